This is an optimization exercise on Yosys and OpenROAD, whose aim is small area, not a production implementation. In this exercise RTL edits were held to simulation tests only and were not proved equivalent to the original. Order is by start time. A run may have started before the one above it ended, and the first run may already hold edits. Some runs may be left out. An edit can pass the tests and still lose a function that they never use. Power figures rest on the tool's default switching activity, not on a simulated workload.

`design/flow/run.sh`:
```
#!/bin/bash
# synth_recipe.tcl (not shown) runs the flow's synth.tcl, then flattens the netlist and writes it again
# the make line also repeats each setting of config.mk as NAME=value (left out here)
make -C /OpenROAD-flow-scripts/flow DESIGN_CONFIG=/design/flow/config.mk WORK_HOME=/design/flow/orfs CLKGATE_MAP_FILE= SYNTH_SCRIPT=/design/flow/synth_recipe.tcl finish
```
`design/flow/config.mk`:
```
export PLATFORM = sky130hd
export DESIGN_NAME = battleship_top
export DESIGN_NICKNAME = battleship_top
export VERILOG_FILES = /design/flow/design.v
export SDC_FILE = /design/flow/constraint.sdc
export NUM_CORES = 4
export LEC_CHECK = 0
export CAP_MARGIN = 20
export CORE_MARGIN = 2
export CORE_UTILIZATION = 40
export SLEW_MARGIN = 20
```
`design/flow/constraint.sdc`:
```
create_clock -name core_clock -period 10.0 [get_ports {clk}]
set_input_delay 2.0000 -clock core_clock [delete_from_list [all_inputs] [get_ports {clk}]]
set_output_delay 2.0000 -clock core_clock [all_outputs]
set_load 0.01 [all_outputs]
```
`design/flow/design.v`:
```
module uart_tx #(
    parameter CLK_HZ   = 100_000_000,
    parameter BAUD     = 115_200,
    parameter BAUD_DIV = CLK_HZ / BAUD             
) (
    input  wire clk,
    input  wire rst,
    input  wire start,         
    input  wire [7:0] data,    
    output reg  tx,            
    output reg  busy           
);
    reg [12:0] ctr;            
    reg [9:0]  shift;          
    always @(posedge clk) begin
        if (rst) begin
            tx    <= 1'b1;
            busy  <= 1'b0;
            ctr   <= 0;
            shift <= 10'h3FF;
        end else if (!busy) begin
            if (start) begin
                busy  <= 1'b1;
                shift <= {1'b1, data, 1'b0};    
                ctr   <= BAUD_DIV - 1;
            end
            tx <= 1'b1;                         
        end else begin
            if (ctr == 0) begin                 
                tx    <= shift[0];              
                shift <= {1'b1, shift[9:1]};    
                ctr   <= BAUD_DIV - 1;
                if (shift == 10'h3FF)           
                    busy <= 1'b0;
            end else
                ctr <= ctr - 1;
        end
    end
endmodule
`timescale 1ns / 1ps
module clock_dividers(
    input wire clk,
    input wire rst,
    output reg mux_clk,
    output wire mux_rise           
);
    reg [31:0] counter;
    assign mux_rise = (counter == 100000) && !mux_clk;
    always @(posedge clk) begin
        if (rst) begin
            counter <= 0;
            mux_clk <= 0;
        end else if (counter == 100000) begin
            counter <= 0;
            mux_clk <= ~mux_clk;
        end else begin
            counter <= counter + 1;
        end
    end
endmodule
`timescale 1ns / 1ps
module scoreboard(
    input clk,
    input rst,
    input [1:0] p1_score,
    input [1:0] p2_score,
    output reg [6:0] seg,
    output reg [3:0] an
    );
    wire mux_clk;
    wire mux_rise;
    clock_dividers clkdv(.clk(clk), .rst(rst), .mux_clk(mux_clk), .mux_rise(mux_rise));
    reg [3:0] anode;
    always @ (posedge clk) begin
        if (rst)
            anode <= 0;
        else if (mux_rise) begin
            if (anode == 3)
                anode <= 0;
            else if(anode == 0)
                anode <= 3;
        end
    end
    reg[1:0] selectDigit;
    reg[3:0] selectAnode;
    always @(*) begin
        if(anode == 0) begin
            selectDigit = p2_score;
            an = 4'b1110;
        end else begin  
            selectDigit = p1_score;
            an = 4'b0111;
        end
        case(selectDigit)
           2'b00: seg = 7'b1000000;  
           2'b01: seg = 7'b1111001;  
           2'b10: seg = 7'b0100100;  
           2'b11: seg  =7'b0110000;  
           default: seg = 7'b1000000;  
        endcase
    end    
endmodule
`timescale 1ns / 1ps
module decoder(
    input clk,
    input rst,
    input [3:0] row,                       
    output reg [3:0] col,                  
    output reg [3:0] dec_out             
    );
    parameter LAG = 10;                    
	reg [19:0] scan_timer;                 
	reg [1:0] col_select;                  
	always @(posedge clk)           
		if (rst) begin
			scan_timer <= 0;
			col_select <= 0;
		end
		else if(scan_timer == 99_999) begin     
			scan_timer <= 0;
			col_select <= col_select + 1;
		end
		else
			scan_timer <= scan_timer + 1;
	always @(posedge clk)
		if (rst) begin
			col <= 4'b0111;
			dec_out <= 4'b0000;
		end
		else
		case(col_select)
			2'b00 :	begin
					   col <= 4'b0111;
					   if(scan_timer == LAG)
						  case(row)
						      4'b0111 :	dec_out <= 4'b0001;	 
						      4'b1011 :	dec_out <= 4'b0100;	 
						      4'b1101 :	dec_out <= 4'b0111;	 
						      4'b1110 :	dec_out <= 4'b0000;	 
						  endcase
					end
			2'b01 :	begin
					   col <= 4'b1011;
					   if(scan_timer == LAG)
						  case(row)    		
						      4'b0111 :	dec_out <= 4'b0010;	 
						      4'b1011 :	dec_out <= 4'b0101;	 
						      4'b1101 :	dec_out <= 4'b1000;	 
					          4'b1110 : dec_out <= 4'b1111;	 
			              endcase
			        end 
			2'b10 :	begin       
					   col <= 4'b1101;
					   if(scan_timer == LAG)
						  case(row)    		       
						      4'b0111 :	dec_out <= 4'b0011;	 
						      4'b1011 :	dec_out <= 4'b0110;	 
						      4'b1101 :	dec_out <= 4'b1001;	 
						      4'b1110 : dec_out <= 4'b1110;	 
						  endcase      
					end
			2'b11 :	begin
					   col <= 4'b1110;
					   if(scan_timer == LAG)
						  case(row)    
						      4'b0111 :	dec_out <= 4'b1010;	 
						      4'b1011 :	dec_out <= 4'b1011;	 
						      4'b1101 :	dec_out <= 4'b1100;	 
						      4'b1110 :	dec_out <= 4'b1101;	 
						  endcase      
					end
		endcase
endmodule
`timescale 1ns / 1ps
module keyFromSwitches(
    input clk,
    input rst,
    input [3:0] row,
    output [3:0] col,
    output wire [3:0] key
    );
    decoder d(.clk(clk), .rst(rst), .row(row), .col(col), .dec_out(key));
endmodule
`timescale 1ns / 1ps
module display(
    input clk,
    input rst,
    input [3:0] row,
    output [3:0] col,
    output reg [15:0] value,
    output wire [3:0] key
    );
    keyFromSwitches k(.clk(clk), .rst(rst), .row(row), .col(col), .key(key));
    always @(posedge clk) begin
        if (rst)
             value <= 16'b0000000000000001;
        else
        case(key)
             4'b0000: value <= 16'b0000000000000001;
             4'b0001: value <= 16'b0000000000000010;
             4'b0010: value <= 16'b0000000000000100;
             4'b0011: value <= 16'b0000000000001000;
             4'b0100: value <= 16'b0000000000010000;
             4'b0101: value <= 16'b0000000000100000;
             4'b0110: value <= 16'b0000000001000000;
             4'b0111: value <= 16'b0000000010000000;
             4'b1000: value <= 16'b0000000100000000;
             4'b1001: value <= 16'b0000001000000000;
             4'b1010: value <= 16'b0000010000000000;
             4'b1011: value <= 16'b0000100000000000;
             4'b1100: value <= 16'b0001000000000000;
             4'b1101: value <= 16'b0010000000000000;
             4'b1110: value <= 16'b0100000000000000;
             4'b1111: value <= 16'b1000000000000000;
        endcase
    end
endmodule
`timescale 1ns / 1ps
module battleship_top(
    input clk,
    input rst,
    input confirm,
    input btnReset,
    input [3:0] row,
    output [3:0] col,
    output [15:0] led,
    output [6:0] seg,
    output [3:0] an,
    output uart_tx
    );
    reg [2:0] tx_stage;
    reg [7:0] tx_byte;
    reg       tx_start;
    wire      tx_busy;
    uart_tx #(.BAUD_DIV(868)) UTX (
        .clk   (clk),
        .rst   (rst),
        .start (tx_start),
        .data  (tx_byte),
        .tx    (uart_tx),
        .busy  (tx_busy)
    );
    reg [15:0] p1_board;
    reg [15:0] p2_board;
    reg [1:0] p1_ships;
    reg [1:0] p2_ships;
    scoreboard scoreboard(
        .clk(clk),
        .rst(rst),
        .p1_score(p1_ships),
        .p2_score(p2_ships),
        .seg(seg),
        .an(an)
    );
    reg [15:0] p1_guesses;
    reg [15:0] p2_guesses;
    reg player;
    reg [1:0] mode;
    reg winner;
    wire [3:0] sw;
    wire [15:0] select_led;
    display d(.clk(clk), .rst(rst), .row(row), .col(col), .value(select_led), .key(sw));
    reg [16:0] c_debounce;     
    reg confirm_pulse;   
    reg player_snap;          
    reg [3:0] square_snap;          
    always @(posedge clk) begin
      if (rst) begin
        tx_stage      <= 3'd0;
        tx_start      <= 1'b0;
        p1_board      <= 16'b0;
        p2_board      <= 16'b0;
        p1_ships      <= 2'b00;
        p2_ships      <= 2'b00;
        p1_guesses    <= 16'b0;
        p2_guesses    <= 16'b0;
        player        <= 1'b0;
        mode          <= 2'b00;
        winner        <= 1'b0;
        c_debounce    <= 17'd0;
        confirm_pulse <= 1'b0;
      end else begin
        tx_start <= 1'b0; 
        if (confirm == 1'b0)
            c_debounce <= 17'd0;                     
        else if (c_debounce != 17'h1_FFFF)
            c_debounce <= c_debounce + 1'b1;         
        confirm_pulse <= (c_debounce == 17'h1_FFFE);
        if (confirm_pulse) begin
            player_snap  <= player;  
            square_snap  <= sw;
        end
        case (tx_stage)
            3'd0: begin                                  
                if (confirm_pulse && !tx_busy) begin
                    tx_byte  <= "P";                     
                    tx_start <= 1'b1;
                    tx_stage <= 3'd1;
                end
            end
            3'd1: if (!tx_busy && !tx_start) begin                    
                    tx_byte  <= player_snap ? "2" : "1";
                    tx_start <= 1'b1;
                    tx_stage <= 3'd2;
                  end
            3'd2: if (!tx_busy && !tx_start) begin                    
                    tx_byte  <= ":";
                    tx_start <= 1'b1;
                    tx_stage <= 3'd3;
                  end
            3'd3: if (!tx_busy && !tx_start) begin                    
                    tx_byte  <= (square_snap < 10) ? ("0"+square_snap)
                                                   : ("A"+square_snap-4'd10);
                    tx_start <= 1'b1;
                    tx_stage <= 3'd4;
                  end
            3'd4: if (!tx_busy && !tx_start) begin                    
                    tx_byte  <= 8'd13;
                    tx_start <= 1'b1;
                    tx_stage <= 3'd5;
                  end
            3'd5: if (!tx_busy && !tx_start) begin                    
                    tx_byte  <= 8'd10;
                    tx_start <= 1'b1;
                    tx_stage <= 3'd0;                    
                  end
        endcase
        if (confirm_pulse) begin
            if (mode == 0) begin  
                if (!player) begin
                    if(btnReset) begin  
                        p1_board <= 0;
                        p1_ships <= 0;
                    end
                    if (!p1_board[sw] && p1_ships < 3) begin
                        p1_board[sw] <= 1'b1;
                        p1_ships <= p1_ships + 1'b1;
                        if (p1_ships == 2)           
                            player <= 1'b1;          
                    end
                end else begin
                    if(btnReset) begin  
                        p2_board <= 0;
                        p2_ships <= 0;
                    end
                    if (!p2_board[sw] && p2_ships < 3) begin
                        p2_board[sw] <= 1'b1;
                        p2_ships <= p2_ships + 1'b1;
                        if (p2_ships == 2) begin           
                            player <= 1'b0;          
                            mode <= 2'b01;
                        end
                    end
                end
            end else if (mode == 1) begin  
                if (!player) begin
                    if(!p1_guesses[sw]) begin
                        if (p2_board[sw]) begin  
                            p1_guesses[sw] <= 1'b1;     
                            player <= 1'b1;
                            p2_ships <= p2_ships - 1;
                            if (p2_ships == 1) begin
                                mode <= 2'b10;  
                                winner <= 1'b0;
                            end
                        end else begin
                            player <= 1'b1;
                        end
                    end
                end else begin
                    if(!p2_guesses[sw]) begin
                        if (p1_board[sw]) begin  
                            p2_guesses[sw] <= 1'b1;     
                            player <= 1'b0; 
                            p1_ships <= p1_ships - 1;
                            if (p1_ships == 1) begin
                                mode <= 2'b10;  
                                winner <= 1'b1;
                            end          
                        end else begin
                            player <= 1'b0;
                        end
                    end
                end
            end else if (mode == 2) begin  
                if (btnReset) begin  
                    p1_board <= 0;
                    p2_board <= 0;
                    p1_guesses <= 0;
                    p2_guesses <= 0;
                    p1_ships <= 0;
                    p2_ships <= 0;
                    mode <= 0;
                    player <= 1'b0;
                end
            end
        end
      end
    end
    reg [15:0] led_r;
    always @(*) begin
        if (mode == 0 && !player && p1_ships < 3)           
            led_r = p1_board | select_led;     
        else if (mode == 0 && player && p2_ships < 3)       
            led_r = p2_board | select_led;
        else if (mode == 1 && !player)       
            led_r = p1_guesses | select_led; 
        else if (mode == 1 && player)      
            led_r = p2_guesses | select_led;
        else if (mode == 2 && !winner)  
            led_r = 16'b1111111111111111; 
        else  
            led_r = 16'b1111111111111111;    
    end
    assign led = led_r;
endmodule
```
==> impl_metrics.csv, run 1 <==
group,metric,value,unit
status,status,"no timing/DRC/antenna violations",
critical_path,end_kind,"output port",
hold_path,hold_depth,1,
final_layout,drive_gt1_frac,0.07023,
yosys,netlist_area,0.01042,sq mm
floorplanning,chipHeight,165.4,microns
yosys,synth_cells,1183,
pwr,power.share.clock,0.410,
sta,hold_slack,0.4590,ns
pwr,p_total,2.098,mW
floorplanning,placementRows,59,
clocking,cts-root-buf,"clkbuf_16",
final_layout,area_delta_synth_final,12.36,%
yosys,synthArstFlopShare,0,
critical_path,reg2reg_depth,7,
final_layout,multi_input_area,0.005678,sq mm
pwr,power_leakage,4.291,nW
sta,layout_min_cycle_time,5.281,ns
drt,wl_per_cell,16.70,microns
pwr,p_switching,0.5651,mW
clocking,cts-resized-gates,0,
critical_path,required,8.00,ns
sta,clock_skew,0.01918,ns
critical_path,crit_type,"reg2out",
final_layout,postLayoutCoreUtil,0.4530,
global_routing,grt_pass1_wl,41.81,mm
yosys,ys_ff_latch,209,
drt,drc,0,
yosys,synth.avg_cell_area,8.806,sq um
pwr,seq_power_share,0.450,
sta,rsz0062_at_grt,"false",
yosys,synth_edf_count,12,
drt,drt_iter0_drc,651,
sta,maxSlewHeadroom,0.3674,
place,hpwl,17.10,mm
sta,clock.fmax,0.1893,GHz
sta,setup_viol,0,
pwr,p_int,1.533,mW
global_routing,grt_overflow_total,0,
global_routing,grt_max_degree,74,
final_layout,fin_nets,1219,
global_routing,grtUsageTotal,0.1885,
place,place_congestion,0.8355,
sta,hold_violations,0,
pwr,ir_worst_vdd,139.2,uV
floorplanning,die_w,165.4,microns
final_layout,antenna_cells,0,
clocking,cts_tree,"done",
pwr,switching_share,0.2693,
clocking,clock_path_buffers,3,
clocking,cts_buffers,23,
sta,finalSetupTns,0,ns
clocking,path_clk_slew,0.06,ns
clocking,ctsHoldBuffers,0,
final_layout,final_cell_mix,"nor2_1 (220), dfxtp_1 (197), nand2_1 (75)",
clocking,cts_setup_buffers,0,
sta,tightest_slew,0.9357,ns
sta,fin_crit_sh,0.5281,
final_layout,mostFrequentLayoutCell,"nor2_1",
floorplanning,core-area,0.02584,sq mm
run,drv_cap,0,
floorplanning,start_util,0.4032,
drt,ant_nets,0,
critical_path,cp-start-kind,"flip-flop",
sta,setup_ws,4.719,ns
clocking,htreeDepth,1,
critical_path,arrival,3.28,ns
yosys,synth.yosys.seq_area_share,0.4132,
yosys,synth_cell_type_count,80,
global_routing,grt_antenna_before_repair,0,
drt,viasPerCell,5.586,
clocking,clock_sinks,209,
drt,dr.pass1.iters,5,
global_routing,grt_pass1_vias,7875,
yosys,ys.flop_type,"dfxtp_1",
sta,maxSlewViolCount,0,
floorplanning,io_pins,40,
hold_path,hp-class,"reg2reg",
drt,vias,8552,
place,pre_cts_ws,5.281,ns
yosys,ys_warn_count,6,
place,portBuffers,36,
pwr,p_comb_frac,0.140,
critical_path,path_max_fanout,32,
clocking,clock_latency,0.51,ns
floorplanning,fp.dieArea,0.02735,sq mm
drt,routed_wl,25.58,mm
pwr,power_density,179.3,mW/mm^2
final_layout,fillCellCount,2524,
final_layout,regArea,0.004304,sq mm
cell type report:
cell class	instances	area share
inverter	30	0.009621
clock buffer	33	0.05847
timing repair buffer	44	0.03602
sequential	209	0.3677
tap	335	0.03581
multi-input combinational	873	0.4851
clock inverter	7	0.007269
stage by stage:
| stage | cells | instance area, sq um |
|---|---|---|
| CTS | 1530 | 11690 |
| detailed placement | 1490 | 10920 |
| floorplan | 1184 | 10420 |
| global route | 1531 | 11710 |
| finish | 1531 | 11710 |
| global placement | 1490 | 10920 |
per-layer routing:
layer	GRT usage	part of all wire	vias to the layer above
li1	-	-	4203
met1	0.2777	0.49	4037
met2	0.2822	0.42	271
met3	0.03621	0.068	41
met4	0.04781	0.017	0
met5	0	0	-
registers in the layout (all words and copies together), names as in the netlist, 16 cells and up:
signal / flops
p2_board: 16
d.k.d.scan_timer: 20
p1_guesses: 16
c_debounce: 17
scoreboard.clkdv.counter: 32
p1_board: 16
p2_guesses: 16
d.value: 16
cell families after synthesis:
logic type / synth area share
fa+ha+maj: 0.03603
mux: 0.06017
simple gates: 0.2292
xor+xnor: 0.06221
flops: 0.4132
compound gates: 0.1558
other cells: 0.0007209
buf+inv: 0.04276
critical path: stages (launching register included):
cell             delay (ns)
dfxtp_1                0.34
inv_1                  0.11
ha_1                   0.41
nand2_1                0.20
or2_2                  0.58
a311oi_1               0.36
a211o_1                0.21
clkdlybuf4s50_1        0.55
power by group through the flow:
stage               Clock (mW)  Sequential, mW  Combinational (mW)
finish                   0.861           0.943               0.294
global route             0.919           0.950               0.340
CTS                      0.887           0.943               0.294
detailed placement           0           0.961               0.292
global placement             0           0.961               0.290
floorplan                    0           0.939               0.253
final timing paths:
check	start	to	slack [ns]
min	scoreboard.clkdv.counter[0]	scoreboard.clkdv.counter[0]	0.46
max reg2reg	d.k.d.dec_out[0]	p1_board[0]	6.53
max	mode[1]	led[2]	4.72
min reg2reg	scoreboard.clkdv.counter[0]	scoreboard.clkdv.counter[0]	0.46
synth_stat cells (13+ instances only):
master / number / area share
nand3_1: 29 / 0.014
and2_1: 17 / 0.010
ha_1: 30 / 0.036
nor2b_1: 13 / 0.0078
a211o_1: 17 / 0.014
and3_1: 16 / 0.0096
a22oi_1: 34 / 0.025
xor2_1: 51 / 0.043
xnor2_1: 23 / 0.019
a311oi_1: 19 / 0.016
nor3_1: 26 / 0.012
inv_1: 27 / 0.0097
nor4_1: 13 / 0.0078
a31oi_1: 21 / 0.013
clkbuf_1: 53 / 0.019
o21ai_0: 24 / 0.012
a21oi_1: 45 / 0.022
nand2_1: 75 / 0.027
nand4_1: 19 / 0.011
nor2_1: 221 / 0.080
dfxtp_1: 197 / 0.38
mux2i_1: 27 / 0.026
==> run 2: changes to the inputs <==
==> design/flow/design.v (replaced) <==
module battleship_top(
    input clk,
    input rst,
    input confirm,
    input btnReset,
    input [3:0] row,
    output [3:0] col,
    output [15:0] led,
    output [6:0] seg,
    output [3:0] an,
    output uart_tx
    );
    reg [16:0] sc;
    reg [1:0] cd;
    reg       wrapped;               
    wire sc_term = (sc == 17'h1AB94);
    wire sc_lag  = (sc == 17'h1FC00);
    always @(posedge clk) begin
        if (rst | sc_term) sc <= 17'h1FFFF;
        else               sc <= {sc[15:0], sc[16] ^ sc[13]};
        wrapped <= ~rst & sc_term;
        if (rst)          cd <= 2'd0;
        else if (wrapped) cd <= {cd[0], ~cd[1]};    
    end
    reg [3:0] col_r;
    always @(*) begin
        case (cd)
            2'b00: col_r = 4'b0111; 2'b01: col_r = 4'b1011;
            2'b11: col_r = 4'b1101; default: col_r = 4'b1110;
        endcase
    end
    assign col = col_r;
    reg [3:0] key;                   
    reg [3:0] kold;                  
    reg [1:0] rsel;
    reg       rvalid;
    always @(*) begin
        rvalid = 1'b1;
        rsel = 2'd0;
        case (row)
            4'b0111: rsel = 2'd0;
            4'b1011: rsel = 2'd1;
            4'b1101: rsel = 2'd2;
            4'b1110: rsel = 2'd3;
            default: rvalid = 1'b0;
        endcase
    end
    reg [3:0] kcode;
    always @(*) begin
        case ({cd, rsel})
            4'b0000: kcode = 4'h1; 4'b0001: kcode = 4'h4; 4'b0010: kcode = 4'h7; 4'b0011: kcode = 4'h0;
            4'b0100: kcode = 4'h2; 4'b0101: kcode = 4'h5; 4'b0110: kcode = 4'h8; 4'b0111: kcode = 4'hF;
            4'b1100: kcode = 4'h3; 4'b1101: kcode = 4'h6; 4'b1110: kcode = 4'h9; 4'b1111: kcode = 4'hE;
            4'b1000: kcode = 4'hA; 4'b1001: kcode = 4'hB; 4'b1010: kcode = 4'hC; default: kcode = 4'hD;
        endcase
    end
    always @(posedge clk) begin
        if (rst)                    key <= 4'd0;
        else if (sc_lag & rvalid)   key <= kcode;
        kold <= rst ? 4'd0 : key;
    end
    reg [16:0] db;
    reg pulse;
    wire db_term = (db == 17'hFFFF);
    always @(posedge clk) begin
        if (rst | ~confirm) db <= 17'h1FFFF;
        else if (db_term)   db <= 0;
        else                db <= {db[15:0], db[16] ^ db[13]};
        pulse <= ~rst & db_term;
    end
    reg [1:0] mode;                  
    reg       player;
    reg [3:0] a0, a1, a2, b0, b1, b2;    
    reg [1:0] an_, bn_;              
    reg [2:0] ah, bh;                
    reg [1:0] ac, bc;                
    wire       sel = player ^ mode[0];           
    wire [3:0] t0 = sel ? b0 : a0;
    wire [3:0] t1 = sel ? b1 : a1;
    wire [3:0] t2 = sel ? b2 : a2;
    wire [1:0] tn = sel ? bn_ : an_;
    wire [2:0] th = sel ? bh : ah;
    wire [1:0] tc = sel ? bc : ac;
    wire [2:0] tv = {tn[1] & ~tn[0], tn[1], tn[1] | tn[0]};
    wire [2:0] match = tv & {t2 == key, t1 == key, t0 == key};
    wire occ = |match;
    wire already = |(match & th);
    wire place = ~occ & ~(tc[1] & ~tc[0]);
    function [1:0] inc2(input [1:0] v); inc2 = {v[0], ~v[1]}; endfunction
    function [1:0] dec2(input [1:0] v); dec2 = {~v[0], v[1]}; endfunction
    always @(posedge clk) begin
        if (rst) begin
            mode <= 2'd0; player <= 1'b0;
            an_ <= 2'd0; bn_ <= 2'd0; ah <= 3'd0; bh <= 3'd0; ac <= 2'd0; bc <= 2'd0;
        end else if (pulse) begin
            case (mode)
            2'd0: begin
                if (btnReset) begin
                    if (sel) begin bn_ <= 2'd0; bc <= 2'd0; end
                    else     begin an_ <= 2'd0; ac <= 2'd0; end
                end
                if (place) begin
                    if (sel) begin
                        bn_ <= btnReset ? 2'b01 : inc2(bn_);
                        bc <= inc2(bc);
                        if (btnReset | bn_ == 2'd0) b0 <= key;
                        else if (bn_ == 2'b01)      b1 <= key;
                        else                        b2 <= key;
                    end else begin
                        an_ <= btnReset ? 2'b01 : inc2(an_);
                        ac <= inc2(ac);
                        if (btnReset | an_ == 2'd0) a0 <= key;
                        else if (an_ == 2'b01)      a1 <= key;
                        else                        a2 <= key;
                    end
                    if (tc == 2'b11) begin
                        player <= ~player;
                        if (player) mode <= 2'd1;
                    end
                end
            end
            2'd1: if (!already) begin
                player <= ~player;
                if (occ) begin
                    if (sel) begin bh <= bh | match; bc <= dec2(bc); end
                    else     begin ah <= ah | match; ac <= dec2(ac); end
                    if (tc == 2'b01) mode <= 2'd2;
                end
            end
            default: if (btnReset) begin
                mode <= 2'd0; player <= 1'b0;
                an_ <= 2'd0; bn_ <= 2'd0; ah <= 3'd0; bh <= 3'd0; ac <= 2'd0; bc <= 2'd0;
            end
            endcase
        end
    end
    wire [2:0] show = mode[0] ? th : tv;
    genvar gi;
    generate for (gi = 0; gi < 16; gi = gi + 1) begin : g_led
        assign led[gi] = mode[1] | (kold == gi) | (show[0] & (t0 == gi))
                       | (show[1] & (t1 == gi)) | (show[2] & (t2 == gi));
    end endgenerate
    reg [16:0] sb;
    reg mclk, dig;
    wire sb_term = (sb == 17'h15728);
    always @(posedge clk) begin
        if (rst | sb_term) sb <= 17'h1FFFF;
        else               sb <= {sb[15:0], sb[16] ^ sb[13]};
        if (rst) begin mclk <= 1'b0; dig <= 1'b0; end
        else if (sb_term) begin mclk <= ~mclk; dig <= dig ^ ~mclk; end
    end
    wire [1:0] digit = dig ? ac : bc;
    assign an = dig ? 4'b0111 : 4'b1110;
    assign seg = (digit == 2'b00) ? 7'b1000000 :
                 (digit == 2'b01) ? 7'b1111001 :
                 (digit == 2'b11) ? 7'b0100100 : 7'b0110000;
    reg [2:0] stage;                 
    reg [3:0] ph;
    reg [9:0] uc;
    reg       psnap;
    reg [3:0] ssnap;
    wire uc_term = (uc == 10'h299);
    wire urun = ~(ph[3] & (ph[1] | ph[2]));       
    reg [3:0] ph_inc;
    always @(*) begin
        case (ph)
            4'd0: ph_inc = 4'd1; 4'd1: ph_inc = 4'd2; 4'd2: ph_inc = 4'd3; 4'd3: ph_inc = 4'd4;
            4'd4: ph_inc = 4'd5; 4'd5: ph_inc = 4'd6; 4'd6: ph_inc = 4'd7; 4'd7: ph_inc = 4'd8;
            4'd8: ph_inc = 4'd9; default: ph_inc = 4'd10;
        endcase
    end
    reg [2:0] stage_inc;
    always @(*) begin
        case (stage)
            3'd0: stage_inc = 3'd1; 3'd1: stage_inc = 3'd2; 3'd2: stage_inc = 3'd3;
            3'd3: stage_inc = 3'd4; 3'd4: stage_inc = 3'd5; default: stage_inc = 3'd0;
        endcase
    end
    always @(posedge clk) begin
        if (~urun | uc_term) uc <= 10'h3FF;
        else                 uc <= {uc[8:0], uc[9] ^ uc[6]};
        if (rst) begin
            ph <= 4'd10; stage <= 3'd0;
        end else if (ph == 4'd11) ph <= 4'd0;
        else if (ph == 4'd10) begin
            if (stage != 3'd0 || pulse) begin
                ph <= 4'd11;
                stage <= stage_inc;
            end
        end else if (uc_term) ph <= ph_inc;
        if (pulse) begin
            psnap <= player;
            ssnap <= key;
        end
    end
    reg [7:0] tbyte;
    always @(*) begin
        case (stage)
            3'd1: tbyte = "P";
            3'd2: tbyte = psnap ? "2" : "1";
            3'd3: tbyte = ":";
            3'd4: case (ssnap)
                    4'hA: tbyte = "A"; 4'hB: tbyte = "B"; 4'hC: tbyte = "C";
                    4'hD: tbyte = "D"; 4'hE: tbyte = "E"; 4'hF: tbyte = "F";
                    default: tbyte = {4'h3, ssnap};
                  endcase
            3'd5: tbyte = 8'd13;
            default: tbyte = 8'd10;
        endcase
    end
    reg txb;
    always @(*) begin
        case (ph)
            4'd1: txb = 1'b0;
            4'd2: txb = tbyte[0]; 4'd3: txb = tbyte[1]; 4'd4: txb = tbyte[2]; 4'd5: txb = tbyte[3];
            4'd6: txb = tbyte[4]; 4'd7: txb = tbyte[5]; 4'd8: txb = tbyte[6]; 4'd9: txb = tbyte[7];
            default: txb = 1'b1;
        endcase
    end
    assign uart_tx = txb;
endmodule
==> impl_metrics.csv, run 2 <==
group,metric,value,unit
critical_path,end_kind,"output port",
critical_path,rr_endpoint,"b2[2]",
floorplanning,placementRows,47,
yosys,synth_cell_type_count,70,
critical_path,path_depth,7,
yosys,ys_ff_latch,128,
drt,drc,0,
critical_path,slowest_delay,0.75,ns
sta,clock_skew,0.007784,ns
place,dpl_cell_area,0.007067,sq mm
place,hpwl,11.10,mm
hold_path,hp-class,"reg2reg",
critical_path,crit_type,"reg2out",
sta,rsz0062_at_grt,"false",
yosys,netlist.area_leader.share,0.2992,
clocking,cts-root-buf,"clkbuf_16",
yosys,synthArstFlopShare,0,
yosys,synth_edf_count,29,
pwr,ir_worst_vdd,133.5,uV
floorplanning,io_pins,40,
clocking,cts_setup_buffers,0,
final_layout,fin_nets,754,
sta,fin_crit_sh,0.5613,
drt,viasPerCell,5.757,
critical_path,r2r_start,"player",
floorplanning,die_w,132.7,microns
status,status,"no timing/DRC/antenna violations",
drt,vias,5573,
drt,dr.pass1.iters,6,
drt,drt_iter0_drc,638,
final_layout,antenna_cells,0,
critical_path,required,8.00,ns
yosys,synth_top_area_cell,"dfxtp_1",
hold_path,hold_start,"uc[4]",
global_routing,grt_max_degree,71,
clocking,cts_buffers,17,
critical_path,path_max_fanout,28,
floorplanning,start_util,0.4038,
final_layout,stdcell_area,0.007711,sq mm
critical_path,crit_end,"led[8]",
sta,setup_viol,0,
sta,layout_min_cycle_time,5.613,ns
clocking,clock_path_buffers,2,
global_routing,grt_antenna_before_repair,0,
drt,ant_nets,0,
final_layout,mostFrequentLayoutCell,"dfxtp_1",
place,portBuffers,36,
place,place_congestion,0.9034,
drt,routed_wl,16.26,mm
critical_path,crit_family,"compound AO/OA/AOI/OAI gates",
critical_path,timing.critical_path.buf_inv,2,
yosys,netlist_area,0.006625,sq mm
yosys,ys_warn_count,1,
critical_path,slowest_stage,"dfxtp_1",
drt,wl_per_cell,16.79,microns
final_layout,reg.largest.list,"db x17, sb x17, sc x17",
clocking,ctsHoldBuffers,0,
floorplanning,chipHeight,132.7,microns
sta,maxSlewViolCount,0,
clocking,cts-resized-gates,0,
clocking,cts_tree,"done",
critical_path,arrival,3.61,ns
floorplanning,core-area,0.01641,sq mm
final_layout,area_delta_synth_final,16.39,%
critical_path,r2r_slack,6.32,ns
yosys,synth.yosys.seq_area_share,0.4306,
critical_path,cp-start-kind,"flip-flop",
clocking,path_clk_slew,0.06,ns
sta,hold_violations,0,
global_routing,grt_overflow_total,0,
critical_path,cp_cell_sequence,"xor2_4, buf_16, nand2_1, a31oi_1, o21ai_0, o221ai_1, clkdlybuf4s50_1",
sta,finalSetupTns,0,ns
critical_path,crit_path_start,"player",
yosys,yosysMostFrequentCell,"dfxtp_1",
critical_path,reg2reg_depth,7,
sta,maxSlewHeadroom,0.4402,
yosys,synth_cells,721,
yosys,ys.flop_type,"dfxtp_1",
yosys,synth.avg_cell_area,9.189,sq um
yosys,synth_area_leaders,"dfxtp_1 (30%), edfxtp_1 (13%), nor2_1 (3.3%)",
final_layout,drive_gt1_frac,0.08690,
pwr,p_total,1.364,mW
pwr,power_leakage,2.621,nW
sta,tightest_slew,0.8334,ns
clocking,clock_sinks,128,
global_routing,grt_pass1_vias,5296,
sta,clock.fmax,0.1782,GHz
final_layout,final_cell_mix,"dfxtp_1 (99), nor2_1 (59), clkdlybuf4s50_1 (35)",
run,drv_cap,0,
floorplanning,fp.dieArea,0.01761,sq mm
global_routing,grt_pass1_wl,26.64,mm
clocking,clock_latency,0.43,ns
yosys,synth_common_cells,"dfxtp_1 (99), nor2_1 (59), o21ai_0 (33)",
clocking,htreeDepth,4,
pwr,power_density,176.9,mW/mm^2
global_routing,grtUsageTotal,0.1871,
[run 2: changes by cell type in the layout (fill, tap and decap cells not counted), sizes merged, moves of 19 or more]
cell,delta
a22oi,-33
xor2,-35
dfxtp,-98
or3,+22
nor2,-162
ha,-19
nand2,-46
[run 2: how the worst min path moves through the flow]
stage / end / slack [ns] / cells past startpoint
global route: sb[11] / 0.46 / 1
global placement: uc[1] / 0.41 / 1
CTS: sb[16] / 0.44 / 1
detailed placement: sb[16] / 0.42 / 1
floorplan: uc[9] / 0.40 / 1
finish: uc[5] / 0.44 / 1
[run 2: layer usage]
layer	part of all wire	track usage
met1	0.47	0.2419
met2	0.47	0.3014
met3	0.048	0.05287
met4	0.014	0.06332
met5	0	0
[run 2: kinds of logic after synthesis]
family	share of synthesized area
other cells	0.001134
flops	0.4306
compound gates	0.1932
simple gates	0.2319
buf+inv	0.05118
xor+xnor	0.04627
mux	0.02493
fa+ha+maj	0.02077
[run 2: final cells by class]
type                            instances  area [sq um]
Inverter                               29         108.9
Tap cell                              220         275.3
Clock buffer                           19         442.9
Fill cell                            1500          8696
Timing Repair Buffer                   42         420.4
Multi-Input combinational cell        517          3437
Clock inverter                         13         173.9
Sequential cell                       128          2853
[run 2: where the power goes]
part / internal, mW / leakage, nW / total [mW] / switching [mW]
logic: 0.0598 / 1.20 / 0.168 / 0.108
registers: 0.535 / 1.12 / 0.548 / 0.0129
clock network: 0.404 / 0.305 / 0.648 / 0.244
[run 2: per-stage QoR]
stage / util / worst slack [ns] / std cells / hold WS, ns
2_1_floorplan: - / 5.894 / 722 / 0.4011
3_3_place_gp: 0.4307 / 4.776 / 935 / 0.4091
3_5_place_dp: 0.4307 / 4.568 / 935 / 0.4237
4_1_cts: 0.4683 / 4.104 / 967 / 0.4395
5_1_grt: 0.4700 / 4.216 / 968 / 0.4563
6_report: 0.4700 / 4.387 / 968 / 0.4351
==> run 3: changes to the inputs <==
--- a/design/flow/design.v
+++ b/design/flow/design.v
@@ -15,7 +15,7 @@
     reg       wrapped;               
-    wire sc_term = (sc == 17'h1AB94);
-    wire sc_lag  = (sc == 17'h1FC00);
-    always @(posedge clk) begin
-        if (rst | sc_term) sc <= 17'h1FFFF;
-        else               sc <= {sc[15:0], sc[16] ^ sc[13]};
+    wire sc_term = (sc == 17'h164F1);
+    wire sc_lag  = (sc == 17'h6AA);
+    always @(posedge clk) begin
+        if (rst | sc_term) sc <= 17'h1;
+        else               sc <= {~sc[15:0], sc[16] ^ sc[13]};
         wrapped <= ~rst & sc_term;
@@ -63,7 +63,7 @@
     reg pulse;
-    wire db_term = (db == 17'hFFFF);
-    always @(posedge clk) begin
-        if (rst | ~confirm) db <= 17'h1FFFF;
-        else if (db_term)   db <= 0;
-        else                db <= {db[15:0], db[16] ^ db[13]};
+    wire db_term = (db == 17'h5555);
+    always @(posedge clk) begin
+        if (rst | ~confirm) db <= 17'h15554;
+        else if (db_term)   db <= 17'h15555;
+        else                db <= {~db[15:0], db[16] ^ db[13]};
         pulse <= ~rst & db_term;
@@ -73,3 +73,2 @@
     reg [3:0] a0, a1, a2, b0, b1, b2;    
-    reg [1:0] an_, bn_;              
     reg [2:0] ah, bh;                
@@ -80,6 +79,5 @@
     wire [3:0] t2 = sel ? b2 : a2;
-    wire [1:0] tn = sel ? bn_ : an_;
     wire [2:0] th = sel ? bh : ah;
     wire [1:0] tc = sel ? bc : ac;
-    wire [2:0] tv = {tn[1] & ~tn[0], tn[1], tn[1] | tn[0]};
+    wire [2:0] tv = mode[0] ? 3'b111 : {tc[1] & ~tc[0], tc[1], tc[1] | tc[0]};
     wire [2:0] match = tv & {t2 == key, t1 == key, t0 == key};
@@ -88,2 +86,6 @@
     wire place = ~occ & ~(tc[1] & ~tc[0]);
+    wire [2:0] wslot = btnReset ? {tc[1] & tc[0], tc[0], 1'b1}
+                                : {tc[1] & tc[0], ~tc[1] & tc[0], ~tc[1] & ~tc[0]};
+    wire [2:0] wa = {3{pulse & ~mode[0] & ~mode[1] & place & ~sel}} & wslot;
+    wire [2:0] wb = {3{pulse & ~mode[0] & ~mode[1] & place &  sel}} & wslot;
     function [1:0] inc2(input [1:0] v); inc2 = {v[0], ~v[1]}; endfunction
@@ -91,5 +93,11 @@
     always @(posedge clk) begin
+        if (wa[0]) a0 <= key;
+        if (wa[1]) a1 <= key;
+        if (wa[2]) a2 <= key;
+        if (wb[0]) b0 <= key;
+        if (wb[1]) b1 <= key;
+        if (wb[2]) b2 <= key;
         if (rst) begin
             mode <= 2'd0; player <= 1'b0;
-            an_ <= 2'd0; bn_ <= 2'd0; ah <= 3'd0; bh <= 3'd0; ac <= 2'd0; bc <= 2'd0;
+            ah <= 3'd0; bh <= 3'd0; ac <= 2'd0; bc <= 2'd0;
         end else if (pulse) begin
@@ -98,19 +106,8 @@
                 if (btnReset) begin
-                    if (sel) begin bn_ <= 2'd0; bc <= 2'd0; end
-                    else     begin an_ <= 2'd0; ac <= 2'd0; end
+                    if (sel) bc <= 2'd0;
+                    else     ac <= 2'd0;
                 end
                 if (place) begin
-                    if (sel) begin
-                        bn_ <= btnReset ? 2'b01 : inc2(bn_);
-                        bc <= inc2(bc);
-                        if (btnReset | bn_ == 2'd0) b0 <= key;
-                        else if (bn_ == 2'b01)      b1 <= key;
-                        else                        b2 <= key;
-                    end else begin
-                        an_ <= btnReset ? 2'b01 : inc2(an_);
-                        ac <= inc2(ac);
-                        if (btnReset | an_ == 2'd0) a0 <= key;
-                        else if (an_ == 2'b01)      a1 <= key;
-                        else                        a2 <= key;
-                    end
+                    if (sel) bc <= inc2(bc);
+                    else     ac <= inc2(ac);
                     if (tc == 2'b11) begin
@@ -131,3 +128,3 @@
                 mode <= 2'd0; player <= 1'b0;
-                an_ <= 2'd0; bn_ <= 2'd0; ah <= 3'd0; bh <= 3'd0; ac <= 2'd0; bc <= 2'd0;
+                ah <= 3'd0; bh <= 3'd0; ac <= 2'd0; bc <= 2'd0;
             end
@@ -144,6 +141,6 @@
     reg mclk, dig;
-    wire sb_term = (sb == 17'h15728);
-    always @(posedge clk) begin
-        if (rst | sb_term) sb <= 17'h1FFFF;
-        else               sb <= {sb[15:0], sb[16] ^ sb[13]};
+    wire sb_term = (sb == 17'h1361C);
+    always @(posedge clk) begin
+        if (rst | sb_term) sb <= 17'h1;
+        else               sb <= {~sb[15:0], sb[16] ^ sb[13]};
         if (rst) begin mclk <= 1'b0; dig <= 1'b0; end
@@ -161,3 +158,3 @@
     reg [3:0] ssnap;
-    wire uc_term = (uc == 10'h299);
+    wire uc_term = (uc == 10'h211);
     wire urun = ~(ph[3] & (ph[1] | ph[2]));       
@@ -179,4 +176,4 @@
     always @(posedge clk) begin
-        if (~urun | uc_term) uc <= 10'h3FF;
-        else                 uc <= {uc[8:0], uc[9] ^ uc[6]};
+        if (~urun | uc_term) uc <= 10'h1;
+        else                 uc <= {~uc[8:0], uc[9] ^ uc[6]};
         if (rst) begin
==> design/flow/flow/run.sh (new file) <==
#!/bin/bash
# Own layout flow: the standard flow (standard.sh) with three changes.
#  1. Synthesis runs the standard flow's own synthesis script, except that ABC maps with an
#     area-oriented script (flow/area.abc) and Yosys's full-adder extraction is off
#     (ADDER_MAP_FILE empty). Registers, their names and cell types are untouched.
#  2. Port buffers use the smallest buffer, sky130_fd_sc_hd__buf_1.
#  3. CTS uses clkbuf_4 buffers and inserts no dummy loads.
# Each tool's log is under orfs/logs/; make's own output goes to flow_make.log.
set -euo pipefail
W=$PWD
F=$W/flow
ORFS_SYNTH=$FLOW_HOME/scripts/synth.tcl

# synth_core.tcl: ORFS's synth.tcl, with the ABC script taken from MY_ABC_SCRIPT
sed 's|^  log_cmd abc {\*}\$abc_args$|  set abc_args [lreplace $abc_args 1 1 $::env(MY_ABC_SCRIPT)]\n  log_cmd abc {*}$abc_args|' \
    "$ORFS_SYNTH" > "$W/synth_core.tcl"
grep -q 'MY_ABC_SCRIPT' "$W/synth_core.tcl"
# my_synth.tcl: the standard flow's synthesis script, sourcing synth_core.tcl instead of synth.tcl
sed "s|source \$::env(SCRIPTS_DIR)/synth.tcl|source $W/synth_core.tcl|" "$W/synth_recipe.tcl" > "$W/my_synth.tcl"
grep -q 'synth_core.tcl' "$W/my_synth.tcl"

export MY_ABC_SCRIPT=$F/area.abc
bash "$W/standard.sh" \
    "SYNTH_SCRIPT=$W/my_synth.tcl" \
    "ADDER_MAP_FILE=" \
    "BUFFER_PORTS_ARGS=-buffer_cell sky130_fd_sc_hd__buf_1" \
    "CTS_ARGS=-sink_clustering_enable -repair_clock_nets -dont_use_dummy_load -buf_list sky130_fd_sc_hd__clkbuf_4" \
    finish > "$W/flow_make.log" 2>&1
==> design/flow/flow/area.abc (new file) <==
&get -n
&st
&syn2
&dch -f
&nf -a -R 1000
&put
==> design/flow/standard.sh (new file) <==
#!/bin/bash
# synth_recipe.tcl (not shown) runs the flow's synth.tcl, then flattens the netlist and writes it again
# the make line also repeats each setting of config.mk as NAME=value (left out here)
make -C /OpenROAD-flow-scripts/flow DESIGN_CONFIG=/design/flow/config.mk WORK_HOME=/design/flow/orfs CLKGATE_MAP_FILE= SYNTH_SCRIPT=/design/flow/synth_recipe.tcl "${@:-finish}"
removed: design/flow/run.sh
==> impl_metrics.csv, run 3 <==
group,metric,value,unit
pwr,power_leakage,1.992,nW
place,hpwl,8.248,mm
sta,setup_viol,0,
yosys,netlist.area_leader.share,0.3576,
final_layout,area_delta_synth_final,8.986,%
final_layout,drive_gt1_frac,0.03460,
yosys,synth_area_leaders,"dfxtp_1 (36%), edfxtp_1 (16%), nor2_1 (8.2%)",
yosys,synthArstFlopShare,0,
global_routing,grt_max_degree,36,
sta,rsz0062_at_grt,"false",
final_layout,multi_input_area,0.002489,sq mm
floorplanning,io_pins,40,
clocking,clock_path_buffers,2,
clocking,cts_setup_buffers,0,
global_routing,grt_pass1_wl,19.18,mm
global_routing,grtUsageTotal,0.1666,
yosys,synth.avg_cell_area,9.566,sq um
place,dp_cells,766,
critical_path,arrival,3.65,ns
clocking,htreeDepth,4,
yosys,synth_top_area_cell,"dfxtp_1",
clocking,ctsHoldBuffers,0,
global_routing,grt_antenna_before_repair,0,
final_layout,fin_cells,783,
yosys,ys.flop_type,"dfxtp_1",
drt,vias,4279,
critical_path,crit_type,"reg2out",
clocking,cts_tree,"done",
floorplanning,start_util,0.4049,
final_layout,antenna_cells,0,
pwr,power_density,147.0,mW/mm^2
clocking,clock_sinks,124,
floorplanning,fp.dieArea,0.01424,sq mm
drt,drt_iter0_drc,363,
yosys,netlist_area,0.005319,sq mm
drt,wl_per_cell,14.67,microns
drt,routed_wl,11.49,mm
drt,ant_nets,0,
place,place_congestion,0.8778,
sta,maxSlewViolCount,0,
floorplanning,core-area,0.01314,sq mm
clocking,cts-resized-gates,0,
yosys,synth_cells,556,
yosys,ys_ff_latch,124,
sta,clock_skew,0.03492,ns
yosys,synth_edf_count,29,
run,drv_cap,0,
yosys,synth_common_cells,"nor2_1 (116), dfxtp_1 (95), nand2_1 (34)",
status,status,"no timing/DRC/antenna violations",
clocking,cts_buffers,17,
clocking,cts-root-buf,"clkbuf_4",
sta,finalSetupTns,0,ns
floorplanning,die_w,119.3,microns
critical_path,cp-start-kind,"flip-flop",
floorplanning,chipHeight,119.3,microns
yosys,yosysMostFrequentCell,"nor2_1",
hold_path,hp-class,"reg2reg",
sta,layout_min_cycle_time,5.647,ns
global_routing,grt_pass1_vias,4039,
final_layout,fillCellCount,1296,
final_layout,regArea,0.002773,sq mm
clocking,path_clk_slew,0.10,ns
final_layout,reg.largest.list,"db x17, sb x17, sc x17",
critical_path,end_kind,"output port",
sta,hold_violations,0,
yosys,ys_warn_count,1,
floorplanning,placementRows,42,
final_layout,mostFrequentLayoutCell,"nor2_1",
sta,fin_crit_sh,0.5647,
place,portBuffers,36,
pwr,ir_worst_vdd,99.04,uV
drt,dr.pass1.iters,5,
sta,tightest_slew,0.8563,ns
sta,clock.fmax,0.1771,GHz
clocking,clock_latency,0.48,ns
drt,viasPerCell,5.465,
critical_path,required,8.00,ns
sta,maxSlewHeadroom,0.4283,
final_layout,fin_nets,617,
yosys,synth.yosys.seq_area_share,0.5213,
critical_path,path_max_fanout,23,
drt,drc,0,
global_routing,grt_overflow_total,0,
yosys,synth_cell_type_count,46,
final_layout,final_cell_mix,"nor2_1 (116), dfxtp_1 (95), buf_1 (36)",
[run 3: cell types whose count changed after synthesis, moves of 16 or more]
cell | previous run | this run
a221o_1 | 1 | 32
or3_1 | 30 | 4
nor2_1 | 59 | 116
o221ai_1 | 16 | 0
inv_1 | 29 | 0
a221oi_1 | 20 | 4
a21o_1 | 21 | 1
clkbuf_1 | 29 | 0
[run 3: cells by family (layout without fill, tap and decap cells)]
family / count (synthesis) / after routing / share of synthesized area
compound gates: 122 / 122 / 0.1621
xor+xnor: 18 / 18 / 0.02964
buf+inv: 15 / 65 / 0.01412
flops: 124 / 124 / 0.5213
mux: 22 / 22 / 0.04234
other cells: 2 / 3 / 0.001412
simple gates: 253 / 253 / 0.2291
[run 3: layer usage]
| metal | GRT usage | share of wire | vias to the layer above |
|---|---|---|---|
| li1 | - | - | 2122 |
| met1 | 0.2198 | 0.48 | 2012 |
| met2 | 0.2733 | 0.46 | 134 |
| met3 | 0.04693 | 0.052 | 11 |
| met4 | 0.03676 | 0.0084 | 0 |
| met5 | 0 | 0 | - |
[run 3: through the flow]
| step | util | hold WS [ns] | cell area (sq um) | power, mW | setup WS [ns] |
|---|---|---|---|---|---|
| 4_1_cts | 0.4408 | 0.3806 | 5791 | 0.8642 | 4.425 |
| 5_1_grt | 0.4412 | 0.3865 | 5797 | 0.9015 | 4.193 |
| 6_report | 0.4412 | 0.3805 | 5797 | 0.8523 | 4.353 |
| 3_5_place_dp | 0.4310 | 0.3693 | 5663 | 0.6428 | 4.976 |
| 3_3_place_gp | 0.4310 | 0.3656 | 5663 | 0.6400 | 5.159 |
| 2_1_floorplan | - | 0.3580 | 5323 | 0.6195 | 4.573 |
[run 3: layout make-up]
cell class	instances	area share
flip-flops and latches	124	0.4783
multi-input cells	418	0.4293
well taps	176	0.03799
repair buffers	38	0.02590
clock buffers	17	0.02202
inverters	10	0.006475
[run 3: critical path, cell delays in order (launching register included)]
cell and delay (ns):
dfxtp_1 0.75, xor2_2 0.17, buf_4 0.32, mux2_1 0.43
nor2_1 0.22, nor2_1 0.10, nor4_1 0.75, a221o_1 0.29
buf_1 0.15
[run 3: worst paths after layout]
kind / start / to / slack (ns) / cells past startpoint
setup / recovery: mode[0] / led[13] / 4.35 / 8
hold reg to reg: db[15] / db[16] / 0.38 / 1
setup reg to reg: mode[0] / bh[0] / 5.74 / 14
hold / removal: db[15] / db[16] / 0.38 / 1
[run 3: report_power, final]
| part | switching (mW) | leakage [nW] | internal [mW] |
|---|---|---|---|
| registers | 0.0191 | 1.05 | 0.535 |
| logic | 0.0489 | 0.867 | 0.0286 |
| clock network | 0.143 | 0.0782 | 0.0778 |
| total | 0.211 | 1.99 | 0.641 |
==> run 4: changes to the inputs <==
==> design/flow/design.v (replaced) <==
module battleship_top(
    input clk,
    input rst,
    input confirm,
    input btnReset,
    input [3:0] row,
    output [3:0] col,
    output [15:0] led,
    output [6:0] seg,
    output [3:0] an,
    output uart_tx
    );
    reg [16:0] sc;
    reg [1:0] cd;
    reg       wrapped;               
    wire sc_term = (sc == 17'h164F1);
    wire sc_lag  = (sc == 17'h6AA);
    always @(posedge clk) begin
        if (rst | sc_term) sc <= 17'h1;
        else               sc <= {~sc[15:0], sc[16] ^ sc[13]};
        wrapped <= ~rst & sc_term;
        if (rst)          cd <= 2'd0;
        else if (wrapped) cd <= {cd[0], ~cd[1]};    
    end
    reg [3:0] col_r;
    always @(*) begin
        case (cd)
            2'b00: col_r = 4'b0111; 2'b01: col_r = 4'b1011;
            2'b11: col_r = 4'b1101; default: col_r = 4'b1110;
        endcase
    end
    assign col = col_r;
    reg [3:0] key;                   
    reg [3:0] kold;                  
    reg [1:0] rsel;
    reg       rvalid;
    always @(*) begin
        rvalid = 1'b1;
        rsel = 2'd0;
        case (row)
            4'b0111: rsel = 2'd0;
            4'b1011: rsel = 2'd1;
            4'b1101: rsel = 2'd2;
            4'b1110: rsel = 2'd3;
            default: rvalid = 1'b0;
        endcase
    end
    reg [3:0] kcode;
    always @(*) begin
        case ({cd, rsel})
            4'b0000: kcode = 4'h1; 4'b0001: kcode = 4'h4; 4'b0010: kcode = 4'h7; 4'b0011: kcode = 4'h0;
            4'b0100: kcode = 4'h2; 4'b0101: kcode = 4'h5; 4'b0110: kcode = 4'h8; 4'b0111: kcode = 4'hF;
            4'b1100: kcode = 4'h3; 4'b1101: kcode = 4'h6; 4'b1110: kcode = 4'h9; 4'b1111: kcode = 4'hE;
            4'b1000: kcode = 4'hA; 4'b1001: kcode = 4'hB; 4'b1010: kcode = 4'hC; default: kcode = 4'hD;
        endcase
    end
    always @(posedge clk) begin
        if (rst)                    key <= 4'd0;
        else if (sc_lag & rvalid)   key <= kcode;
        kold <= rst ? 4'd0 : key;
    end
    reg [16:0] db;
    reg pulse;
    wire db_term = (db == 17'h5555);
    always @(posedge clk) begin
        if (rst | ~confirm) db <= 17'h15554;
        else if (db_term)   db <= 17'h15555;
        else                db <= {~db[15:0], db[16] ^ db[13]};
        pulse <= ~rst & db_term;
    end
    reg       fire;                  
    reg       player;
    reg [3:0] a0, a1, a2, b0, b1, b2;    
    reg [2:0] ax, bx;
    wire       over = fire & ((&ax) | (&bx));
    wire       sel = player ^ fire;              
    wire [3:0] t0 = sel ? b0 : a0;
    wire [3:0] t1 = sel ? b1 : a1;
    wire [3:0] t2 = sel ? b2 : a2;
    wire [2:0] tx = sel ? bx : ax;
    wire [2:0] eq = {t2 == key, t1 == key, t0 == key};
    wire       hit_x = |(eq & tx);               
    wire       any = |eq;                        
    wire       place = ~hit_x & ~tx[2];
    wire [2:0] xinc = {tx[1], tx[0], 1'b1};
    wire [2:0] wslot = btnReset ? xinc : (xinc & ~tx);
    wire       wr = pulse & ~fire & place;
    wire [2:0] wa = {3{wr & ~sel}} & wslot;
    wire [2:0] wb = {3{wr &  sel}} & wslot;
    wire [2:0] lowest = {eq[2] & ~eq[1] & ~eq[0], eq[1] & ~eq[0], eq[0]};
    always @(posedge clk) begin
        if (wa[0]) a0 <= key;
        if (wa[1]) a1 <= key;
        if (wa[2]) a2 <= key;
        if (wb[0]) b0 <= key;
        if (wb[1]) b1 <= key;
        if (wb[2]) b2 <= key;
        if (rst) begin
            fire <= 1'b0; player <= 1'b0; ax <= 3'd0; bx <= 3'd0;
        end else if (pulse) begin
            if (!fire) begin
                if (btnReset | place) begin
                    if (sel) bx <= place ? xinc : 3'd0;
                    else     ax <= place ? xinc : 3'd0;
                end
                if (place & tx[1]) begin             
                    player <= ~player;
                    if (player) begin
                        fire <= 1'b1; ax <= 3'd0; bx <= 3'd0;
                    end
                end
            end else if (!over) begin
                if (!hit_x) begin
                    player <= ~player;
                    if (sel) bx <= bx | lowest;
                    else     ax <= ax | lowest;
                end
            end else if (btnReset) begin
                fire <= 1'b0; player <= 1'b0; ax <= 3'd0; bx <= 3'd0;
            end
        end
    end
    function [1:0] ships(input f, input [2:0] x);
        case ({f, x})
            4'b0000: ships = 2'd0; 4'b0001: ships = 2'd1; 4'b0011: ships = 2'd2; 4'b0111: ships = 2'd3;
            4'b1000: ships = 2'd3;
            4'b1001, 4'b1010, 4'b1100: ships = 2'd2;
            4'b1011, 4'b1101, 4'b1110: ships = 2'd1;
            4'b1111: ships = 2'd0;
            default: ships = 2'bxx;
        endcase
    endfunction
    wire [1:0] ac = ships(fire, ax);
    wire [1:0] bc = ships(fire, bx);
    genvar gi;
    generate for (gi = 0; gi < 16; gi = gi + 1) begin : g_led
        assign led[gi] = over | (kold == gi) | (tx[0] & (t0 == gi))
                       | (tx[1] & (t1 == gi)) | (tx[2] & (t2 == gi));
    end endgenerate
    reg [16:0] sb;
    reg mclk, dig;
    wire sb_term = (sb == 17'h1361C);
    always @(posedge clk) begin
        if (rst | sb_term) sb <= 17'h1;
        else               sb <= {~sb[15:0], sb[16] ^ sb[13]};
        if (rst) begin mclk <= 1'b0; dig <= 1'b0; end
        else if (sb_term) begin mclk <= ~mclk; dig <= dig ^ ~mclk; end
    end
    wire [1:0] digit = dig ? ac : bc;
    assign an = dig ? 4'b0111 : 4'b1110;
    assign seg = (digit == 2'd0) ? 7'b1000000 :
                 (digit == 2'd1) ? 7'b1111001 :
                 (digit == 2'd2) ? 7'b0100100 : 7'b0110000;
    localparam ST_LF = 3'd0, ST_P1 = 3'd7, ST_P2 = 3'd6, ST_D1 = 3'd2, ST_D2 = 3'd1,
               ST_COL = 3'd4, ST_HEX = 3'd3, ST_CR = 3'd5;
    reg [2:0] stage;
    reg [3:0] ph;
    reg [9:0] uc;
    reg [3:0] ssnap;
    wire uc_term = (uc == 10'h211);
    wire urun = ph[3] | (ph[1] ^ ph[0]);
    reg [3:0] ph_inc;
    always @(*) begin
        case (ph)
            4'b0001: ph_inc = 4'b0010;
            4'b0010: ph_inc = 4'b1000;
            4'b1000: ph_inc = 4'b1001; 4'b1001: ph_inc = 4'b1010; 4'b1010: ph_inc = 4'b1011;
            4'b1011: ph_inc = 4'b1100; 4'b1100: ph_inc = 4'b1101; 4'b1101: ph_inc = 4'b1110;
            4'b1110: ph_inc = 4'b1111;
            default: ph_inc = 4'b0011;
        endcase
    end
    reg [2:0] stage_inc;
    always @(*) begin
        case (stage)
            ST_LF:  stage_inc = player ? ST_P2 : ST_P1;
            ST_P1:  stage_inc = ST_D1;
            ST_P2:  stage_inc = ST_D2;
            ST_D1:  stage_inc = ST_COL;
            ST_D2:  stage_inc = ST_COL;
            ST_COL: stage_inc = ST_HEX;
            ST_HEX: stage_inc = ST_CR;
            default: stage_inc = ST_LF;
        endcase
    end
    always @(posedge clk) begin
        if (~urun | uc_term) uc <= 10'h1;
        else                 uc <= {~uc[8:0], uc[9] ^ uc[6]};
        if (rst) begin
            ph <= 4'b0011; stage <= ST_LF;
        end else if (ph == 4'b0000) ph <= 4'b0001;
        else if (ph == 4'b0011) begin
            if (stage != ST_LF || pulse) begin
                ph <= 4'b0000;
                stage <= stage_inc;
            end
        end else if (uc_term) ph <= ph_inc;
        if (pulse) ssnap <= key;
    end
    reg [7:0] tbyte;
    always @(*) begin
        case (stage)
            ST_P1, ST_P2: tbyte = "P";
            ST_D1: tbyte = "1";
            ST_D2: tbyte = "2";
            ST_COL: tbyte = ":";
            ST_HEX: case (ssnap)
                    4'hA: tbyte = "A"; 4'hB: tbyte = "B"; 4'hC: tbyte = "C";
                    4'hD: tbyte = "D"; 4'hE: tbyte = "E"; 4'hF: tbyte = "F";
                    default: tbyte = {4'h3, ssnap};
                  endcase
            ST_CR: tbyte = 8'd13;
            default: tbyte = 8'd10;
        endcase
    end
    assign uart_tx = ph[3] ? tbyte[ph[2:0]] : ~(ph == 4'b0010);
endmodule
==> impl_metrics.csv, run 4 <==
group,metric,value,unit
status,status,"no timing/DRC/antenna violations",
final_layout,area_delta_synth_final,9.063,%
hold_path,hold_start,"db[1]",
sta,clock_skew,0.04061,ns
drt,ant_nets,0,
yosys,yosysMostFrequentCell,"nor2_1",
final_layout,drive_gt1_frac,0.03628,
drt,drt_iter0_drc,360,
sta,maxSlewViolCount,0,
critical_path,required,8.00,ns
final_layout,mostFrequentLayoutCell,"nor2_1",
drt,drc,0,
sta,clock.fmax,0.2002,GHz
floorplanning,io_pins,40,
drt,viasPerCell,5.460,
pwr,ir_worst_vdd,90.19,uV
yosys,ys_warn_count,1,
sta,finalSetupTns,0,ns
drt,wl_met2,5.613,mm
clocking,path_clk_slew,0.11,ns
critical_path,reg2reg_depth,9,
sta,tightest_slew,0.7564,ns
drt,route.met3.wl,659,microns
clocking,clock_sinks,118,
hold_path,holdPathEnd,"db[2]",
place,dpl_cell_area,0.005550,sq mm
final_layout,fin_nets,644,
floorplanning,start_util,0.4119,
drt,dr.pass1.iters,5,
yosys,synth_edf_count,28,
global_routing,grt_overflow_total,0,
sta,layout_min_cycle_time,4.995,ns
yosys,synth_cells,583,
critical_path,path_max_fanout,20,
clocking,cts-resized-gates,0,
yosys,synth.avg_cell_area,8.952,sq um
yosys,synth_top_area_cell,"dfxtp_1",
sta,setup_viol,0,
drt,wl_per_cell,14.26,microns
drt,vias,4401,
clocking,ctsHoldBuffers,0,
yosys,ys_ff_latch,118,
floorplanning,die_w,118.2,microns
yosys,synth_area_leaders,"dfxtp_1 (35%), edfxtp_1 (16%), nor2_1 (8.8%)",
final_layout,antenna_cells,0,
hold_path,hp-class,"reg2reg",
clocking,cts_buffers,17,
floorplanning,core-area,0.01267,sq mm
critical_path,r2r_start,"fire",
critical_path,crit_type,"reg2out",
yosys,synth_common_cells,"nor2_1 (123), dfxtp_1 (90), nand2_1 (60)",
floorplanning,fp.dieArea,0.01398,sq mm
final_layout,final_cell_mix,"nor2_1 (122), dfxtp_1 (90), nand2_1 (60)",
drt,routed_wl,11.50,mm
yosys,synth_cell_type_count,46,
place,hpwl,8.273,mm
floorplanning,placementRows,41,
place,place_congestion,0.9363,
drt,highest_layer,"met4",
hold_path,hold_depth,1,
clocking,clock_latency,0.47,ns
final_layout,reg.largest.list,"db x17, sb x17, sc x17",
clocking,clock_path_buffers,2,
drt,drt-met1-wl,5.085,mm
global_routing,grtUsageTotal,0.1661,
sta,hold_violations,0,
yosys,synth.yosys.seq_area_share,0.5064,
clocking,cts-root-buf,"clkbuf_4",
yosys,synthArstFlopShare,0,
yosys,netlist_area,0.005219,sq mm
global_routing,grt_pass1_wl,18.93,mm
place,portBuffers,36,
yosys,ys.flop_type,"dfxtp_1",
clocking,cts_setup_buffers,0,
pwr,power_density,154.7,mW/mm^2
sta,fin_crit_sh,0.4995,
critical_path,r2r_slack,6.31,ns
global_routing,grt_antenna_before_repair,0,
global_routing,grt_max_degree,36,
clocking,cts_tree,"done",
critical_path,arrival,3.00,ns
run,drv_cap,0,
yosys,netlist.area_leader.share,0.3452,
critical_path,cp-start-kind,"flip-flop",
clocking,htreeDepth,4,
floorplanning,chipHeight,118.2,microns
critical_path,rr_endpoint,"a2[2]",
critical_path,end_kind,"output port",
pwr,power_leakage,1.988,nW
final_layout,stdcell_area,0.005692,sq mm
sta,rsz0062_at_grt,"false",
global_routing,grt_pass1_vias,4041,
sta,maxSlewHeadroom,0.4958,
## run 4: area by class of cell
type	count	area (sq um)
Clock buffer	17	127.6
Multi-Input combinational cell	451	2519
Tap cell	172	215.2
Timing Repair Buffer	38	150.1
Sequential cell	118	2643
Inverter	10	37.54
Fill cell	1264	6979
## run 4: worst max path at each step
stage	from	endpoint	slack, ns	cells past startpoint
detailed placement	fire	led[0]	5.52	9
global route	fire	led[0]	4.73	9
floorplan	fire	led[11]	5.33	6
CTS	fire	led[0]	4.99	9
finish	fire	led[0]	5.00	9
global placement	fire	led[0]	5.51	9
## run 4: cell families after synthesis
family                    Yosys count  synth area share
muxes                              12           0.02565
and+or+nand+nor                   300            0.2688
buffers and inverters              15           0.01439
other                               2          0.001439
xor gates and xnor gates           23           0.03860
DFF                               118            0.5064
AOI/OAI and AO/OA                 113            0.1448
## run 4: metal layers
metal / up-vias / global-route usage
li1: 2191 / -
met5: - / 0
met4: 0 / 0.05045
met3: 14 / 0.05309
met1: 2068 / 0.2065
met2: 128 / 0.2746
## run 4: power breakdown
group | leakage (nW) | internal [mW] | switching, mW
logic | 0.920 | 0.0508 | 0.0650
clock network | 0.0782 | 0.0776 | 0.134
registers | 0.990 | 0.519 | 0.0341
## run 4: worst max-delay path: stages, from the launching register on
cell      delay [ns]
dfxtp_1         0.67
xor2_1          0.18
buf_4           0.29
nor2_1          0.07
a21oi_1         0.52
nand2b_1        0.21
nor2_1          0.09
a22oi_1         0.28
nand2_1         0.09
buf_1           0.13
## run 4: metrics by stage
step	hold slack, ns	cells	power [mW]	worst slack, ns	util
after floorplan	0.3580	584	0.6468	5.328	-
after global placement	0.3646	789	0.6744	5.510	0.4380
after detailed placement	0.3684	789	0.6785	5.519	0.4380
after CTS	0.3853	806	0.8941	4.992	0.4481
after global routing	0.4075	806	0.9401	4.733	0.4492
final	0.3843	806	0.8804	5.005	0.4492
==> run 5: changes to the inputs <==
==> design/flow/flow/area.abc (replaced) <==
&get -n
&st
&deepsyn -T 120
&dch -f
&nf -a -R 1000
&put
==> impl_metrics.csv, run 5 <==
group,metric,value,unit
status,status,"no timing/DRC/antenna violations",
drt,dr.pass1.iters,6,
critical_path,arrival,3.22,ns
final_layout,antenna_cells,0,
yosys,yosysMostFrequentCell,"nor2_1",
yosys,synth.avg_cell_area,9.341,sq um
sta,setup_ws,4.779,ns
sta,hold_slack,0.3804,ns
sta,layout_min_cycle_time,5.221,ns
clocking,ctsHoldBuffers,0,
place,hpwl,8.015,mm
yosys,netlist_area,0.005054,sq mm
global_routing,grt_antenna_before_repair,0,
sta,tightest_slew,0.9012,ns
floorplanning,core-area,0.01247,sq mm
hold_path,hold_depth,1,
drt,drt_iter0_drc,374,
yosys,ys.flop_type,"dfxtp_1",
final_layout,stdcell_area,0.005530,sq mm
drt,routed_wl,10.83,mm
place,portBuffers,36,
pwr,power_density,160.4,mW/mm^2
clocking,cts_buffers,17,
yosys,ys_warn_count,1,
place,dpl_cell_area,0.005385,sq mm
yosys,netlist.area_leader.share,0.3565,
yosys,synthMuxAreaShare,0.03838,
pwr,p_switching,0.2370,mW
clocking,htreeDepth,4,
pwr,seq_power_share,0.622,
global_routing,grt_overflow_total,0,
yosys,synth.yosys.seq_area_share,0.5229,
yosys,synth_xor_area_frac,0.03986,
critical_path,cp_cell_sequence,"xor2_4, nor2_1, a21oi_1, nand2b_1, nor2_1, a22oi_1, nand3_1, buf_1",
critical_path,slowest_delay,0.69,ns
floorplanning,fp.dieArea,0.01355,sq mm
yosys,synth_cell_type_count,51,
global_routing,grtUsageTotal,0.1689,
sta,maxSlewViolCount,0,
clocking,cts-resized-gates,0,
yosys,synthArstFlopShare,0,
sta,maxSlewHeadroom,0.3989,
yosys,synth_common_cells,"nor2_1 (102), dfxtp_1 (90), nand2_1 (51)",
sta,finalSetupTns,0,ns
final_layout,drive_gt1_frac,0.03384,
global_routing,grt_max_degree,36,
floorplanning,chipHeight,116.4,microns
floorplanning,io_pins,40,
drt,vias,4071,
sta,fin_crit_sh,0.5221,
floorplanning,placementRows,41,
critical_path,critPathMostFrequentCell,"nor2_1",
final_layout,fin_nets,601,
critical_path,path_depth,8,
run,drv_cap,0,
yosys,ys_ff_latch,118,
final_layout,mostFrequentLayoutCell,"nor2_1",
clocking,clock_latency,0.48,ns
floorplanning,start_util,0.4054,
yosys,synth-simple-area-share,0.2419,
clocking,path_clk_slew,0.09,ns
yosys,synth_cells,541,
critical_path,path_max_fanout,19,
sta,clock.fmax,0.1915,GHz
sta,hold_violations,0,
pwr,switching_share,0.2671,
sta,setup_viol,0,
pwr,p_comb_frac,0.143,
critical_path,slowest_stage,"dfxtp_1",
clocking,clock_sinks,118,
drt,wl_per_cell,14.20,microns
drt,ant_nets,0,
pwr,power_leakage,1.924,nW
yosys,synth_top_family_by_area,"simple AND/OR/NAND/NOR gates",
critical_path,cp-start-kind,"flip-flop",
critical_path,required,8.00,ns
final_layout,fillCellCount,1243,
critical_path,timing.critical_path.buf_inv,1,
final_layout,area_delta_synth_final,9.433,%
critical_path,crit_family,"compound AO/OA/AOI/OAI gates",
yosys,synth_area_leaders,"dfxtp_1 (36%), edfxtp_1 (17%), nor2_1 (7.6%)",
global_routing,grt_pass1_vias,3741,
critical_path,crit_type,"reg2out",
pwr,power.share.clock,0.235,
yosys,synthAdderAreaFrac,0,
drt,viasPerCell,5.336,
place,pre_cts_ws,5.054,ns
clocking,cts_setup_buffers,0,
pwr,ir_worst_vdd,65.73,uV
yosys,synth_edf_count,28,
sta,clock_skew,0.03407,ns
yosys,synth_top_area_cell,"dfxtp_1",
pwr,p_int,0.6503,mW
final_layout,final_cell_mix,"nor2_1 (102), dfxtp_1 (90), nand2_1 (51)",
sta,rsz0062_at_grt,"false",
critical_path,end_kind,"output port",
final_layout,reg.largest.list,"db x17, sb x17, sc x17",
clocking,cts-root-buf,"clkbuf_4",
hold_path,hp-class,"reg2reg",
clocking,clock_path_buffers,2,
place,place_congestion,0.8547,
global_routing,grt_pass1_wl,17.68,mm
yosys,synth_compound_area_frac,0.1369,
floorplanning,die_w,116.4,microns
drt,drc,0,
critical_path,reg2reg_depth,8,
clocking,cts_tree,"done",
run 5: cell types whose count changed after synthesis, sizes merged, moves of 3 or more:
| cell | previous run | this run |
|---|---|---|
| nand2b | 16 | 10 |
| nor3 | 23 | 19 |
| a22o | 0 | 3 |
| clkinv | 10 | 15 |
| nand4 | 10 | 5 |
| mux2i | 10 | 16 |
| o211ai | 4 | 1 |
| o21ai | 21 | 14 |
| nor2 | 123 | 102 |
| nand2 | 60 | 51 |
run 5: kinds of logic after synthesis:
group | Yosys count
other cells | 2
xor+xnor | 23
compound gates | 102
simple gates | 257
buf+inv | 20
flops | 118
mux | 19
run 5: final timing paths:
check / start / to / slack [ns]
worst max-delay path: fire / led[7] / 4.78
worst min-delay path: db[15] / db[16] / 0.38
worst max register to register: fire / b0[2] / 6.05
worst min register to register: db[15] / db[16] / 0.38
run 5: metal layers:
layer,GRT usage,share of wire
met1,0.2172,0.47
met5,0,0
met3,0.05812,0.054
met2,0.2601,0.45
met4,0.07143,0.027
run 5: worst register-to-register path, cell delays in order, from the launching register on:
cell and delay, ns:
dfxtp_1 0.69, xor2_4 0.61, mux2i_1 0.52, xor2_1 0.12, nand4_1 0.20, o22ai_1 0.12, or2_0 0.33, nor3_1 0.41
a21boi_0 0.59
run 5: through the flow:
stage | utilization | instances | power, mW
final | 0.4436 | 763 | 0.8873
after global routing | 0.4436 | 763 | 0.9483
after floorplan | - | 542 | 0.6541
after global placement | 0.4320 | 746 | 0.6831
after CTS | 0.4422 | 763 | 0.8990
after detailed placement | 0.4320 | 746 | 0.6873
run 5: layout make-up:
type	count	area (sq um)	share of cell area
tap	172	215.2	0.03891
multi-input combinational	404	2346	0.4242
timing repair buffer	37	142.6	0.02579
clock buffer	17	127.6	0.02308
sequential	118	2643	0.4778
inverter	15	56.30	0.01018
run 5: power by group through the flow:
| stage | Combinational (mW) | Sequential [mW] | Clock (mW) |
|---|---|---|---|
| 5_1_grt | 0.147 | 0.557 | 0.244 |
| 4_1_cts | 0.127 | 0.551 | 0.221 |
| 2_1_floorplan | 0.101 | 0.553 | 0 |
| 6_report | 0.127 | 0.552 | 0.209 |
| 3_3_place_gp | 0.122 | 0.561 | 0 |
| 3_5_place_dp | 0.126 | 0.561 | 0 |
==> run 6: changes to the inputs <==
--- a/design/flow/design.v
+++ b/design/flow/design.v
@@ -90,2 +90,9 @@
     wire [2:0] lowest = {eq[2] & ~eq[1] & ~eq[0], eq[1] & ~eq[0], eq[0]};
+    wire       third = place & tx[1];                          
+    wire       start = ~fire & third & player;                 
+    wire       greset = over & btnReset;                       
+    wire       clr_all = rst | (pulse & (start | greset));
+    wire       upd = pulse & (fire ? (~over & ~hit_x) : (place | btnReset));
+    wire [2:0] newx = fire ? (tx | lowest) : (place ? xinc : 3'd0);
+    wire       ptog = pulse & (fire ? (~over & ~hit_x) : third);
     always @(posedge clk) begin
@@ -97,39 +104,13 @@
         if (wb[2]) b2 <= key;
-        if (rst) begin
-            fire <= 1'b0; player <= 1'b0; ax <= 3'd0; bx <= 3'd0;
-        end else if (pulse) begin
-            if (!fire) begin
-                if (btnReset | place) begin
-                    if (sel) bx <= place ? xinc : 3'd0;
-                    else     ax <= place ? xinc : 3'd0;
-                end
-                if (place & tx[1]) begin             
-                    player <= ~player;
-                    if (player) begin
-                        fire <= 1'b1; ax <= 3'd0; bx <= 3'd0;
-                    end
-                end
-            end else if (!over) begin
-                if (!hit_x) begin
-                    player <= ~player;
-                    if (sel) bx <= bx | lowest;
-                    else     ax <= ax | lowest;
-                end
-            end else if (btnReset) begin
-                fire <= 1'b0; player <= 1'b0; ax <= 3'd0; bx <= 3'd0;
-            end
+        if (clr_all)          ax <= 3'd0;
+        else if (upd & ~sel)  ax <= newx;
+        if (clr_all)          bx <= 3'd0;
+        else if (upd &  sel)  bx <= newx;
+        if (rst | (pulse & greset)) begin
+            fire <= 1'b0; player <= 1'b0;
+        end else begin
+            if (pulse & start) fire <= 1'b1;
+            if (ptog) player <= ~player;
         end
     end
-    function [1:0] ships(input f, input [2:0] x);
-        case ({f, x})
-            4'b0000: ships = 2'd0; 4'b0001: ships = 2'd1; 4'b0011: ships = 2'd2; 4'b0111: ships = 2'd3;
-            4'b1000: ships = 2'd3;
-            4'b1001, 4'b1010, 4'b1100: ships = 2'd2;
-            4'b1011, 4'b1101, 4'b1110: ships = 2'd1;
-            4'b1111: ships = 2'd0;
-            default: ships = 2'bxx;
-        endcase
-    endfunction
-    wire [1:0] ac = ships(fire, ax);
-    wire [1:0] bc = ships(fire, bx);
     genvar gi;
@@ -148,7 +129,16 @@
     end
-    wire [1:0] digit = dig ? ac : bc;
+    wire [2:0] xd = dig ? ax : bx;
+    reg  [6:0] seg_r;
+    always @(*) begin
+        case ({fire, xd})
+            4'b0000, 4'b1111:                            seg_r = 7'b1000000;    
+            4'b0001, 4'b0010, 4'b0100,
+            4'b1011, 4'b1101, 4'b1110:                   seg_r = 7'b1111001;    
+            4'b0011, 4'b0101, 4'b0110,
+            4'b1001, 4'b1010, 4'b1100:                   seg_r = 7'b0100100;    
+            default:                                     seg_r = 7'b0110000;    
+        endcase
+    end
     assign an = dig ? 4'b0111 : 4'b1110;
-    assign seg = (digit == 2'd0) ? 7'b1000000 :
-                 (digit == 2'd1) ? 7'b1111001 :
-                 (digit == 2'd2) ? 7'b0100100 : 7'b0110000;
+    assign seg = seg_r;
     localparam ST_LF = 3'd0, ST_P1 = 3'd7, ST_P2 = 3'd6, ST_D1 = 3'd2, ST_D2 = 3'd1,
@@ -161,11 +151,12 @@
     wire urun = ph[3] | (ph[1] ^ ph[0]);
-    reg [3:0] ph_inc;
+    wire go = (stage != ST_LF) | pulse;        
+    reg [3:0] ph_next;
     always @(*) begin
         case (ph)
-            4'b0001: ph_inc = 4'b0010;
-            4'b0010: ph_inc = 4'b1000;
-            4'b1000: ph_inc = 4'b1001; 4'b1001: ph_inc = 4'b1010; 4'b1010: ph_inc = 4'b1011;
-            4'b1011: ph_inc = 4'b1100; 4'b1100: ph_inc = 4'b1101; 4'b1101: ph_inc = 4'b1110;
-            4'b1110: ph_inc = 4'b1111;
-            default: ph_inc = 4'b0011;
+            4'b0000: ph_next = 4'b0001;
+            4'b0011: ph_next = go ? 4'b0000 : 4'b0011;
+            4'b0001: ph_next = uc_term ? 4'b0010 : 4'b0001;
+            4'b0010: ph_next = uc_term ? 4'b1000 : 4'b0010;
+            4'b1111: ph_next = uc_term ? 4'b0011 : 4'b1111;
+            default: ph_next = uc_term ? {1'b1, ph[2:0] + 3'd1} : ph;
         endcase
@@ -188,11 +179,5 @@
         else                 uc <= {~uc[8:0], uc[9] ^ uc[6]};
-        if (rst) begin
-            ph <= 4'b0011; stage <= ST_LF;
-        end else if (ph == 4'b0000) ph <= 4'b0001;
-        else if (ph == 4'b0011) begin
-            if (stage != ST_LF || pulse) begin
-                ph <= 4'b0000;
-                stage <= stage_inc;
-            end
-        end else if (uc_term) ph <= ph_inc;
+        ph <= rst ? 4'b0011 : ph_next;
+        if (rst)                       stage <= ST_LF;
+        else if ((ph == 4'b0011) & go) stage <= stage_inc;
         if (pulse) ssnap <= key;
==> impl_metrics.csv, run 6 <==
group,metric,value,unit
drt,routed_wl,10.62,mm
sta,setup_viol,0,
yosys,synth_area_leaders,"dfxtp_1 (36%), edfxtp_1 (17%), nor2_1 (6.7%)",
yosys,netlist_area,0.004995,sq mm
yosys,synth.avg_cell_area,9.550,sq um
pwr,power_leakage,1.932,nW
yosys,synthAdderAreaFrac,0,
final_layout,area_delta_synth_final,9.569,%
clocking,htreeDepth,4,
drt,vias,3983,
hold_path,hold_start,"db[15]",
clocking,cts-resized-gates,0,
critical_path,reg2reg_depth,12,
pwr,p_total,0.8623,mW
yosys,synth_edf_count,28,
yosys,synth_top_area_cell,"dfxtp_1",
drt,dr.pass1.iters,6,
yosys,synth.yosys.seq_area_share,0.5291,
floorplanning,chipHeight,115.7,microns
critical_path,required,8.00,ns
drt,ant_nets,0,
yosys,synth_cell_type_count,50,
critical_path,r2r_slack,6.34,ns
pwr,p_switching,0.2241,mW
final_layout,reg.largest.list,"db x17, sb x17, sc x17",
critical_path,r2r_start,"fire",
final_layout,antenna_cells,0,
yosys,synth_cells,523,
sta,maxSlewViolCount,0,
pwr,power_density,157.6,mW/mm^2
final_layout,fin_cells,744,
pwr,p_comb_frac,0.114,
final_layout,fillCellCount,1258,
drt,wl_per_cell,14.27,microns
global_routing,grt_antenna_before_repair,0,
final_layout,drive_gt1_frac,0.03819,
yosys,synth_top_family_by_area,"simple AND/OR/NAND/NOR gates",
yosys,synth_xor_area_frac,0.04734,
place,pre_cts_ws,5.628,ns
clocking,clock_sinks,118,
pwr,switching_share,0.2599,
place,place_congestion,0.9750,
sta,hold_violations,0,
critical_path,crit_type,"reg2out",
hold_path,holdPathEnd,"db[16]",
hold_path,hold_depth,1,
drt,drc,0,
clocking,cts_buffers,17,
sta,layout_min_cycle_time,4.914,ns
floorplanning,core-area,0.01211,sq mm
sta,tightest_slew,0.6812,ns
clocking,cts_setup_buffers,0,
sta,maxSlewHeadroom,0.5431,
sta,clock_skew,0.04641,ns
global_routing,grt_max_degree,24,
global_routing,grt_pass1_wl,17.49,mm
clocking,clock_path_buffers,2,
global_routing,grt_overflow_total,0,
yosys,ys_warn_count,1,
pwr,seq_power_share,0.635,
critical_path,end_kind,"output port",
yosys,synthMuxAreaShare,0.04534,
clocking,cts_tree,"done",
floorplanning,die_w,115.7,microns
critical_path,arrival,2.91,ns
clocking,ctsHoldBuffers,0,
yosys,ys.flop_type,"dfxtp_1",
global_routing,grtUsageTotal,0.1654,
drt,viasPerCell,5.353,
yosys,synth-simple-area-share,0.2237,
yosys,synth_common_cells,"dfxtp_1 (90), nor2_1 (89), nand2_1 (61)",
floorplanning,fp.dieArea,0.01340,sq mm
final_layout,mostFrequentLayoutCell,"dfxtp_1",
yosys,yosysMostFrequentCell,"dfxtp_1",
clocking,path_clk_slew,0.11,ns
sta,rsz0062_at_grt,"false",
clocking,clock_latency,0.50,ns
yosys,synth_compound_area_frac,0.1373,
drt,drt_iter0_drc,305,
sta,hold_slack,0.3709,ns
yosys,synthArstFlopShare,0,
sta,finalSetupTns,0,ns
yosys,netlist.area_leader.share,0.3607,
hold_path,hp-class,"reg2reg",
final_layout,fin_nets,586,
floorplanning,start_util,0.4124,
critical_path,cp-start-kind,"flip-flop",
critical_path,path_max_fanout,22,
pwr,ir_worst_vdd,96.19,uV
floorplanning,placementRows,40,
pwr,p_int,0.6381,mW
floorplanning,io_pins,40,
clocking,cts-root-buf,"clkbuf_4",
sta,fin_crit_sh,0.4914,
final_layout,final_cell_mix,"dfxtp_1 (90), nor2_1 (89), nand2_1 (61)",
global_routing,grt_pass1_vias,3726,
sta,setup_ws,5.086,ns
place,hpwl,7.751,mm
critical_path,rr_endpoint,"bx[2]",
place,portBuffers,36,
sta,clock.fmax,0.2035,GHz
run,drv_cap,0,
place,dp_cells,727,
pwr,power.share.clock,0.250,
status,status,"no timing/DRC/antenna violations",
yosys,ys_ff_latch,118,
[run 6: worst max-delay path: stages, from the launching register on]
cell	delay [ns]
dfxtp_1	0.60
xor2_2	0.16
buf_4	0.32
mux2_1	0.38
nor3_1	0.49
a22oi_1	0.20
nand3_1	0.12
buf_1	0.16
[run 6: how the worst max path moves through the flow]
stage | startpoint | endpoint | slack [ns]
floorplan | fire | led[13] | 4.96
global placement | fire | led[15] | 5.65
detailed placement | fire | led[11] | 5.63
CTS | fire | led[11] | 5.08
global route | fire | led[6] | 4.87
finish | fire | led[7] | 5.09
[run 6: stage by stage]
stage / cell area [sq um] / util
3_3_place_gp: 5345 / 0.4413
4_1_cts: 5473 / 0.4519
2_1_floorplan: 4999 / -
6_report: 5473 / 0.4519
5_1_grt: 5473 / 0.4519
3_5_place_dp: 5345 / 0.4413
[run 6: power groups by stage]
stage	Sequential (mW)	Combinational [mW]	Clock [mW]
detailed placement	0.558	0.0994	0
CTS	0.547	0.0995	0.226
finish	0.548	0.0987	0.216
floorplan	0.550	0.0791	0
global placement	0.557	0.0974	0
global route	0.551	0.113	0.243
[run 6: layout make-up]
| class | count | area (sq um) | area share |
|---|---|---|---|
| flip-flops and latches | 118 | 2643 | 0.4829 |
| multi-input cells | 390 | 2286 | 0.4177 |
| well taps | 168 | 210.2 | 0.03841 |
| repair buffers | 40 | 165.2 | 0.03018 |
| clock buffers | 17 | 127.6 | 0.02332 |
| inverters | 11 | 41.29 | 0.007545 |
[run 6: layer usage]
| layer | vias up | GRT usage | share of wire |
|---|---|---|---|
| met1 | 1869 | 0.2106 | 0.45 |
| met3 | 17 | 0.04864 | 0.056 |
| met5 | - | 0 | 0 |
| met2 | 115 | 0.2698 | 0.47 |
| met4 | 0 | 0.05794 | 0.018 |
| li1 | 1982 | - | - |
[run 6: logic make-up (layout without fill, tap and decap cells)]
family                 Yosys count  count (layout)
AO/OA/AOI/OAI                  101             101
XOR/XNOR                        27              27
buffers and inverters           16              68
flip-flops                     118             118
multiplexers                    22              22
other                            2               3
AND/OR/NAND/NOR                237             237
==> run 7: changes to the inputs <==
--- a/design/flow/design.v
+++ b/design/flow/design.v
@@ -15,6 +15,6 @@
     reg       wrapped;               
-    wire sc_term = (sc == 17'h164F1);
-    wire sc_lag  = (sc == 17'h6AA);
-    always @(posedge clk) begin
-        if (rst | sc_term) sc <= 17'h1;
+    wire sc_term = (sc == 17'h1299C);
+    wire sc_lag  = (sc == 17'h1699C);
+    always @(posedge clk) begin
+        if (rst | sc_term) sc <= 17'h35DA;
         else               sc <= {~sc[15:0], sc[16] ^ sc[13]};
==> design/flow/flow/area.abc (replaced) <==
&get -n
&st
&deepsyn -T 120
&nf -a -p -R 1000
&put
==> impl_metrics.csv, run 7 <==
group,metric,value,unit
sta,finalSetupTns,0,ns
sta,clock_skew,0.04255,ns
yosys,netlist_area,0.004954,sq mm
yosys,synth_top_area_cell,"dfxtp_1",
critical_path,path_max_fanout,22,
sta,setup_viol,0,
yosys,synth.yosys.seq_area_share,0.5335,
clocking,cts_tree,"done",
pwr,ir_worst_vdd,72.63,uV
yosys,synth_cell_type_count,47,
drt,wl_per_cell,14.64,microns
sta,hold_violations,0,
global_routing,grt_antenna_before_repair,0,
final_layout,fin_nets,577,
sta,maxSlewViolCount,0,
drt,ant_nets,0,
yosys,yosysMostFrequentCell,"dfxtp_1",
critical_path,crit_end,"led[8]",
drt,drt_iter0_drc,241,
run,drv_cap,0,
critical_path,r2r_start,"fire",
yosys,synth_common_cells,"dfxtp_1 (90), nor2_1 (83), nand2_1 (49)",
clocking,clock_sinks,118,
drt,dr.pass1.iters,6,
floorplanning,die_w,115.3,microns
yosys,synth_edf_count,28,
sta,rsz0062_at_grt,"false",
clocking,clock_latency,0.51,ns
yosys,ys_ff_latch,118,
critical_path,required,8.00,ns
sta,fin_crit_sh,0.5187,
yosys,ys.flop_type,"dfxtp_1",
place,hpwl,7.981,mm
status,status,"no timing/DRC/antenna violations",
yosys,synth.avg_cell_area,9.618,sq um
place,dp_cells,718,
critical_path,reg2reg_depth,8,
clocking,clock_path_buffers,2,
critical_path,slowest_delay,0.66,ns
sta,clock.fmax,0.1928,GHz
sta,maxSlewHeadroom,0.3802,
sta,layout_min_cycle_time,5.187,ns
clocking,cts-root-buf,"clkbuf_4",
final_layout,mostFrequentLayoutCell,"dfxtp_1",
yosys,synth_area_leaders,"dfxtp_1 (36%), edfxtp_1 (17%), nor2_1 (6.3%)",
critical_path,arrival,3.19,ns
critical_path,crit_type,"reg2out",
floorplanning,io_pins,40,
pwr,power_density,156.8,mW/mm^2
critical_path,slowest_stage,"dfxtp_1",
clocking,htreeDepth,4,
floorplanning,start_util,0.4107,
yosys,synth_cells,515,
drt,vias,3976,
final_layout,area_delta_synth_final,9.699,%
drt,viasPerCell,5.410,
place,portBuffers,36,
hold_path,hp-class,"reg2reg",
floorplanning,core-area,0.01206,sq mm
critical_path,cp_cell_sequence,"xor2_4, mux2i_1, a21oi_1, and2_0, a221oi_1, o21ai_0, buf_1",
global_routing,grtUsageTotal,0.1732,
clocking,ctsHoldBuffers,0,
global_routing,grt_max_degree,31,
clocking,path_clk_slew,0.10,ns
critical_path,rr_endpoint,"a1[1]",
global_routing,grt_pass1_wl,17.92,mm
global_routing,grt_pass1_vias,3797,
critical_path,crit_path_start,"fire",
drt,drc,0,
sta,setup_ws,4.813,ns
clocking,cts_setup_buffers,0,
clocking,cts_buffers,17,
final_layout,final_cell_mix,"dfxtp_1 (90), nor2_1 (83), nand2_1 (49)",
place,pre_cts_ws,5.029,ns
floorplanning,placementRows,40,
clocking,cts-resized-gates,0,
floorplanning,chipHeight,115.3,microns
yosys,synthArstFlopShare,0,
drt,routed_wl,10.76,mm
sta,tightest_slew,0.9063,ns
floorplanning,fp.dieArea,0.01329,sq mm
critical_path,cp-start-kind,"flip-flop",
final_layout,antenna_cells,0,
yosys,ys_warn_count,1,
yosys,netlist.area_leader.share,0.3637,
pwr,power_leakage,1.802,nW
place,place_congestion,0.9039,
critical_path,end_kind,"output port",
final_layout,fin_cells,735,
final_layout,drive_gt1_frac,0.03704,
final_layout,reg.largest.list,"db x17, sb x17, sc x17",
critical_path,r2r_slack,5.88,ns
global_routing,grt_overflow_total,0,
run 7: how the worst min path moves through the flow:
stage          startpoint     end  slack (ns)  cells past startpoint
2_1_floorplan      sc[11]  sc[12]        0.35                      1
3_3_place_gp       sc[11]  sc[12]        0.36                      1
4_1_cts            sc[12]  sc[13]        0.36                      1
6_report            sc[9]  sc[10]        0.36                      1
3_5_place_dp        sc[3]   sc[4]        0.37                      1
5_1_grt            sc[12]  sc[13]        0.36                      1
run 7: through the flow:
stage,power [mW],utilization,instance area (sq um),hold slack (ns)
finish,0.8519,0.4505,5434,0.3557
detailed placement,0.6496,0.4390,5295,0.3662
global route,0.9030,0.4505,5434,0.3581
global placement,0.6449,0.4390,5295,0.3587
CTS,0.8644,0.4496,5423,0.3550
floorplan,0.6217,-,4957,0.3534
run 7: report_power, final:
group	internal, mW	switching [mW]	total (mW)
registers	0.518	0.0289	0.546
clock network	0.0774	0.136	0.214
logic	0.0393	0.0526	0.0919
run 7: cell type report:
| cell class | count | area (sq um) |
|---|---|---|
| Tap cell | 168 | 210.2 |
| Inverter | 11 | 41.29 |
| Timing Repair Buffer | 39 | 157.7 |
| Sequential cell | 118 | 2643 |
| Clock buffer | 17 | 127.6 |
| Multi-Input combinational cell | 382 | 2255 |
| Fill cell | 1178 | 6628 |
run 7: layer usage:
metal / track usage / vias up / part of all wire
met2: 0.2800 / 97 / 0.46
met3: 0.04955 / 14 / 0.055
met5: 0 / - / 0
met1: 0.2233 / 1905 / 0.47
met4: 0.05944 / 0 / 0.011
li1: - / 1960 / -
run 7: critical path: cells and delay by family, from the launching register on:
family / cells / cell delay, ns
xor gates and xnor gates: 1 / 0.64
muxes: 1 / 0.51
AOI/OAI and AO/OA: 3 / 0.52
and+or+nand+nor: 1 / 0.22
buffers and inverters: 1 / 0.15
DFF: 1 / 0.66
run 7: cells by family after synthesis:
family,Yosys count,share of synthesized area
flops,118,0.5335
xor+xnor,22,0.03890
mux,15,0.03081
simple gates,229,0.2296
buf+inv,16,0.01591
other cells,2,0.001516
compound gates,113,0.1498
==> run 8: changes to the inputs <==
--- a/design/flow/design.v
+++ b/design/flow/design.v
@@ -32,4 +32,5 @@
     assign col = col_r;
-    reg [3:0] key;                   
-    reg [3:0] kold;                  
+    reg [3:0] kold;
+    reg [1:0] rs;                    
+    reg       rv;                    
     reg [1:0] rsel;
@@ -49,3 +50,3 @@
     always @(*) begin
-        case ({cd, rsel})
+        case ({cd, rs})
             4'b0000: kcode = 4'h1; 4'b0001: kcode = 4'h4; 4'b0010: kcode = 4'h7; 4'b0011: kcode = 4'h0;
@@ -57,6 +58,8 @@
     always @(posedge clk) begin
-        if (rst)                    key <= 4'd0;
-        else if (sc_lag & rvalid)   key <= kcode;
-        kold <= rst ? 4'd0 : key;
-    end
+        rv <= ~rst & sc_lag & rvalid;
+        rs <= rsel;
+        if (rst)      kold <= 4'd0;
+        else if (rv)  kold <= kcode;
+    end
+    wire [3:0] key = rv ? kcode : kold;      
     reg [16:0] db;
==> impl_metrics.csv, run 8 <==
group,metric,value,unit
status,status,"no timing/DRC/antenna violations",
critical_path,path_max_fanout,22,
clocking,htreeDepth,4,
critical_path,crit_family,"simple AND/OR/NAND/NOR gates",
drt,wl_per_cell,14.59,microns
sta,hold_violations,0,
sta,maxSlewViolCount,0,
critical_path,end_kind,"output port",
run,drv_cap,0,
yosys,synth_xor_area_frac,0.04222,
yosys,synth.yosys.seq_area_share,0.5268,
hold_path,hp-class,"reg2reg",
clocking,ctsHoldBuffers,0,
place,place_congestion,0.9461,
sta,rsz0062_at_grt,"false",
critical_path,crit_type,"reg2out",
yosys,synth_edf_count,28,
clocking,clock_latency,0.47,ns
sta,layout_min_cycle_time,5.245,ns
pwr,power_density,161.1,mW/mm^2
clocking,clock_path_buffers,2,
final_layout,final_cell_mix,"dfxtp_1 (89), nor2_1 (84), nand2_1 (61)",
yosys,synth_cell_type_count,53,
critical_path,required,8.00,ns
yosys,synth_top_area_cell,"dfxtp_1",
floorplanning,io_pins,40,
yosys,ys_ff_latch,117,
pwr,ir_worst_vdd,67.40,uV
global_routing,grtUsageTotal,0.1711,
clocking,cts_buffers,17,
yosys,synthAdderAreaFrac,0,
global_routing,grt_overflow_total,0,
drt,viasPerCell,5.319,
final_layout,reg.largest.list,"db x17, sb x17, sc x17",
final_layout,area_delta_synth_final,9.475,%
clocking,path_clk_slew,0.10,ns
global_routing,gr-usage-met2,0.2877,
critical_path,timing.critical_path.buf_inv,2,
drt,routed_wl,10.87,mm
floorplanning,core-area,0.01206,sq mm
floorplanning,die_w,115.6,microns
clocking,clock_sinks,117,
drt,drc,0,
place,portBuffers,36,
sta,clock.fmax,0.1906,GHz
critical_path,cp_cell_sequence,"xor2_2, buf_4, mux2i_1, nor3b_1, nand2_1, o311ai_0, a221o_1, buf_1",
floorplanning,chipHeight,115.6,microns
yosys,synth_area_leaders,"dfxtp_1 (36%), edfxtp_1 (17%), nor2_1 (6.3%)",
final_layout,drive_gt1_frac,0.03646,
global_routing,grt_pass1_vias,3772,
global_routing,grt_util_met3,0.04079,
global_routing,grt_pass1_wl,17.97,mm
final_layout,stdcell_area,0.005450,sq mm
sta,finalSetupTns,0,ns
floorplanning,fp.dieArea,0.01336,sq mm
final_layout,fillCellCount,1217,
yosys,ys.flop_type,"dfxtp_1",
critical_path,cp-start-kind,"flip-flop",
sta,fin_crit_sh,0.5245,
final_layout,fin_nets,586,
yosys,netlist_area,0.004979,sq mm
drt,dr.pass1.iters,5,
yosys,synth.avg_cell_area,9.501,sq um
yosys,synth_common_cells,"dfxtp_1 (89), nor2_1 (84), nand2_1 (61)",
yosys,synth_compound_area_frac,0.1390,
floorplanning,start_util,0.4128,
yosys,synth-simple-area-share,0.2367,
clocking,cts-resized-gates,0,
place,hpwl,8.098,mm
yosys,synthMuxAreaShare,0.02815,
global_routing,grt_antenna_before_repair,1,
clocking,cts-root-buf,"clkbuf_4",
critical_path,slowest_delay,0.67,ns
drt,drt_iter0_drc,312,
pwr,power_leakage,1.838,nW
yosys,synth_cells,524,
drt,ant_nets,0,
yosys,ys_warn_count,1,
sta,tightest_slew,0.8940,ns
place,dpl_cell_area,0.005320,sq mm
global_routing,top_usage_layer,"met2",
global_routing,grt.met1_usage,0.2086,
yosys,netlist.area_leader.share,0.3579,
floorplanning,placementRows,40,
sta,setup_viol,0,
drt,vias,3963,
global_routing,grt_max_degree,30,
yosys,yosysMostFrequentCell,"dfxtp_1",
yosys,synthArstFlopShare,0,
yosys,synth_top_family_by_area,"simple AND/OR/NAND/NOR gates",
clocking,cts_tree,"done",
clocking,cts_setup_buffers,0,
sta,clock_skew,0.03849,ns
critical_path,arrival,3.25,ns
critical_path,slowest_stage,"nor3b_1",
sta,maxSlewHeadroom,0.3977,
final_layout,mostFrequentLayoutCell,"dfxtp_1",
## run 8: changes by cell type in the layout (fill, tap and decap cells not counted), moves of 6 or more
cell       delta
xor2_1        +9
xnor2_1       -7
clkinv_1     +13
o22ai_1       +8
o21ai_0      -17
a21oi_1      -10
nor2b_1      -10
o2111ai_1     +6
nand2_1      +12
## run 8: path summary, 6_finish.rpt
kind	startpoint	slack, ns	endpoint	cells after the start
setup / recovery	fire	4.75	led[6]	8
hold / removal	sc[2]	0.38	sc[3]	1
setup reg to reg	fire	6.13	b1[1]	9
hold reg to reg	sc[2]	0.38	sc[3]	1
## run 8: cells by family (layout without fill, tap and decap cells)
kind of cell	count (synthesis)	in the layout
XOR/XNOR	24	24
AND/OR/NAND/NOR	241	241
other	2	4
AO/OA/AOI/OAI	97	97
flip-flops	117	117
buffers and inverters	29	80
multiplexers	14	14
## run 8: cell type report
| type | count | area [sq um] | area share |
|---|---|---|---|
| well taps | 168 | 210.2 | 0.03857 |
| clock buffers | 17 | 127.6 | 0.02342 |
| inverters | 24 | 90.09 | 0.01653 |
| diodes | 1 | 2.502 | 0.0004591 |
| multi-input cells | 379 | 2240 | 0.4109 |
| flip-flops and latches | 117 | 2623 | 0.4812 |
| repair buffers | 39 | 157.7 | 0.02893 |
## run 8: power by group
part | switching, mW | total [mW] | internal (mW)
clock | 0.131 | 0.208 | 0.0776
combinational | 0.0680 | 0.121 | 0.0525
sequential | 0.0328 | 0.549 | 0.516
## run 8: through the flow
| stage | hold WS, ns | instances | power, mW | setup slack [ns] | util |
|---|---|---|---|---|---|
| floorplan | 0.3534 | 525 | 0.6479 | 5.068 | - |
| global placement | 0.3582 | 727 | 0.6763 | 5.342 | 0.4411 |
| detailed placement | 0.3698 | 727 | 0.6802 | 5.322 | 0.4411 |
| CTS | 0.3794 | 744 | 0.8899 | 4.754 | 0.4517 |
| global route | 0.3931 | 745 | 0.9338 | 4.543 | 0.4519 |
| finish | 0.3782 | 745 | 0.8780 | 4.755 | 0.4519 |
## run 8: routing by layer
metal	vias to the layer above	wire [microns]
met1	1847	4927
met3	23	482
met5	-	0
met2	112	5163
li1	1981	-
met4	0	295
==> run 9: changes to the inputs <==
--- a/design/flow/design.v
+++ b/design/flow/design.v
@@ -153,3 +153,3 @@
     wire uc_term = (uc == 10'h211);
-    wire urun = ph[3] | (ph[1] ^ ph[0]);
+    wire urun = ~((ph == 4'b0011) | (ph == 4'b0010));
     wire go = (stage != ST_LF) | pulse;        
@@ -158,8 +158,10 @@
         case (ph)
-            4'b0000: ph_next = 4'b0001;
-            4'b0011: ph_next = go ? 4'b0000 : 4'b0011;
-            4'b0001: ph_next = uc_term ? 4'b0010 : 4'b0001;
-            4'b0010: ph_next = uc_term ? 4'b1000 : 4'b0010;
-            4'b1111: ph_next = uc_term ? 4'b0011 : 4'b1111;
-            default: ph_next = uc_term ? {1'b1, ph[2:0] + 3'd1} : ph;
+            4'b0011: ph_next = 4'b0100;
+            4'b0010: ph_next = go ? 4'b0011 : 4'b0010;
+            4'b0100: ph_next = uc_term ? 4'b0000 : 4'b0100;
+            4'b0000: ph_next = uc_term ? 4'b1000 : 4'b0000;
+            4'b1111: ph_next = uc_term ? 4'b0010 : 4'b1111;
+            4'b1000, 4'b1001, 4'b1010, 4'b1011, 4'b1100, 4'b1101, 4'b1110:
+                     ph_next = uc_term ? {1'b1, ph[2:0] + 3'd1} : ph;
+            default: ph_next = 4'b0010;
         endcase
@@ -182,5 +184,5 @@
         else                 uc <= {~uc[8:0], uc[9] ^ uc[6]};
-        ph <= rst ? 4'b0011 : ph_next;
+        ph <= rst ? 4'b0010 : ph_next;
         if (rst)                       stage <= ST_LF;
-        else if ((ph == 4'b0011) & go) stage <= stage_inc;
+        else if ((ph == 4'b0010) & go) stage <= stage_inc;
         if (pulse) ssnap <= key;
@@ -203,3 +205,3 @@
     end
-    assign uart_tx = ph[3] ? tbyte[ph[2:0]] : ~(ph == 4'b0010);
+    assign uart_tx = ph[3] ? tbyte[ph[2:0]] : ~(ph == 4'b0000);
 endmodule
==> impl_metrics.csv, run 9 <==
group,metric,value,unit
status,status,"no timing/DRC/antenna violations",
hold_path,hold_depth,1,
sta,hold_violations,0,
final_layout,postLayoutCoreUtil,0.4513,
critical_path,rr_endpoint,"ax[1]",
place,place_congestion,0.9419,
critical_path,cp-start-kind,"flip-flop",
final_layout,fin_nets,587,
global_routing,grt_max_degree,31,
critical_path,end_kind,"output port",
sta,rsz0062_at_grt,"false",
sta,layout_min_cycle_time,5.526,ns
floorplanning,core-area,0.01206,sq mm
clocking,clock_sinks,117,
pwr,p_total,0.8643,mW
final_layout,reg.largest.list,"db x17, sb x17, sc x17",
clocking,htreeDepth,4,
drt,viasPerCell,5.338,
hold_path,hold_start,"db[8]",
pwr,power_leakage,1.831,nW
global_routing,grtUsageTotal,0.1753,
floorplanning,start_util,0.4115,
yosys,synth_edf_count,28,
pwr,ir_worst_vdd,90.81,uV
sta,setup_viol,0,
clocking,cts-root-buf,"clkbuf_4",
drt,ant_nets,0,
yosys,synth.avg_cell_area,9.472,sq um
yosys,ys.flop_type,"dfxtp_1",
yosys,synth.yosys.seq_area_share,0.5284,
critical_path,r2r_slack,5.69,ns
yosys,synth_cell_type_count,49,
final_layout,drive_gt1_frac,0.03813,
run,drv_cap,0,
pwr,power_density,158.8,mW/mm^2
yosys,netlist_area,0.004964,sq mm
critical_path,r2r_start,"fire",
floorplanning,chipHeight,115.4,microns
yosys,synth_area_leaders,"dfxtp_1 (36%), edfxtp_1 (17%), nor2_1 (6.4%)",
drt,vias,3977,
clocking,clock_latency,0.50,ns
critical_path,path_max_fanout,14,
drt,routed_wl,11.12,mm
critical_path,reg2reg_depth,15,
sta,maxSlewHeadroom,0.4154,
sta,tightest_slew,0.8548,ns
final_layout,stdcell_area,0.005444,sq mm
clocking,clock_path_buffers,2,
drt,drt_iter0_drc,341,
yosys,netlist.area_leader.share,0.3590,
critical_path,crit_type,"reg2out",
clocking,cts_buffers,17,
global_routing,grt_overflow_total,0,
yosys,synth_top_area_cell,"dfxtp_1",
place,portBuffers,36,
critical_path,slowest_delay,0.65,ns
critical_path,slowest_stage,"dfxtp_1",
sta,clock_skew,0.04676,ns
yosys,synth_cells,524,
floorplanning,io_pins,40,
final_layout,antenna_cells,0,
clocking,ctsHoldBuffers,0,
clocking,cts_tree,"done",
clocking,cts_setup_buffers,0,
final_layout,area_delta_synth_final,9.680,%
floorplanning,die_w,115.4,microns
clocking,path_clk_slew,0.10,ns
final_layout,fillCellCount,1187,
yosys,synthArstFlopShare,0,
place,dpl_cell_area,0.005316,sq mm
final_layout,final_cell_mix,"dfxtp_1 (89), nor2_1 (85), nand2_1 (67)",
sta,clock.fmax,0.1810,GHz
floorplanning,placementRows,40,
sta,finalSetupTns,0,ns
yosys,synth_common_cells,"dfxtp_1 (89), nor2_1 (85), nand2_1 (67)",
drt,dr.pass1.iters,5,
yosys,yosysMostFrequentCell,"dfxtp_1",
critical_path,cp_cell_sequence,"xor2_2, buf_6, mux2i_1, nor3b_1, a22oi_1, o2111ai_1, buf_1",
drt,drc,0,
sta,maxSlewViolCount,0,
critical_path,required,8.00,ns
critical_path,arrival,3.53,ns
clocking,cts-resized-gates,0,
critical_path,timing.critical_path.buf_inv,2,
critical_path,crit_family,"flip-flops",
floorplanning,fp.dieArea,0.01332,sq mm
global_routing,grt_antenna_before_repair,0,
final_layout,mostFrequentLayoutCell,"dfxtp_1",
yosys,ys_ff_latch,117,
place,hpwl,8.266,mm
global_routing,grt_pass1_wl,18.27,mm
hold_path,holdPathEnd,"db[9]",
hold_path,hp-class,"reg2reg",
global_routing,grt_pass1_vias,3874,
sta,fin_crit_sh,0.5526,
drt,wl_per_cell,14.93,microns
yosys,ys_warn_count,1,
==> run 9: cell count changes after synthesis, moves of 4 or more <==
cell and change:
clkinv_1 -11, o21ai_0 +10, nand2_1 +6, o22ai_1 -6
nand3_1 +4, nor4_1 -4, xor2_1 -4
==> run 9: metrics by stage <==
step	instances	hold slack, ns	worst slack, ns
2_1_floorplan	525	0.3534	4.959
3_3_place_gp	727	0.3599	4.815
3_5_place_dp	728	0.3676	5.102
4_1_cts	745	0.3874	4.475
5_1_grt	745	0.3864	4.223
6_report	745	0.3821	4.474
==> run 9: worst max-delay path by stage <==
| stage | startpoint | cells after the start | to |
|---|---|---|---|
| floorplan | fire | 6 | led[8] |
| global placement | fire | 7 | led[5] |
| detailed placement | fire | 8 | led[5] |
| CTS | fire | 8 | led[5] |
| global route | fire | 7 | led[6] |
| finish | fire | 7 | led[6] |
==> run 9: kinds of logic (layout without fill, tap and decap cells) <==
group,count (synthesis),count (layout),share of synthesized area
compound gates,102,102,0.1402
other cells,2,3,0.001513
flops,117,117,0.5284
simple gates,248,248,0.2422
xor+xnor,19,19,0.03353
buf+inv,18,70,0.01739
mux,18,18,0.03680
==> run 9: cell type report <==
type	instances	area, sq um	area share
clock buffer	17	127.6	0.02344
inverter	13	48.80	0.008963
multi-input combinational	390	2266	0.4162
sequential	117	2623	0.4817
tap	168	210.2	0.03861
timing repair buffer	40	168.9	0.03103
==> run 9: per-layer routing <==
| metal | GRT usage | up-vias | wire length [microns] | part of all wire |
|---|---|---|---|---|
| met5 | 0 | - | 0 | 0 |
| met3 | 0.04797 | 20 | 502 | 0.045 |
| met2 | 0.2912 | 89 | 5357 | 0.48 |
| li1 | - | 1998 | - | - |
| met4 | 0.07711 | 0 | 221 | 0.020 |
| met1 | 0.2132 | 1870 | 5042 | 0.45 |
==> run 9: report_power, final <==
part	total, mW	internal, mW	switching (mW)
Sequential	0.551	0.518	0.0329
Combinational	0.101	0.0428	0.0583
Clock	0.212	0.0774	0.135
==> run 10: changes to the inputs <==
==> design/flow/flow/run.sh (replaced) <==
#!/bin/bash
# Own layout flow: the standard flow (standard.sh) with three changes.
#  1. Synthesis runs the standard flow's own synthesis script, except that the ABC step maps the logic
#     with each of three area-oriented scripts (flow/area1.abc, area2.abc, area3.abc) and
#     keeps the smallest result (flow/best_abc.tcl), and Yosys's full-adder extraction is
#     off (ADDER_MAP_FILE empty). Registers, their names and cell types are untouched:
#     flip-flops are mapped before ABC.
#  2. Port buffers use the smallest buffer, sky130_fd_sc_hd__buf_1.
#  3. CTS uses clkbuf_4 buffers and inserts no dummy loads.
# Each tool's log is under orfs/logs/; make's own output goes to flow_make.log.
set -euo pipefail
W=$PWD
F=$W/flow
ORFS_SYNTH=$FLOW_HOME/scripts/synth.tcl

# synth_core.tcl: ORFS's synth.tcl, with its ABC call replaced by best_abc
sed 's|^  log_cmd abc {\*}\$abc_args$|  best_abc $abc_args|' "$ORFS_SYNTH" > "$W/synth_core.tcl"
grep -q 'best_abc \$abc_args' "$W/synth_core.tcl"
# my_synth.tcl: the standard flow's synthesis script, sourcing synth_core.tcl instead of synth.tcl
{
  echo "source $F/best_abc.tcl"
  sed "s|source \$::env(SCRIPTS_DIR)/synth.tcl|source $W/synth_core.tcl|" "$W/synth_recipe.tcl"
} > "$W/my_synth.tcl"
grep -q 'synth_core.tcl' "$W/my_synth.tcl"

export MY_ABC_SCRIPTS="$F/area1.abc $F/area2.abc $F/area3.abc"
bash "$W/standard.sh" \
    "SYNTH_SCRIPT=$W/my_synth.tcl" \
    "ADDER_MAP_FILE=" \
    "BUFFER_PORTS_ARGS=-buffer_cell sky130_fd_sc_hd__buf_1" \
    "CTS_ARGS=-sink_clustering_enable -repair_clock_nets -dont_use_dummy_load -buf_list sky130_fd_sc_hd__clkbuf_4" \
    finish > "$W/flow_make.log" 2>&1
==> design/flow/flow/area1.abc (new file) <==
&get -n
&st
&deepsyn -T 120
&nf -a -p -R 1000
&put
==> design/flow/flow/area2.abc (new file) <==
&get -n
&st
&deepsyn -T 120
&dch -f
&nf -a -R 1000
&put
==> design/flow/flow/area3.abc (new file) <==
&get -n
&st
&syn2
&dch -f
&nf -a -R 1000
&put
==> design/flow/flow/best_abc.tcl (new file) <==
# best_abc: map with ABC once per script in MY_ABC_SCRIPTS (space separated) and keep the
# netlist with the smallest cell area. Only the combinational mapping differs between the
# tries; the flip-flops are mapped before ABC and are the same in all of them.
proc best_abc { abc_args } {
  set scripts [regexp -all -inline {\S+} $::env(MY_ABC_SCRIPTS)]
  design -save best_abc_pre
  set best -1
  set bests ""
  set i 0
  foreach s $scripts {
    if { $i > 0 } { design -load best_abc_pre }
    log_cmd abc {*}[lreplace $abc_args 1 1 $s]
    set st [tee -q -s result.string stat {*}$::lib_args]
    if { ![regexp {Chip area for module[^:]*:\s*([0-9.]+)} $st -> area] } {
      error "best_abc: no area after $s"
    }
    puts "best_abc: $s gives $area"
    if { $best < 0 || $area < $best } {
      set best $area
      set bests $s
      design -save best_abc_best
    }
    incr i
  }
  design -load best_abc_best
  puts "best_abc: kept $bests ($best)"
}
removed: design/flow/flow/area.abc
==> impl_metrics.csv, run 10 <==
group,metric,value,unit
status,status,"no timing/DRC/antenna violations",
sta,setup_viol,0,
final_layout,postLayoutCoreUtil,0.4478,
drt,viasPerCell,5.377,
floorplanning,chipHeight,114.9,microns
sta,clock_skew,0.02739,ns
final_layout,area_delta_synth_final,9.306,%
yosys,synthArstFlopShare,0,
sta,rsz0062_at_grt,"false",
critical_path,cp-start-kind,"flip-flop",
clocking,path_clk_slew,0.09,ns
yosys,synth_cells,524,
sta,fin_crit_sh,0.4914,
global_routing,grt_antenna_before_repair,0,
pwr,power_leakage,1.886,nW
final_layout,mostFrequentLayoutCell,"nor2_1",
yosys,synth_top_area_cell,"dfxtp_1",
critical_path,path_max_fanout,21,
final_layout,drive_gt1_frac,0.03979,
yosys,ys.flop_type,"dfxtp_1",
yosys,synth_common_cells,"nor2_1 (98), dfxtp_1 (89), nand2_1 (66)",
sta,tightest_slew,0.8794,ns
drt,ant_nets,0,
drt,routed_wl,10.50,mm
clocking,cts-resized-gates,0,
yosys,netlist_area,0.004921,sq mm
place,portBuffers,36,
sta,layout_min_cycle_time,4.914,ns
final_layout,reg.largest.list,"db x17, sb x17, sc x17",
yosys,yosysMostFrequentCell,"nor2_1",
yosys,ys_warn_count,1,
place,dpl_cell_area,0.005251,sq mm
clocking,clock_latency,0.48,ns
critical_path,end_kind,"output port",
clocking,cts_buffers,17,
floorplanning,core-area,0.01201,sq mm
clocking,ctsHoldBuffers,0,
drt,drc,0,
floorplanning,start_util,0.4097,
clocking,clock_sinks,117,
pwr,p_switching,0.2288,mW
yosys,synth.avg_cell_area,9.391,sq um
drt,dr.pass1.iters,4,
final_layout,final_cell_mix,"nor2_1 (98), dfxtp_1 (89), nand2_1 (66)",
clocking,clock_path_buffers,2,
sta,setup_ws,5.086,ns
sta,clock.fmax,0.2035,GHz
global_routing,grt_overflow_total,0,
yosys,synth_area_leaders,"dfxtp_1 (36%), edfxtp_1 (17%), nor2_1 (7.5%)",
yosys,synth_cell_type_count,48,
pwr,power.share.clock,0.247,
critical_path,required,8.00,ns
pwr,ir_worst_vdd,62.65,uV
clocking,cts-root-buf,"clkbuf_4",
sta,finalSetupTns,0,ns
pwr,p_int,0.6390,mW
yosys,ys_ff_latch,117,
floorplanning,io_pins,40,
drt,wl_per_cell,14.48,microns
critical_path,crit_type,"reg2out",
clocking,htreeDepth,4,
place,hpwl,7.735,mm
pwr,seq_power_share,0.626,
global_routing,grtUsageTotal,0.1682,
yosys,synth.yosys.seq_area_share,0.5329,
pwr,switching_share,0.2637,
floorplanning,die_w,114.9,microns
final_layout,stdcell_area,0.005379,sq mm
final_layout,fin_nets,588,
hold_path,hp-class,"reg2reg",
pwr,p_comb_frac,0.126,
sta,hold_violations,0,
global_routing,grt_pass1_wl,17.57,mm
clocking,cts_tree,"done",
yosys,netlist.area_leader.share,0.3621,
global_routing,grt_pass1_vias,3715,
floorplanning,placementRows,40,
final_layout,antenna_cells,0,
place,pre_cts_ws,5.596,ns
sta,maxSlewViolCount,0,
sta,maxSlewHeadroom,0.4075,
clocking,cts_setup_buffers,0,
place,place_congestion,0.9075,
global_routing,grt_max_degree,28,
pwr,power_density,161.3,mW/mm^2
run,drv_cap,0,
critical_path,arrival,2.91,ns
yosys,synth_edf_count,28,
drt,vias,3898,
floorplanning,fp.dieArea,0.01321,sq mm
drt,drt_iter0_drc,232,
## run 10: cell types whose count changed in the layout (fill, tap and decap cells not counted), sizes merged, moves of 4 or more
cell,change
o311ai,-6
a22oi,+8
nand2b,-5
a221oi,+10
xnor2,+5
o31ai,-4
a221o,-4
o221ai,-4
nor2,+13
a31oi,+5
o2111ai,-6
## run 10: stage by stage
step / hold WS (ns) / instances / total power [mW]
6_report: 0.3781 / 725 / 0.8678
5_1_grt: 0.3893 / 725 / 0.9231
4_1_cts: 0.3764 / 725 / 0.8787
3_5_place_dp: 0.3649 / 708 / 0.6642
3_3_place_gp: 0.3592 / 708 / 0.6609
2_1_floorplan: 0.3528 / 525 / 0.6360
## run 10: cell type report
type / instances / area, sq um
multi-input combinational: 392 / 2231
clock buffer: 17 / 127.6
fill: 1198 / 6633
tap: 147 / 183.9
sequential: 117 / 2623
timing repair buffer: 41 / 172.7
inverter: 11 / 41.29
## run 10: power groups by stage
| stage | sequential [mW] | combinational [mW] | clock (mW) |
|---|---|---|---|
| 2_1_floorplan | 0.545 | 0.0906 | 0 |
| 3_3_place_gp | 0.553 | 0.108 | 0 |
| 3_5_place_dp | 0.554 | 0.111 | 0 |
| 4_1_cts | 0.543 | 0.111 | 0.225 |
| 5_1_grt | 0.550 | 0.127 | 0.246 |
| 6_report | 0.544 | 0.110 | 0.215 |
## run 10: cells by family (layout without fill, tap and decap cells)
logic type,after synthesis,after routing,synth area share
simple gates,248,248,0.2357
other cells,2,3,0.001526
buf+inv,16,69,0.01602
flops,117,117,0.5329
mux,19,19,0.03966
xor+xnor,21,21,0.03738
compound gates,101,101,0.1368
## run 10: worst max-delay path, stage by stage, from the launching register on
cell and delay, ns:
dfxtp_1 0.52, xor2_2 0.15, buf_4 0.31, mux2i_1 0.43, clkinv_1 0.16, nor3_1 0.43
a221oi_1 0.19, nand2_1 0.08, buf_1 0.15
## run 10: final timing paths
path / startpoint / end / cells past startpoint / slack [ns]
worst min register to register: db[9] / db[10] / 1 / 0.38
worst min-delay path: db[9] / db[10] / 1 / 0.38
worst max register to register: fire / bx[0] / 16 / 6.39
worst max-delay path: fire / led[6] / 8 / 5.09
## run 10: layer usage
metal	vias up	share of wire	global-route usage
met4	0	0.018	0.07390
met5	-	0	0
met1	1812	0.48	0.2172
met2	91	0.45	0.2639
met3	19	0.049	0.04744
li1	1976	-	-
==> run 11: changes to the inputs <==
--- a/design/flow/flow/run.sh
+++ b/design/flow/flow/run.sh
@@ -3,3 +3,4 @@
 #  1. Synthesis runs the standard flow's own synthesis script, except that the ABC step maps the logic
-#     with each of three area-oriented scripts (flow/area1.abc, area2.abc, area3.abc) and
+#     with each of five area-oriented scripts (flow/area1.abc ... area5.abc: AIG
+#     optimisation by &deepsyn with three random seeds or by &syn2, then &nf mapping) and
 #     keeps the smallest result (flow/best_abc.tcl), and Yosys's full-adder extraction is
@@ -25,3 +26,3 @@
 
-export MY_ABC_SCRIPTS="$F/area1.abc $F/area2.abc $F/area3.abc"
+export MY_ABC_SCRIPTS="$F/area1.abc $F/area2.abc $F/area3.abc $F/area4.abc $F/area5.abc"
 bash "$W/standard.sh" \
==> design/flow/flow/area1.abc (replaced) <==
&get -n
&st
&deepsyn -T 240
&nf -a -p -R 1000
&put
==> design/flow/flow/area4.abc (new file) <==
&get -n
&st
&deepsyn -T 120 -S 1
&nf -a -p -R 1000
&put
==> design/flow/flow/area5.abc (new file) <==
&get -n
&st
&deepsyn -T 120 -S 2
&nf -a -p -R 1000
&put
==> impl_metrics.csv, run 11 <==
group,metric,value,unit
sta,layout_min_cycle_time,4.914,ns
critical_path,cp-start-kind,"flip-flop",
final_layout,fin_nets,588,
yosys,synth.avg_cell_area,9.391,sq um
hold_path,hold_depth,1,
final_layout,fillCellCount,1198,
yosys,synth.yosys.seq_area_share,0.5329,
clocking,cts_buffers,17,
yosys,ys_ff_latch,117,
critical_path,required,8.00,ns
yosys,synth_top_area_cell,"dfxtp_1",
place,portBuffers,36,
pwr,ir_worst_vdd,62.65,uV
critical_path,rr_endpoint,"bx[0]",
critical_path,path_max_fanout,21,
final_layout,final_cell_mix,"nor2_1 (98), dfxtp_1 (89), nand2_1 (66)",
yosys,synth_area_leaders,"dfxtp_1 (36%), edfxtp_1 (17%), nor2_1 (7.5%)",
floorplanning,chipHeight,114.9,microns
clocking,cts_setup_buffers,0,
sta,tightest_slew,0.8794,ns
global_routing,grt_pass1_vias,3715,
clocking,path_clk_slew,0.09,ns
drt,ant_nets,0,
global_routing,grt_util_met3,0.04744,
pwr,power_density,161.3,mW/mm^2
sta,fin_crit_sh,0.4914,
critical_path,end_kind,"output port",
global_routing,grt_max_degree,28,
critical_path,r2r_start,"fire",
floorplanning,core-area,0.01201,sq mm
drt,viasPerCell,5.377,
sta,finalSetupTns,0,ns
sta,setup_viol,0,
critical_path,reg2reg_depth,16,
place,place_congestion,0.9075,
floorplanning,die_w,114.9,microns
hold_path,holdPathEnd,"db[10]",
sta,hold_violations,0,
hold_path,hp-class,"reg2reg",
clocking,clock_sinks,117,
yosys,synth_common_cells,"nor2_1 (98), dfxtp_1 (89), nand2_1 (66)",
sta,clock_skew,0.02739,ns
final_layout,regArea,0.002623,sq mm
run,drv_cap,0,
yosys,synthArstFlopShare,0,
sta,maxSlewHeadroom,0.4075,
drt,vias,3898,
critical_path,crit_type,"reg2out",
clocking,clock_latency,0.48,ns
floorplanning,fp.dieArea,0.01321,sq mm
floorplanning,placementRows,40,
floorplanning,io_pins,40,
place,dpl_cell_area,0.005251,sq mm
sta,clock.fmax,0.2035,GHz
final_layout,antenna_cells,0,
yosys,netlist_area,0.004921,sq mm
sta,maxSlewViolCount,0,
pwr,power_leakage,1.886,nW
clocking,clock_path_buffers,2,
clocking,cts-resized-gates,0,
drt,dr.pass1.iters,4,
final_layout,multi_input_area,0.002231,sq mm
hold_path,hold_start,"db[9]",
sta,rsz0062_at_grt,"false",
place,pre_cts_ws,5.596,ns
critical_path,r2r_slack,6.39,ns
status,status,"no timing/DRC/antenna violations",
drt,drc,0,
global_routing,grt.met1_usage,0.2172,
final_layout,mostFrequentLayoutCell,"nor2_1",
clocking,cts_tree,"done",
floorplanning,start_util,0.4097,
final_layout,stdcell_area,0.005379,sq mm
global_routing,grt_pass1_wl,17.57,mm
global_routing,grt_overflow_total,0,
drt,routed_wl,10.50,mm
yosys,ys.flop_type,"dfxtp_1",
drt,wl_per_cell,14.48,microns
yosys,yosysMostFrequentCell,"nor2_1",
drt,drt_iter0_drc,232,
clocking,htreeDepth,4,
global_routing,gr-usage-met2,0.2639,
yosys,netlist.area_leader.share,0.3621,
global_routing,grt_antenna_before_repair,0,
yosys,ys_warn_count,1,
yosys,synth_cells,524,
yosys,synth_cell_type_count,48,
final_layout,drive_gt1_frac,0.03979,
clocking,ctsHoldBuffers,0,
critical_path,arrival,2.91,ns
final_layout,reg.largest.list,"db x17, sb x17, sc x17",
yosys,synth_edf_count,28,
place,hpwl,7.735,mm
clocking,cts-root-buf,"clkbuf_4",
critical_path,crit_path_start,"fire",
global_routing,top_usage_layer,"met2",
final_layout,area_delta_synth_final,9.306,%
sta,setup_ws,5.086,ns
global_routing,grtUsageTotal,0.1682,
## run 11: cell counts in the layout (fill, tap and decap cells not counted)
Identical to the previous run, type by type.
## run 11: cell families (layout without fill, tap and decap cells)
family                 after synthesis  in the layout  synth area share
AND/OR/NAND/NOR                    248            248            0.2357
buffers and inverters               16             69           0.01602
multiplexers                        19             19           0.03966
other                                2              3          0.001526
XOR/XNOR                            21             21           0.03738
flip-flops                         117            117            0.5329
AO/OA/AOI/OAI                      101            101            0.1368
## run 11: through the flow
step	hold slack, ns	utilization	power, mW	std cells
after global routing	0.3893	0.4478	0.9231	725
after detailed placement	0.3649	0.4372	0.6642	708
final	0.3781	0.4478	0.8678	725
after floorplan	0.3528	-	0.6360	525
after CTS	0.3764	0.4478	0.8787	725
after global placement	0.3592	0.4372	0.6609	708
## run 11: how the worst max path moves through the flow
stage	cells after the start	endpoint	slack, ns
floorplan	6	led[4]	5.06
global placement	8	led[6]	5.64
detailed placement	8	led[6]	5.60
CTS	8	led[6]	5.03
global route	9	led[3]	4.79
finish	8	led[6]	5.09
## run 11: critical path, stage by stage (launching register included)
cell and delay (ns):
dfxtp_1 0.52, xor2_2 0.15, buf_4 0.31, mux2i_1 0.43, clkinv_1 0.16, nor3_1 0.43
a221oi_1 0.19, nand2_1 0.08, buf_1 0.15
## run 11: layout make-up
class                      count  share of cell area
clock buffer                  17             0.02373
inverter                      11            0.007676
multi-input combinational    392              0.4147
sequential                   117              0.4876
tap                          147             0.03419
timing repair buffer          41             0.03210
## run 11: per-layer routing
metal | share of wire | vias to the layer above
met5 | 0 | -
met2 | 0.45 | 91
met1 | 0.48 | 1812
met4 | 0.018 | 0
met3 | 0.049 | 19
li1 | - | 1976
## run 11: where the power goes
part | internal, mW | switching, mW
logic | 0.0496 | 0.0600
clock network | 0.0776 | 0.137
registers | 0.512 | 0.0317
total | 0.639 | 0.229

what the ideal ports hide:
The results above use ideal ports. As a check the final layouts listed here were re-extracted and re-timed, cells and wires unchanged.
Step 1, drivers: a clkbuf_16 drives clk and a buf_2 each remaining input, both assumed.
Step 2, shift: input delay + t, output delay - t, t = (earliest + latest rising clock arrival at the registers) / 2. This alone moves slack from input paths to output paths.
Slacks: no drivers / after step 1 / after step 2; pairs: no drivers / after step 1.
| run | shift t [ns] | slack for setup (ns) | hold slack, ns | worst setup path after step 2 | worst register clock-pin slew, ns |
|---|---|---|---|---|---|
| run 1 | 0.553 | 4.719 / 4.670 / 5.223 | 0.459 / 0.459 / 0.459 | register to output | 0.06 / 0.06 |
| run 2 | 0.463 | 4.387 / 4.346 / 4.809 | 0.435 / 0.435 / 0.435 | register to output | 0.06 / 0.06 |
| run 3 | 0.492 | 4.353 / 4.323 / 4.815 | 0.381 / 0.381 / 0.381 | register to output | 0.10 / 0.10 |
| run 4 | 0.494 | 5.005 / 4.972 / 5.466 | 0.384 / 0.384 / 0.384 | register to output | 0.11 / 0.11 |
| run 5 | 0.493 | 4.779 / 4.746 / 5.239 | 0.380 / 0.380 / 0.380 | register to output | 0.10 / 0.10 |
| run 6 | 0.506 | 5.086 / 5.056 / 5.562 | 0.371 / 0.371 / 0.371 | register to output | 0.11 / 0.11 |
| run 7 | 0.520 | 4.813 / 4.780 / 5.300 | 0.356 / 0.356 / 0.356 | register to output | 0.11 / 0.11 |
| run 8 | 0.485 | 4.755 / 4.726 / 5.211 | 0.378 / 0.378 / 0.378 | register to output | 0.10 / 0.10 |
| run 9 | 0.512 | 4.474 / 4.441 / 4.954 | 0.382 / 0.382 / 0.382 | register to output | 0.10 / 0.10 |
| run 10 | 0.509 | 5.086 / 5.052 / 5.561 | 0.378 / 0.378 / 0.378 | register to output | 0.10 / 0.10 |
| run 11 | 0.509 | 5.086 / 5.052 / 5.561 | 0.378 / 0.378 / 0.378 | register to output | 0.10 / 0.10 |
After both steps every run listed still meets setup and hold.
